What follows belongs to an exercise in optimizing a design on an open flow for small area; a production flow would make more cautious choices. Where RTL was checked, it was by simulation tests only, not by an equivalence proof against the original. Runs are listed by start time; runs that overlapped did not see each other's results, and the first one shown may already differ from the original design. Some runs may be left out. An edit can pass the tests and still lose a function that they never use. No functional check of the RTL was part of run 4. Power is estimated from default activity; no workload was simulated.

[flow/config.mk]
export PLATFORM = sky130hd
export DESIGN_NAME = top_level
export DESIGN_NICKNAME = top_level
export VERILOG_FILES = /design/flow/design.v
export SDC_FILE = /design/flow/constraint.sdc
export NUM_CORES = 4
export LEC_CHECK = 0
export CAP_MARGIN = 20
export CORE_MARGIN = 2
export CORE_UTILIZATION = 40
export SLEW_MARGIN = 20
export SYNTH_MEMORY_MAX_BITS = 16384
[flow/constraint.sdc]
create_clock -name core_clock -period 10.0 [get_ports {clk}]
set_input_delay 2.0000 -clock core_clock [delete_from_list [all_inputs] [get_ports {clk}]]
set_output_delay 2.0000 -clock core_clock [all_outputs]
set_load 0.01 [all_outputs]
[flow/design.v]
module top_level(clk,reset,btn_left,btn_right,sw_left,sw_right,rgb,h_sync,v_sync);
    input clk, reset;
    input btn_left, btn_right;
    input sw_left, sw_right;
    output [11:0] rgb;
    output h_sync, v_sync;
    function [9:0] inc10(input [9:0] a);
        integer i;
        reg c;
        begin
            c = 1'b1;
            for (i = 0; i < 10; i = i + 1) begin
                inc10[i] = a[i] ^ c;
                c = c & a[i];
            end
        end
    endfunction
    function [9:0] dec10(input [9:0] a);
        integer i;
        reg b;
        begin
            b = 1'b1;
            for (i = 0; i < 10; i = i + 1) begin
                dec10[i] = a[i] ^ b;
                b = b & ~a[i];
            end
        end
    endfunction
    function lt10(input [9:0] a, input [9:0] b);
        integer i;
        reg l;
        begin
            l = 1'b0;
            for (i = 0; i < 10; i = i + 1)
                l = (~a[i] & b[i]) | (~(a[i] ^ b[i]) & l);
            lt10 = l;
        end
    endfunction
    function [9:0] add10(input [9:0] a, input [9:0] b);
        integer i;
        reg c;
        begin
            c = 1'b0;
            for (i = 0; i < 10; i = i + 1) begin
                add10[i] = a[i] ^ b[i] ^ c;
                c = (a[i] & b[i]) | (c & (a[i] ^ b[i]));
            end
        end
    endfunction
    reg [9:0] hc, vc;
    wire h_end = (hc == 798);            
    wire v_end = (vc == 523);            
    always @(posedge clk)
        if (reset) begin
            hc <= 799;
            vc <= 524;
        end else begin
            hc <= (hc == 799) ? 10'd0 : inc10(hc);
            if (h_end) vc <= (vc == 524) ? 10'd0 : inc10(vc);
        end
    wire refr = (hc == 799) && (vc == 479);    
    reg [6:0] lc;
    always @(posedge clk)
        if (reset) lc <= 0;
        else if (h_end) lc <= (lc == 124) ? 7'd0 : inc10({3'b000, lc});
    wire deb_tick = h_end && (lc == 124);
    reg [2:0] dl, dr;
    always @(posedge clk)
        if (reset) begin
            dl <= 3'b000;
            dr <= 3'b000;
        end else if (deb_tick) begin
            dl <= deb_next(dl, btn_left);
            dr <= deb_next(dr, btn_right);
        end
    function [2:0] deb_next(input [2:0] s, input in);
        case (s)
            3'b000: deb_next = in ? 3'b001 : 3'b000;
            3'b001: deb_next = in ? 3'b011 : 3'b000;
            3'b011: deb_next = in ? 3'b111 : 3'b000;
            3'b111: deb_next = in ? 3'b111 : 3'b110;
            3'b110: deb_next = in ? 3'b111 : 3'b100;
            3'b100: deb_next = in ? 3'b111 : 3'b000;
            default: deb_next = s;
        endcase
    endfunction
    reg [5:0] pl, pr;        
    reg [6:0] bx;            
    reg [5:0] by;            
    reg vx, vy;              
    reg [5:0] score;
    reg [1:0] cd;            
    reg cm;                  
    reg armed;               
    wire lost_l = (bx == 0);
    wire lost_r = (bx == 78);
    wire hit_l = (bx == 8) && lt10({4'b0, pl}, {4'b0, by}) && lt10({4'b0, by}, add10({4'b0, pl}, 10'd12));
    wire hit_r = (bx == 70) && lt10({4'b0, pr}, {4'b0, by}) && lt10({4'b0, by}, add10({4'b0, pr}, 10'd12));
    reg cd_at;
    always @*
        case ({cm, cd})
            3'b011: cd_at = (vc == 99)  && (hc == 2);
            3'b010: cd_at = (vc == 199) && (hc == 3);
            3'b001: cd_at = (vc == 299) && (hc == 4);
            3'b111: cd_at = (vc == 54)  && (hc == 3);
            3'b110: cd_at = (vc == 154) && (hc == 4);
            3'b101: cd_at = (vc == 254) && (hc == 5);
            default: cd_at = 1'b0;
        endcase
    wire cd_step = armed && cd_at;
    always @(posedge clk)
        if (reset) begin
            pl <= 23;
            pr <= 23;
            bx <= 39;
            by <= 29;
            vx <= 1;
            vy <= 0;
            score <= 0;
            cd <= 3;
            cm <= 0;
            armed <= 0;
        end else begin
            if (by <= 4) vy <= 1;
            else if (by >= 58) vy <= 0;
            else if (hit_l) vx <= 1;
            else if (hit_r) vx <= 0;
            if (refr) begin
                if (sw_left && dl[2] && (pl >= 5)) pl <= dec10({4'b0, pl});
                else if (!sw_left && dl[2] && (pl <= 45)) pl <= inc10({4'b0, pl});
                if (sw_right && dr[2] && (pr >= 5)) pr <= dec10({4'b0, pr});
                else if (!sw_right && dr[2] && (pr <= 45)) pr <= inc10({4'b0, pr});
            end
            if (refr && (lost_l || lost_r)) begin
                if (lost_l) score[2:0] <= inc10({7'b0, score[2:0]});
                if (lost_r || score[2:0] == 7) score[5:3] <= inc10({7'b0, score[5:3]});
                bx <= 39;
                by <= 29;
                cd <= 3;
                cm <= 1;
            end else begin
                if (refr && cd == 0) begin
                    bx <= vx ? inc10({3'b0, bx}) : dec10({3'b0, bx});
                    by <= vy ? inc10({4'b0, by}) : dec10({4'b0, by});
                end
                if (cd_step) cd <= dec10({8'b0, cd});
            end
            if (refr) armed <= !(lost_l || lost_r);
            else if (cd_step) armed <= 0;
        end
    wire video_on = ((hc < 639) || (hc == 799)) && ((vc < 479) || (vc == 524));
    wire top_on = (vc >= 33) && (vc <= 35);
    wire [6:0] vq = vc[9:3];
    wire [2:0] vl = vc[2:0];
    wire pl_v = lt10(add10({4'b0, pl, 3'b100}, 10'd0), vc) && lt10(vc, add10({1'b0, pl, 3'b000}, 10'd105));
    wire pr_v = lt10(add10({4'b0, pr, 3'b100}, 10'd0), vc) && lt10(vc, add10({1'b0, pr, 3'b000}, 10'd105));
    wire lp_on = (hc >= 59) && (hc <= 68) && pl_v;
    wire rp_on = (hc >= 569) && (hc <= 578) && pr_v;
    wire [2:0] hl = hc[2:0];
    wire bh0 = (hc[9:3] == bx);
    wire bv0 = (vc[9:3] == {1'b0, by});
    reg bh1, bv1;            
    always @(posedge clk) begin
        if (hl == 7) bh1 <= bh0;
        if (reset) bv1 <= 1'b0;
        else if (h_end && vl == 7) bv1 <= bv0;
    end
    wire [3:0] rx = bh0 ? {1'b0, hl} - 4'd2 : {1'b0, hl} + 4'd6;
    wire [3:0] ry = bv0 ? {1'b0, vl} - 4'd2 : {1'b0, vl} + 4'd6;
    wire bh_in = (bh0 && hl >= 2) || (bh1 && hl <= 3);
    wire bv_in = (bv0 && vl >= 2) || (bv1 && vl <= 3);
    reg shape;
    always @*
        case (ry)
            0, 9: shape = (rx >= 3) && (rx <= 6);
            1, 2, 7, 8: shape = (rx >= 1) && (rx <= 8);
            default: shape = 1'b1;
        endcase
    wire ball_on = bh_in && bv_in && shape;
    wire [6:0] tx = hc[9:3];
    wire [2:0] k = hc[2:0];
    wire [5:0] ty = vc[9:4];
    wire [3:0] r = vc[3:0];
    reg [4:0] code;
    reg cvalid;
    always @* begin
        cvalid = 1'b1;
        code = 5'd0;
        if (ty == 1)
            case (tx)
                1, 72: code = 8;
                2, 73: code = 9;
                3, 74: code = 10;
                4, 75: code = 11;
                5, 76: code = 12;
                6, 77: code = 13;
                7: code = {2'b00, score[5:3]};
                78: code = {2'b00, score[2:0]};
                33, 38: code = 14;
                34: code = 15;
                35, 40: code = 16;
                36, 41: code = 17;
                37: code = 18;
                39: code = 10;
                default: cvalid = 1'b0;
            endcase
        else if (ty == 15 && (tx == 35 || tx == 44) && cd != 0)
            code = {3'b000, cd};
        else
            cvalid = 1'b0;
    end
    reg [6:0] w;
    always @*
        case ({code, r})
            {5'd0, 4'd2}: w = 7'b0111110;   
            {5'd0, 4'd3}: w = 7'b1100011;   
            {5'd0, 4'd4}: w = 7'b1100011;   
            {5'd0, 4'd5}: w = 7'b1100111;   
            {5'd0, 4'd6}: w = 7'b1101111;   
            {5'd0, 4'd7}: w = 7'b1111011;   
            {5'd0, 4'd8}: w = 7'b1110011;   
            {5'd0, 4'd9}: w = 7'b1100011;   
            {5'd0, 4'd10}: w = 7'b1100011;   
            {5'd0, 4'd11}: w = 7'b0111110;   
            {5'd1, 4'd2}: w = 7'b0001100;   
            {5'd1, 4'd3}: w = 7'b0011100;   
            {5'd1, 4'd4}: w = 7'b0111100;   
            {5'd1, 4'd5}: w = 7'b0001100;   
            {5'd1, 4'd6}: w = 7'b0001100;   
            {5'd1, 4'd7}: w = 7'b0001100;   
            {5'd1, 4'd8}: w = 7'b0001100;   
            {5'd1, 4'd9}: w = 7'b0001100;   
            {5'd1, 4'd10}: w = 7'b0001100;   
            {5'd1, 4'd11}: w = 7'b0111111;   
            {5'd2, 4'd2}: w = 7'b0111110;   
            {5'd2, 4'd3}: w = 7'b1100011;   
            {5'd2, 4'd4}: w = 7'b0000011;   
            {5'd2, 4'd5}: w = 7'b0000110;   
            {5'd2, 4'd6}: w = 7'b0001100;   
            {5'd2, 4'd7}: w = 7'b0011000;   
            {5'd2, 4'd8}: w = 7'b0110000;   
            {5'd2, 4'd9}: w = 7'b1100000;   
            {5'd2, 4'd10}: w = 7'b1100011;   
            {5'd2, 4'd11}: w = 7'b1111111;   
            {5'd3, 4'd2}: w = 7'b0111110;   
            {5'd3, 4'd3}: w = 7'b1100011;   
            {5'd3, 4'd4}: w = 7'b0000011;   
            {5'd3, 4'd5}: w = 7'b0000011;   
            {5'd3, 4'd6}: w = 7'b0011110;   
            {5'd3, 4'd7}: w = 7'b0000011;   
            {5'd3, 4'd8}: w = 7'b0000011;   
            {5'd3, 4'd9}: w = 7'b0000011;   
            {5'd3, 4'd10}: w = 7'b1100011;   
            {5'd3, 4'd11}: w = 7'b0111110;   
            {5'd4, 4'd2}: w = 7'b0000110;   
            {5'd4, 4'd3}: w = 7'b0001110;   
            {5'd4, 4'd4}: w = 7'b0011110;   
            {5'd4, 4'd5}: w = 7'b0110110;   
            {5'd4, 4'd6}: w = 7'b1100110;   
            {5'd4, 4'd7}: w = 7'b1111111;   
            {5'd4, 4'd8}: w = 7'b0000110;   
            {5'd4, 4'd9}: w = 7'b0000110;   
            {5'd4, 4'd10}: w = 7'b0000110;   
            {5'd4, 4'd11}: w = 7'b0001111;   
            {5'd5, 4'd2}: w = 7'b1111111;   
            {5'd5, 4'd3}: w = 7'b1100000;   
            {5'd5, 4'd4}: w = 7'b1100000;   
            {5'd5, 4'd5}: w = 7'b1100000;   
            {5'd5, 4'd6}: w = 7'b1111110;   
            {5'd5, 4'd7}: w = 7'b0000011;   
            {5'd5, 4'd8}: w = 7'b0000011;   
            {5'd5, 4'd9}: w = 7'b0000011;   
            {5'd5, 4'd10}: w = 7'b1100011;   
            {5'd5, 4'd11}: w = 7'b0111110;   
            {5'd6, 4'd2}: w = 7'b0011100;   
            {5'd6, 4'd3}: w = 7'b0110000;   
            {5'd6, 4'd4}: w = 7'b1100000;   
            {5'd6, 4'd5}: w = 7'b1100000;   
            {5'd6, 4'd6}: w = 7'b1111110;   
            {5'd6, 4'd7}: w = 7'b1100011;   
            {5'd6, 4'd8}: w = 7'b1100011;   
            {5'd6, 4'd9}: w = 7'b1100011;   
            {5'd6, 4'd10}: w = 7'b1100011;   
            {5'd6, 4'd11}: w = 7'b0111110;   
            {5'd7, 4'd2}: w = 7'b1111111;   
            {5'd7, 4'd3}: w = 7'b1100011;   
            {5'd7, 4'd4}: w = 7'b0000011;   
            {5'd7, 4'd5}: w = 7'b0000011;   
            {5'd7, 4'd6}: w = 7'b0000110;   
            {5'd7, 4'd7}: w = 7'b0001100;   
            {5'd7, 4'd8}: w = 7'b0011000;   
            {5'd7, 4'd9}: w = 7'b0011000;   
            {5'd7, 4'd10}: w = 7'b0011000;   
            {5'd7, 4'd11}: w = 7'b0011000;   
            {5'd8, 4'd2}: w = 7'b0111110;   
            {5'd8, 4'd3}: w = 7'b1100011;   
            {5'd8, 4'd4}: w = 7'b1100011;   
            {5'd8, 4'd5}: w = 7'b0110000;   
            {5'd8, 4'd6}: w = 7'b0011100;   
            {5'd8, 4'd7}: w = 7'b0000110;   
            {5'd8, 4'd8}: w = 7'b0000011;   
            {5'd8, 4'd9}: w = 7'b1100011;   
            {5'd8, 4'd10}: w = 7'b1100011;   
            {5'd8, 4'd11}: w = 7'b0111110;   
            {5'd9, 4'd2}: w = 7'b0011110;   
            {5'd9, 4'd3}: w = 7'b0110011;   
            {5'd9, 4'd4}: w = 7'b1100001;   
            {5'd9, 4'd5}: w = 7'b1100000;   
            {5'd9, 4'd6}: w = 7'b1100000;   
            {5'd9, 4'd7}: w = 7'b1100000;   
            {5'd9, 4'd8}: w = 7'b1100000;   
            {5'd9, 4'd9}: w = 7'b1100001;   
            {5'd9, 4'd10}: w = 7'b0110011;   
            {5'd9, 4'd11}: w = 7'b0011110;   
            {5'd10, 4'd2}: w = 7'b0111110;   
            {5'd10, 4'd3}: w = 7'b1100011;   
            {5'd10, 4'd4}: w = 7'b1100011;   
            {5'd10, 4'd5}: w = 7'b1100011;   
            {5'd10, 4'd6}: w = 7'b1100011;   
            {5'd10, 4'd7}: w = 7'b1100011;   
            {5'd10, 4'd8}: w = 7'b1100011;   
            {5'd10, 4'd9}: w = 7'b1100011;   
            {5'd10, 4'd10}: w = 7'b1100011;   
            {5'd10, 4'd11}: w = 7'b0111110;   
            {5'd11, 4'd2}: w = 7'b1111110;   
            {5'd11, 4'd3}: w = 7'b0110011;   
            {5'd11, 4'd4}: w = 7'b0110011;   
            {5'd11, 4'd5}: w = 7'b0110011;   
            {5'd11, 4'd6}: w = 7'b0111110;   
            {5'd11, 4'd7}: w = 7'b0110110;   
            {5'd11, 4'd8}: w = 7'b0110011;   
            {5'd11, 4'd9}: w = 7'b0110011;   
            {5'd11, 4'd10}: w = 7'b0110011;   
            {5'd11, 4'd11}: w = 7'b1110011;   
            {5'd12, 4'd2}: w = 7'b1111111;   
            {5'd12, 4'd3}: w = 7'b0110011;   
            {5'd12, 4'd4}: w = 7'b0110001;   
            {5'd12, 4'd5}: w = 7'b0110100;   
            {5'd12, 4'd6}: w = 7'b0111100;   
            {5'd12, 4'd7}: w = 7'b0110100;   
            {5'd12, 4'd8}: w = 7'b0110000;   
            {5'd12, 4'd9}: w = 7'b0110001;   
            {5'd12, 4'd10}: w = 7'b0110011;   
            {5'd12, 4'd11}: w = 7'b1111111;   
            {5'd13, 4'd4}: w = 7'b0001100;   
            {5'd13, 4'd5}: w = 7'b0001100;   
            {5'd13, 4'd9}: w = 7'b0001100;   
            {5'd13, 4'd10}: w = 7'b0001100;   
            {5'd14, 4'd2}: w = 7'b1111110;   
            {5'd14, 4'd3}: w = 7'b0110011;   
            {5'd14, 4'd4}: w = 7'b0110011;   
            {5'd14, 4'd5}: w = 7'b0110011;   
            {5'd14, 4'd6}: w = 7'b0111110;   
            {5'd14, 4'd7}: w = 7'b0110000;   
            {5'd14, 4'd8}: w = 7'b0110000;   
            {5'd14, 4'd9}: w = 7'b0110000;   
            {5'd14, 4'd10}: w = 7'b0110000;   
            {5'd14, 4'd11}: w = 7'b1111000;   
            {5'd15, 4'd2}: w = 7'b0011110;   
            {5'd15, 4'd3}: w = 7'b0001100;   
            {5'd15, 4'd4}: w = 7'b0001100;   
            {5'd15, 4'd5}: w = 7'b0001100;   
            {5'd15, 4'd6}: w = 7'b0001100;   
            {5'd15, 4'd7}: w = 7'b0001100;   
            {5'd15, 4'd8}: w = 7'b0001100;   
            {5'd15, 4'd9}: w = 7'b0001100;   
            {5'd15, 4'd10}: w = 7'b0001100;   
            {5'd15, 4'd11}: w = 7'b0011110;   
            {5'd16, 4'd2}: w = 7'b1100011;   
            {5'd16, 4'd3}: w = 7'b1110011;   
            {5'd16, 4'd4}: w = 7'b1111011;   
            {5'd16, 4'd5}: w = 7'b1111111;   
            {5'd16, 4'd6}: w = 7'b1101111;   
            {5'd16, 4'd7}: w = 7'b1100111;   
            {5'd16, 4'd8}: w = 7'b1100011;   
            {5'd16, 4'd9}: w = 7'b1100011;   
            {5'd16, 4'd10}: w = 7'b1100011;   
            {5'd16, 4'd11}: w = 7'b1100011;   
            {5'd17, 4'd2}: w = 7'b0011110;   
            {5'd17, 4'd3}: w = 7'b0110011;   
            {5'd17, 4'd4}: w = 7'b1100001;   
            {5'd17, 4'd5}: w = 7'b1100000;   
            {5'd17, 4'd6}: w = 7'b1100000;   
            {5'd17, 4'd7}: w = 7'b1101111;   
            {5'd17, 4'd8}: w = 7'b1100011;   
            {5'd17, 4'd9}: w = 7'b1100011;   
            {5'd17, 4'd10}: w = 7'b0110011;   
            {5'd17, 4'd11}: w = 7'b0011101;   
            {5'd18, 4'd7}: w = 7'b0111111;   
            default: w = 7'b0000000;
        endcase
    wire text_on = cvalid && (k != 0) && w[3'd7 - k];
    wire [11:0] rgb_next =
        !video_on ? 12'h000 :
        text_on   ? 12'h0f0 :
        top_on    ? 12'hff0 :
        ball_on   ? 12'h00f :
        (lp_on || rp_on) ? 12'hfff : 12'h000;
    reg [11:0] rgb_reg;
    reg hs, vs;
    always @(posedge clk) begin
        rgb_reg <= rgb_next;
        hs <= ~((hc >= 663) && (hc < 759));
        vs <= ~((vc >= 489) && (vc < 491));
    end
    assign rgb = rgb_reg;
    assign h_sync = hs;
    assign v_sync = vs;
endmodule
[flow/run.sh]
#!/bin/bash
# synth_recipe.tcl (not shown) runs the flow's synth.tcl, then flattens the netlist and writes it again
# the make line also repeats each setting of config.mk as NAME=value (left out here)
make -C /OpenROAD-flow-scripts/flow DESIGN_CONFIG=/design/flow/config.mk WORK_HOME=/design/flow/orfs CLKGATE_MAP_FILE= SYNTH_SCRIPT=/design/flow/synth_recipe.tcl finish
==> flow_summary.ini, run 1 <==
[cells_and_area]
diodes = 0
drive_gt1_frac = 0.05386
fin_nets = 1243
seqCellArea_um2 = 1551
final_cell_mix = 128 x ha_1, 112 x nand2_1, 81 x nor2_1
n_fill_cell = 2204
multi_input_area_um2 = 6519
reg.largest.list = hc: 10 flops, vc: 10 flops
area_growth_pct = 5.662
mostFrequentLayoutCell = ha_1

[setup_path]
worstSetupPathType = flip-flop to flip-flop
crit_buf_inv = 0
required_ps = 10250
ff2ff_path_depth = 10
r2r_end = rgb_reg[6]
path_delay_family = compound AO/OA/AOI/OAI gates
crit_path_cell_trace = or3b_2 -> a2111oi_2 -> a31oi_1 -> a21oi_1 -> nor2_1 -> a211oi_1 -> a311oi_1 -> o22ai_1 -> nand4_1 -> a21o_1
cp.arrival_ps = 4480
endpoint_kind = flip-flop
r2r-start = hc[4]
max_stage_delay_ps = 870
worst-r2r-setup-slack_ps = 5770
cp_slowest_cell = dfxtp_1
path_max_fanout = 28
cp-start-kind = flip-flop

[floorplan]
fp.dieW_um = 151.5
dieArea_um2 = 22960
die_h_um = 151.5
initial_core_util = 0.4103
num_io_pins = 20
std_cell_rows = 53
core_um2 = 21220

[place]
io_buffers = 19
pre_cts_slack_ps = 5870
place.gp.congestion = 0.9753
place_hpwl_um = 20040

[synthesis]
synth-async-reset-ratio = 0
synthAdderAreaFrac = 0.1839
synth-edff-count = 1
synth_cell_types = 88
synth_area_um2 = 8707
seq_area_frac_synth = 0.1782
synth_fp_nets = 1291
synth.area.mux_share = 0.01897
synth_top_family_by_area = simple AND/OR/NAND/NOR gates
synthCells = 1157
yosysWarnings = 1
synth-seq-cells = 77
yosys.area_share.simple = 0.2579
synth_compound_area_frac = 0.2380
ys.flop_type = dfxtp_1
synth_xor_area_frac = 0.04929
postSynthAreaPerCell_um2 = 7.526

[timing]
worst_pin_slew_ps = 1121
max_slew_margin = 0.2461
fin_skew_ps = 7.301
fin_tns_setup_ps = 0
hold_violations = 0
fin_crit_sh = 0.4228
max_freq_mhz = 236.5
rsz0062_at_grt = no
slew_violations = 0
hold_slack_ps = 473.4
layout_setup_ws_ps = 5772
min_period_ps = 4228
setup_viol = 0

[cts]
numCtsBuffers = 9
htreeDepth = 3
cts_tree = built
cts_resized = 0
postCtsSetupBuffers = 0
path_clk_slew_ps = 60
clock_latency_ps = 350
cts-root-buf = clkbuf_16
cts.sinks = 77
cts_hold_buf = 0
cts_buffer_depth = 2

[flow_run]
cap_violations = 0

[hold_path]
hold_depth = 2
holdCritPathClass = flip-flop to flip-flop
min_from = lc[0]
worstHoldEndpoint = lc[0]

[power_and_ir_drop]
pwr-share-comb = 0.407
p_leak_nw = 3.633
p_per_area_nw_per_um2 = 141.9
switchingPower_w = 0.0005760
peakVddDrop_v = 0.00008840
p_sw_frac = 0.4412
p_int_w = 0.0007296
pwr-share-seq = 0.327
p_clk_frac = 0.266

[routing]
drcViolationCount = 0
drtIter0Drc = 885
vias_per_cell = 6.122
wl_per_cell_um = 19.63
vias = 8503
wl_um = 27270
drt_first_pass_iters = 5
ant_nets = 0

[global_route]
grt_pass1_wl_um = 44080
antenna_found_initial = 0
grt_max_degree = 53
overflow = 0
grt_pass1_vias = 7931
grt_usage = 0.2451

[run_status]
status = finished clean
## per-stage QoR
step,power (W),std cells,instance area (um2),util
6_report,0.001306,1389,9200,0.4336
5_1_grt,0.001382,1389,9200,0.4336
4_1_cts,0.001298,1389,9200,0.4336
3_5_place_dp,0.0009458,1373,8889,0.4189
3_3_place_gp,0.0009485,1373,8884,0.4186
2_1_floorplan,0.0007936,1157,8707,-
## worst max path at each step
stage,from,endpoint,slack (ps),depth (start not counted)
floorplan,vc[2],rgb_reg[2],6790,11
global placement,hc[4],rgb_reg[6],5930,10
detailed placement,hc[4],rgb_reg[6],5870,10
CTS,hc[3],score[5],5850,9
global route,hc[4],rgb_reg[6],5470,10
finish,hc[4],rgb_reg[6],5770,10
## cell families (layout without fill, tap and decap cells)
family                     Yosys count  in the layout
and+or+nand+nor                    430            430
buffers and inverters              146            103
AOI/OAI and AO/OA                  312            312
adders and majority gates          128            128
DFF                                 77             77
muxes                               15             15
xor gates and xnor gates            49             49
## cell usage after synthesis, types with 5 or more instances
cell type / n / area, um2
xnor2_1: 27 / 236.5
buf_4: 12 / 90.09
a21oi_1: 75 / 375.4
ha_1: 128 / 1602
a22oi_1: 8 / 60.06
a21o_1: 10 / 75.07
buf_2: 21 / 105.1
nor2b_1: 18 / 112.6
o21bai_1: 5 / 37.54
o221ai_1: 8 / 70.07
nand4_1: 34 / 212.7
a31oi_1: 16 / 100.1
nand2_1: 112 / 420.4
o2111ai_1: 6 / 52.55
and2_1: 11 / 68.82
mux2i_1: 12 / 120.1
clkbuf_1: 50 / 187.7
dfxtp_1: 76 / 1521
nand3_1: 37 / 185.2
xor2_1: 22 / 192.7
a211oi_1: 12 / 90.09
o211ai_1: 12 / 90.09
inv_1: 56 / 210.2
nor4_1: 17 / 106.4
o21ai_1: 7 / 35.03
nor3b_1: 7 / 52.55
nor2_1: 81 / 304.0
or3_1: 13 / 81.33
o31ai_1: 10 / 75.07
and3_1: 12 / 75.07
or4_1: 6 / 45.04
nor3_1: 21 / 105.1
o22ai_1: 11 / 68.82
or2_2: 9 / 56.30
nand2b_1: 25 / 156.4
o21ai_0: 72 / 360.4
o21a_1: 6 / 45.04
## routing by layer
layer,track usage,wire [um],up-vias
met5,0,0,-
met4,0.08472,793,0
met3,0.04641,1723,57
met2,0.3717,11790,304
met1,0.3471,12960,4016
li1,-,-,4126
## final cells by class
class	count	area share
inverter	59	0.02407
sequential	77	0.1686
clock buffer	11	0.02747
multi-input combinational	934	0.7086
clock inverter	5	0.006392
tap	275	0.03740
timing repair buffer	28	0.02747
## power by group through the flow
stage                     registers (W)  clock network (W)  logic (W)
after floorplan                0.000350                  0   0.000444
after global placement         0.000429                  0   0.000520
after detailed placement       0.000430                  0   0.000515
after CTS                      0.000423           0.000356   0.000519
after global routing           0.000436           0.000369   0.000578
final                          0.000427           0.000347   0.000532
## worst min-delay path, delay by kind of cell (launching register included)
family / cells / cell delay, ps
AO/OA/AOI/OAI: 1 / 50
flip-flops: 1 / 320
AND/OR/NAND/NOR: 1 / 60
==> inputs of run 2 (changes only) <==
==> flow/design.v (replaced) <==
module top_level(clk,reset,btn_left,btn_right,sw_left,sw_right,rgb,h_sync,v_sync);
    input clk, reset;
    input btn_left, btn_right;
    input sw_left, sw_right;
    output [11:0] rgb;
    output h_sync, v_sync;
    reg [9:0] hc, vc;
    wire line_end = (hc == 798);
    always @(posedge clk)
        if (reset) begin
            hc <= 798;
            vc <= 523;
        end else begin
            hc <= (hc == 799) ? 10'd0 : hc + 1'b1;
            if (line_end) vc <= (vc == 524) ? 10'd0 : vc + 1'b1;
        end
    wire refr = (hc == 799) && (vc == 479);
    wire refr_now = (hc == 798) && (vc == 478);
    reg [6:0] lc;
    always @(posedge clk)
        if (reset) lc <= 7'd112;
        else if (line_end) lc <= (lc == 7'd112) ? 7'd1 : {lc[5:0], lc[6] ^ lc[5]};
    wire deb_tick = (hc == 797) && (lc == 7'd112);
    reg [2:0] dl, dr;
    always @(posedge clk)
        if (reset) begin
            dl <= 3'b000;
            dr <= 3'b000;
        end else if (deb_tick) begin
            dl <= (btn_left == dl[2]) ? {3{dl[2]}} : {dl[1:0], btn_left};
            dr <= (btn_right == dr[2]) ? {3{dr[2]}} : {dr[1:0], btn_right};
        end
    reg [5:0] pl, pr;        
    always @(posedge clk)
        if (reset) begin
            pl <= 23;
            pr <= 23;
        end else if (refr_now) begin
            if (sw_left && dl[2] && (pl >= 5)) pl <= pl - 1'b1;
            else if (!sw_left && dl[2] && (pl <= 45)) pl <= pl + 1'b1;
            if (sw_right && dr[2] && (pr >= 5)) pr <= pr - 1'b1;
            else if (!sw_right && dr[2] && (pr <= 45)) pr <= pr + 1'b1;
        end
    wire [6:0] hq = hc[9:3];
    wire [2:0] hl = hc[2:0];
    wire [6:0] vq = vc[9:3];
    wire [2:0] vl = vc[2:0];
    wire [6:0] vq13 = vq - 7'd13;
    reg pl_rows, pr_rows;
    always @(posedge clk)
        if (reset) begin
            pl_rows <= 1'b0;
            pr_rows <= 1'b0;
        end else if (line_end) begin
            if (vq == {1'b0, pl} && vl == 4) pl_rows <= 1'b1;
            else if (vq13 == {1'b0, pl} && vl == 0) pl_rows <= 1'b0;
            if (vq == {1'b0, pr} && vl == 4) pr_rows <= 1'b1;
            else if (vq13 == {1'b0, pr} && vl == 0) pr_rows <= 1'b0;
        end
    wire lp_on = (hc >= 59) && (hc <= 68) && pl_rows;
    wire rp_on = (hc >= 569) && (hc <= 578) && pr_rows;
    reg [6:0] bx;            
    reg [5:0] by;            
    wire bh0 = (hq == bx);
    wire bv0 = (vq == {1'b0, by});
    reg bh1, bv1;            
    always @(posedge clk) begin
        if (hl == 7) bh1 <= bh0;
        if (reset) bv1 <= 1'b0;
        else if (line_end && vl == 7) bv1 <= bv0;
    end
    wire [3:0] rx = bh0 ? {1'b0, hl} - 4'd2 : {1'b0, hl} + 4'd6;
    wire [3:0] ry = bv0 ? {1'b0, vl} - 4'd2 : {1'b0, vl} + 4'd6;
    wire bh_in = (bh0 && hl >= 2) || (bh1 && hl <= 3);
    wire bv_in = (bv0 && vl >= 2) || (bv1 && vl <= 3);
    reg shape;
    always @*
        case (ry)
            0, 9: shape = (rx >= 3) && (rx <= 6);
            1, 2, 7, 8: shape = (rx >= 1) && (rx <= 8);
            default: shape = 1'b1;
        endcase
    wire ball_on = bh_in && bv_in && shape;
    reg vx, vy;              
    reg [5:0] score;
    reg [1:0] cd;            
    reg cx;                  
    wire lost_l = (bx == 0);
    wire lost_r = (bx == 78);
    wire moving = !cd[1] && !cx;
    wire row_0 = bv0 && vl == 2;
    wire row_9 = bv1 && vl == 3;
    reg cl, cr;              
    always @(posedge clk)
        if (row_0) begin
            cl <= pl_rows;
            cr <= pr_rows;
        end
    always @(posedge clk)
        if (reset) begin
            bx <= 39;
            by <= 29;
            vx <= 1;
            vy <= 0;
            score <= 0;
            cd <= 3;
            cx <= 0;
        end else begin
            if (row_9) begin
                if (by <= 4) vy <= 1;
                else if (by >= 58) vy <= 0;
                else if (bx == 8 && cl && pl_rows) vx <= 1;
                else if (bx == 70 && cr && pr_rows) vx <= 0;
            end
            if (refr) begin
                if (lost_l || lost_r) begin
                    if (lost_l) score <= score + 6'd1;
                    else score <= score + 6'd8;
                    bx <= 39;
                    by <= 29;
                    cd <= 3;
                    cx <= 0;
                end else begin
                    if (moving) begin
                        bx <= vx ? bx + 1'b1 : bx - 1'b1;
                        by <= vy ? by + 1'b1 : by - 1'b1;
                    end
                    case ({cd, cx})
                        3'b110: cd <= 2;
                        3'b100: begin cd <= 1; cx <= 1; end
                        3'b011: cx <= 0;
                        3'b010: cd <= 0;
                        default: ;
                    endcase
                end
            end
        end
    wire [6:0] tx = hq;
    wire [2:0] k = hl;
    wire [5:0] ty = vc[9:4];
    wire [3:0] r = vc[3:0];
    reg [2:0] d;
    reg dv;
    always @* begin
        dv = 1'b1;
        d = 3'd0;
        if (ty == 1 && tx == 7) d = score[5:3];
        else if (ty == 1 && tx == 78) d = score[2:0];
        else if (ty == 15 && (tx == 35 || tx == 44) && cd != 0) d = {1'b0, cd};
        else dv = 1'b0;
    end
    reg g_83;
    always @*
        case ({r, k})
            {4'd2, 3'd2}, {4'd2, 3'd3}, {4'd2, 3'd4}, {4'd2, 3'd5}, {4'd2, 3'd6}: g_83 = 1'b1;
            {4'd3, 3'd1}, {4'd3, 3'd2}, {4'd3, 3'd6}, {4'd3, 3'd7}: g_83 = 1'b1;
            {4'd4, 3'd1}, {4'd4, 3'd2}, {4'd4, 3'd6}, {4'd4, 3'd7}: g_83 = 1'b1;
            {4'd5, 3'd2}, {4'd5, 3'd3}: g_83 = 1'b1;
            {4'd6, 3'd3}, {4'd6, 3'd4}, {4'd6, 3'd5}: g_83 = 1'b1;
            {4'd7, 3'd5}, {4'd7, 3'd6}: g_83 = 1'b1;
            {4'd8, 3'd6}, {4'd8, 3'd7}: g_83 = 1'b1;
            {4'd9, 3'd1}, {4'd9, 3'd2}, {4'd9, 3'd6}, {4'd9, 3'd7}: g_83 = 1'b1;
            {4'd10, 3'd1}, {4'd10, 3'd2}, {4'd10, 3'd6}, {4'd10, 3'd7}: g_83 = 1'b1;
            {4'd11, 3'd2}, {4'd11, 3'd3}, {4'd11, 3'd4}, {4'd11, 3'd5}, {4'd11, 3'd6}: g_83 = 1'b1;
            default: g_83 = 1'b0;
        endcase
    reg g_67;
    always @*
        case ({r, k})
            {4'd2, 3'd3}, {4'd2, 3'd4}, {4'd2, 3'd5}, {4'd2, 3'd6}: g_67 = 1'b1;
            {4'd3, 3'd2}, {4'd3, 3'd3}, {4'd3, 3'd6}, {4'd3, 3'd7}: g_67 = 1'b1;
            {4'd4, 3'd1}, {4'd4, 3'd2}, {4'd4, 3'd7}: g_67 = 1'b1;
            {4'd5, 3'd1}, {4'd5, 3'd2}: g_67 = 1'b1;
            {4'd6, 3'd1}, {4'd6, 3'd2}: g_67 = 1'b1;
            {4'd7, 3'd1}, {4'd7, 3'd2}: g_67 = 1'b1;
            {4'd8, 3'd1}, {4'd8, 3'd2}: g_67 = 1'b1;
            {4'd9, 3'd1}, {4'd9, 3'd2}, {4'd9, 3'd7}: g_67 = 1'b1;
            {4'd10, 3'd2}, {4'd10, 3'd3}, {4'd10, 3'd6}, {4'd10, 3'd7}: g_67 = 1'b1;
            {4'd11, 3'd3}, {4'd11, 3'd4}, {4'd11, 3'd5}, {4'd11, 3'd6}: g_67 = 1'b1;
            default: g_67 = 1'b0;
        endcase
    reg g_79;
    always @*
        case ({r, k})
            {4'd2, 3'd2}, {4'd2, 3'd3}, {4'd2, 3'd4}, {4'd2, 3'd5}, {4'd2, 3'd6}: g_79 = 1'b1;
            {4'd3, 3'd1}, {4'd3, 3'd2}, {4'd3, 3'd6}, {4'd3, 3'd7}: g_79 = 1'b1;
            {4'd4, 3'd1}, {4'd4, 3'd2}, {4'd4, 3'd6}, {4'd4, 3'd7}: g_79 = 1'b1;
            {4'd5, 3'd1}, {4'd5, 3'd2}, {4'd5, 3'd6}, {4'd5, 3'd7}: g_79 = 1'b1;
            {4'd6, 3'd1}, {4'd6, 3'd2}, {4'd6, 3'd6}, {4'd6, 3'd7}: g_79 = 1'b1;
            {4'd7, 3'd1}, {4'd7, 3'd2}, {4'd7, 3'd6}, {4'd7, 3'd7}: g_79 = 1'b1;
            {4'd8, 3'd1}, {4'd8, 3'd2}, {4'd8, 3'd6}, {4'd8, 3'd7}: g_79 = 1'b1;
            {4'd9, 3'd1}, {4'd9, 3'd2}, {4'd9, 3'd6}, {4'd9, 3'd7}: g_79 = 1'b1;
            {4'd10, 3'd1}, {4'd10, 3'd2}, {4'd10, 3'd6}, {4'd10, 3'd7}: g_79 = 1'b1;
            {4'd11, 3'd2}, {4'd11, 3'd3}, {4'd11, 3'd4}, {4'd11, 3'd5}, {4'd11, 3'd6}: g_79 = 1'b1;
            default: g_79 = 1'b0;
        endcase
    reg g_82;
    always @*
        case ({r, k})
            {4'd2, 3'd1}, {4'd2, 3'd2}, {4'd2, 3'd3}, {4'd2, 3'd4}, {4'd2, 3'd5}, {4'd2, 3'd6}: g_82 = 1'b1;
            {4'd3, 3'd2}, {4'd3, 3'd3}, {4'd3, 3'd6}, {4'd3, 3'd7}: g_82 = 1'b1;
            {4'd4, 3'd2}, {4'd4, 3'd3}, {4'd4, 3'd6}, {4'd4, 3'd7}: g_82 = 1'b1;
            {4'd5, 3'd2}, {4'd5, 3'd3}, {4'd5, 3'd6}, {4'd5, 3'd7}: g_82 = 1'b1;
            {4'd6, 3'd2}, {4'd6, 3'd3}, {4'd6, 3'd4}, {4'd6, 3'd5}, {4'd6, 3'd6}: g_82 = 1'b1;
            {4'd7, 3'd2}, {4'd7, 3'd3}, {4'd7, 3'd5}, {4'd7, 3'd6}: g_82 = 1'b1;
            {4'd8, 3'd2}, {4'd8, 3'd3}, {4'd8, 3'd6}, {4'd8, 3'd7}: g_82 = 1'b1;
            {4'd9, 3'd2}, {4'd9, 3'd3}, {4'd9, 3'd6}, {4'd9, 3'd7}: g_82 = 1'b1;
            {4'd10, 3'd2}, {4'd10, 3'd3}, {4'd10, 3'd6}, {4'd10, 3'd7}: g_82 = 1'b1;
            {4'd11, 3'd1}, {4'd11, 3'd2}, {4'd11, 3'd3}, {4'd11, 3'd6}, {4'd11, 3'd7}: g_82 = 1'b1;
            default: g_82 = 1'b0;
        endcase
    reg g_69;
    always @*
        case ({r, k})
            {4'd2, 3'd1}, {4'd2, 3'd2}, {4'd2, 3'd3}, {4'd2, 3'd4}, {4'd2, 3'd5}, {4'd2, 3'd6}, {4'd2, 3'd7}: g_69 = 1'b1;
            {4'd3, 3'd2}, {4'd3, 3'd3}, {4'd3, 3'd6}, {4'd3, 3'd7}: g_69 = 1'b1;
            {4'd4, 3'd2}, {4'd4, 3'd3}, {4'd4, 3'd7}: g_69 = 1'b1;
            {4'd5, 3'd2}, {4'd5, 3'd3}, {4'd5, 3'd5}: g_69 = 1'b1;
            {4'd6, 3'd2}, {4'd6, 3'd3}, {4'd6, 3'd4}, {4'd6, 3'd5}: g_69 = 1'b1;
            {4'd7, 3'd2}, {4'd7, 3'd3}, {4'd7, 3'd5}: g_69 = 1'b1;
            {4'd8, 3'd2}, {4'd8, 3'd3}: g_69 = 1'b1;
            {4'd9, 3'd2}, {4'd9, 3'd3}, {4'd9, 3'd7}: g_69 = 1'b1;
            {4'd10, 3'd2}, {4'd10, 3'd3}, {4'd10, 3'd6}, {4'd10, 3'd7}: g_69 = 1'b1;
            {4'd11, 3'd1}, {4'd11, 3'd2}, {4'd11, 3'd3}, {4'd11, 3'd4}, {4'd11, 3'd5}, {4'd11, 3'd6}, {4'd11, 3'd7}: g_69 = 1'b1;
            default: g_69 = 1'b0;
        endcase
    reg g_58;
    always @*
        case ({r, k})
            {4'd4, 3'd4}, {4'd4, 3'd5}: g_58 = 1'b1;
            {4'd5, 3'd4}, {4'd5, 3'd5}: g_58 = 1'b1;
            {4'd9, 3'd4}, {4'd9, 3'd5}: g_58 = 1'b1;
            {4'd10, 3'd4}, {4'd10, 3'd5}: g_58 = 1'b1;
            default: g_58 = 1'b0;
        endcase
    reg g_80;
    always @*
        case ({r, k})
            {4'd2, 3'd1}, {4'd2, 3'd2}, {4'd2, 3'd3}, {4'd2, 3'd4}, {4'd2, 3'd5}, {4'd2, 3'd6}: g_80 = 1'b1;
            {4'd3, 3'd2}, {4'd3, 3'd3}, {4'd3, 3'd6}, {4'd3, 3'd7}: g_80 = 1'b1;
            {4'd4, 3'd2}, {4'd4, 3'd3}, {4'd4, 3'd6}, {4'd4, 3'd7}: g_80 = 1'b1;
            {4'd5, 3'd2}, {4'd5, 3'd3}, {4'd5, 3'd6}, {4'd5, 3'd7}: g_80 = 1'b1;
            {4'd6, 3'd2}, {4'd6, 3'd3}, {4'd6, 3'd4}, {4'd6, 3'd5}, {4'd6, 3'd6}: g_80 = 1'b1;
            {4'd7, 3'd2}, {4'd7, 3'd3}: g_80 = 1'b1;
            {4'd8, 3'd2}, {4'd8, 3'd3}: g_80 = 1'b1;
            {4'd9, 3'd2}, {4'd9, 3'd3}: g_80 = 1'b1;
            {4'd10, 3'd2}, {4'd10, 3'd3}: g_80 = 1'b1;
            {4'd11, 3'd1}, {4'd11, 3'd2}, {4'd11, 3'd3}, {4'd11, 3'd4}: g_80 = 1'b1;
            default: g_80 = 1'b0;
        endcase
    reg g_73;
    always @*
        case ({r, k})
            {4'd2, 3'd3}, {4'd2, 3'd4}, {4'd2, 3'd5}, {4'd2, 3'd6}: g_73 = 1'b1;
            {4'd3, 3'd4}, {4'd3, 3'd5}: g_73 = 1'b1;
            {4'd4, 3'd4}, {4'd4, 3'd5}: g_73 = 1'b1;
            {4'd5, 3'd4}, {4'd5, 3'd5}: g_73 = 1'b1;
            {4'd6, 3'd4}, {4'd6, 3'd5}: g_73 = 1'b1;
            {4'd7, 3'd4}, {4'd7, 3'd5}: g_73 = 1'b1;
            {4'd8, 3'd4}, {4'd8, 3'd5}: g_73 = 1'b1;
            {4'd9, 3'd4}, {4'd9, 3'd5}: g_73 = 1'b1;
            {4'd10, 3'd4}, {4'd10, 3'd5}: g_73 = 1'b1;
            {4'd11, 3'd3}, {4'd11, 3'd4}, {4'd11, 3'd5}, {4'd11, 3'd6}: g_73 = 1'b1;
            default: g_73 = 1'b0;
        endcase
    reg g_78;
    always @*
        case ({r, k})
            {4'd2, 3'd1}, {4'd2, 3'd2}, {4'd2, 3'd6}, {4'd2, 3'd7}: g_78 = 1'b1;
            {4'd3, 3'd1}, {4'd3, 3'd2}, {4'd3, 3'd3}, {4'd3, 3'd6}, {4'd3, 3'd7}: g_78 = 1'b1;
            {4'd4, 3'd1}, {4'd4, 3'd2}, {4'd4, 3'd3}, {4'd4, 3'd4}, {4'd4, 3'd6}, {4'd4, 3'd7}: g_78 = 1'b1;
            {4'd5, 3'd1}, {4'd5, 3'd2}, {4'd5, 3'd3}, {4'd5, 3'd4}, {4'd5, 3'd5}, {4'd5, 3'd6}, {4'd5, 3'd7}: g_78 = 1'b1;
            {4'd6, 3'd1}, {4'd6, 3'd2}, {4'd6, 3'd4}, {4'd6, 3'd5}, {4'd6, 3'd6}, {4'd6, 3'd7}: g_78 = 1'b1;
            {4'd7, 3'd1}, {4'd7, 3'd2}, {4'd7, 3'd5}, {4'd7, 3'd6}, {4'd7, 3'd7}: g_78 = 1'b1;
            {4'd8, 3'd1}, {4'd8, 3'd2}, {4'd8, 3'd6}, {4'd8, 3'd7}: g_78 = 1'b1;
            {4'd9, 3'd1}, {4'd9, 3'd2}, {4'd9, 3'd6}, {4'd9, 3'd7}: g_78 = 1'b1;
            {4'd10, 3'd1}, {4'd10, 3'd2}, {4'd10, 3'd6}, {4'd10, 3'd7}: g_78 = 1'b1;
            {4'd11, 3'd1}, {4'd11, 3'd2}, {4'd11, 3'd6}, {4'd11, 3'd7}: g_78 = 1'b1;
            default: g_78 = 1'b0;
        endcase
    reg g_71;
    always @*
        case ({r, k})
            {4'd2, 3'd3}, {4'd2, 3'd4}, {4'd2, 3'd5}, {4'd2, 3'd6}: g_71 = 1'b1;
            {4'd3, 3'd2}, {4'd3, 3'd3}, {4'd3, 3'd6}, {4'd3, 3'd7}: g_71 = 1'b1;
            {4'd4, 3'd1}, {4'd4, 3'd2}, {4'd4, 3'd7}: g_71 = 1'b1;
            {4'd5, 3'd1}, {4'd5, 3'd2}: g_71 = 1'b1;
            {4'd6, 3'd1}, {4'd6, 3'd2}: g_71 = 1'b1;
            {4'd7, 3'd1}, {4'd7, 3'd2}, {4'd7, 3'd4}, {4'd7, 3'd5}, {4'd7, 3'd6}, {4'd7, 3'd7}: g_71 = 1'b1;
            {4'd8, 3'd1}, {4'd8, 3'd2}, {4'd8, 3'd6}, {4'd8, 3'd7}: g_71 = 1'b1;
            {4'd9, 3'd1}, {4'd9, 3'd2}, {4'd9, 3'd6}, {4'd9, 3'd7}: g_71 = 1'b1;
            {4'd10, 3'd2}, {4'd10, 3'd3}, {4'd10, 3'd6}, {4'd10, 3'd7}: g_71 = 1'b1;
            {4'd11, 3'd3}, {4'd11, 3'd4}, {4'd11, 3'd5}, {4'd11, 3'd7}: g_71 = 1'b1;
            default: g_71 = 1'b0;
        endcase
    reg g_45;
    always @*
        case ({r, k})
            {4'd7, 3'd2}, {4'd7, 3'd3}, {4'd7, 3'd4}, {4'd7, 3'd5}, {4'd7, 3'd6}, {4'd7, 3'd7}: g_45 = 1'b1;
            default: g_45 = 1'b0;
        endcase
    reg g_d;
    always @*
        case ({d, r, k})
            {3'd0, 4'd2, 3'd2}, {3'd0, 4'd2, 3'd3}, {3'd0, 4'd2, 3'd4}, {3'd0, 4'd2, 3'd5}, {3'd0, 4'd2, 3'd6}: g_d = 1'b1;
            {3'd0, 4'd3, 3'd1}, {3'd0, 4'd3, 3'd2}, {3'd0, 4'd3, 3'd6}, {3'd0, 4'd3, 3'd7}: g_d = 1'b1;
            {3'd0, 4'd4, 3'd1}, {3'd0, 4'd4, 3'd2}, {3'd0, 4'd4, 3'd6}, {3'd0, 4'd4, 3'd7}: g_d = 1'b1;
            {3'd0, 4'd5, 3'd1}, {3'd0, 4'd5, 3'd2}, {3'd0, 4'd5, 3'd5}, {3'd0, 4'd5, 3'd6}, {3'd0, 4'd5, 3'd7}: g_d = 1'b1;
            {3'd0, 4'd6, 3'd1}, {3'd0, 4'd6, 3'd2}, {3'd0, 4'd6, 3'd4}, {3'd0, 4'd6, 3'd5}, {3'd0, 4'd6, 3'd6}, {3'd0, 4'd6, 3'd7}: g_d = 1'b1;
            {3'd0, 4'd7, 3'd1}, {3'd0, 4'd7, 3'd2}, {3'd0, 4'd7, 3'd3}, {3'd0, 4'd7, 3'd4}, {3'd0, 4'd7, 3'd6}, {3'd0, 4'd7, 3'd7}: g_d = 1'b1;
            {3'd0, 4'd8, 3'd1}, {3'd0, 4'd8, 3'd2}, {3'd0, 4'd8, 3'd3}, {3'd0, 4'd8, 3'd6}, {3'd0, 4'd8, 3'd7}: g_d = 1'b1;
            {3'd0, 4'd9, 3'd1}, {3'd0, 4'd9, 3'd2}, {3'd0, 4'd9, 3'd6}, {3'd0, 4'd9, 3'd7}: g_d = 1'b1;
            {3'd0, 4'd10, 3'd1}, {3'd0, 4'd10, 3'd2}, {3'd0, 4'd10, 3'd6}, {3'd0, 4'd10, 3'd7}: g_d = 1'b1;
            {3'd0, 4'd11, 3'd2}, {3'd0, 4'd11, 3'd3}, {3'd0, 4'd11, 3'd4}, {3'd0, 4'd11, 3'd5}, {3'd0, 4'd11, 3'd6}: g_d = 1'b1;
            {3'd1, 4'd2, 3'd4}, {3'd1, 4'd2, 3'd5}: g_d = 1'b1;
            {3'd1, 4'd3, 3'd3}, {3'd1, 4'd3, 3'd4}, {3'd1, 4'd3, 3'd5}: g_d = 1'b1;
            {3'd1, 4'd4, 3'd2}, {3'd1, 4'd4, 3'd3}, {3'd1, 4'd4, 3'd4}, {3'd1, 4'd4, 3'd5}: g_d = 1'b1;
            {3'd1, 4'd5, 3'd4}, {3'd1, 4'd5, 3'd5}: g_d = 1'b1;
            {3'd1, 4'd6, 3'd4}, {3'd1, 4'd6, 3'd5}: g_d = 1'b1;
            {3'd1, 4'd7, 3'd4}, {3'd1, 4'd7, 3'd5}: g_d = 1'b1;
            {3'd1, 4'd8, 3'd4}, {3'd1, 4'd8, 3'd5}: g_d = 1'b1;
            {3'd1, 4'd9, 3'd4}, {3'd1, 4'd9, 3'd5}: g_d = 1'b1;
            {3'd1, 4'd10, 3'd4}, {3'd1, 4'd10, 3'd5}: g_d = 1'b1;
            {3'd1, 4'd11, 3'd2}, {3'd1, 4'd11, 3'd3}, {3'd1, 4'd11, 3'd4}, {3'd1, 4'd11, 3'd5}, {3'd1, 4'd11, 3'd6}, {3'd1, 4'd11, 3'd7}: g_d = 1'b1;
            {3'd2, 4'd2, 3'd2}, {3'd2, 4'd2, 3'd3}, {3'd2, 4'd2, 3'd4}, {3'd2, 4'd2, 3'd5}, {3'd2, 4'd2, 3'd6}: g_d = 1'b1;
            {3'd2, 4'd3, 3'd1}, {3'd2, 4'd3, 3'd2}, {3'd2, 4'd3, 3'd6}, {3'd2, 4'd3, 3'd7}: g_d = 1'b1;
            {3'd2, 4'd4, 3'd6}, {3'd2, 4'd4, 3'd7}: g_d = 1'b1;
            {3'd2, 4'd5, 3'd5}, {3'd2, 4'd5, 3'd6}: g_d = 1'b1;
            {3'd2, 4'd6, 3'd4}, {3'd2, 4'd6, 3'd5}: g_d = 1'b1;
            {3'd2, 4'd7, 3'd3}, {3'd2, 4'd7, 3'd4}: g_d = 1'b1;
            {3'd2, 4'd8, 3'd2}, {3'd2, 4'd8, 3'd3}: g_d = 1'b1;
            {3'd2, 4'd9, 3'd1}, {3'd2, 4'd9, 3'd2}: g_d = 1'b1;
            {3'd2, 4'd10, 3'd1}, {3'd2, 4'd10, 3'd2}, {3'd2, 4'd10, 3'd6}, {3'd2, 4'd10, 3'd7}: g_d = 1'b1;
            {3'd2, 4'd11, 3'd1}, {3'd2, 4'd11, 3'd2}, {3'd2, 4'd11, 3'd3}, {3'd2, 4'd11, 3'd4}, {3'd2, 4'd11, 3'd5}, {3'd2, 4'd11, 3'd6}, {3'd2, 4'd11, 3'd7}: g_d = 1'b1;
            {3'd3, 4'd2, 3'd2}, {3'd3, 4'd2, 3'd3}, {3'd3, 4'd2, 3'd4}, {3'd3, 4'd2, 3'd5}, {3'd3, 4'd2, 3'd6}: g_d = 1'b1;
            {3'd3, 4'd3, 3'd1}, {3'd3, 4'd3, 3'd2}, {3'd3, 4'd3, 3'd6}, {3'd3, 4'd3, 3'd7}: g_d = 1'b1;
            {3'd3, 4'd4, 3'd6}, {3'd3, 4'd4, 3'd7}: g_d = 1'b1;
            {3'd3, 4'd5, 3'd6}, {3'd3, 4'd5, 3'd7}: g_d = 1'b1;
            {3'd3, 4'd6, 3'd3}, {3'd3, 4'd6, 3'd4}, {3'd3, 4'd6, 3'd5}, {3'd3, 4'd6, 3'd6}: g_d = 1'b1;
            {3'd3, 4'd7, 3'd6}, {3'd3, 4'd7, 3'd7}: g_d = 1'b1;
            {3'd3, 4'd8, 3'd6}, {3'd3, 4'd8, 3'd7}: g_d = 1'b1;
            {3'd3, 4'd9, 3'd6}, {3'd3, 4'd9, 3'd7}: g_d = 1'b1;
            {3'd3, 4'd10, 3'd1}, {3'd3, 4'd10, 3'd2}, {3'd3, 4'd10, 3'd6}, {3'd3, 4'd10, 3'd7}: g_d = 1'b1;
            {3'd3, 4'd11, 3'd2}, {3'd3, 4'd11, 3'd3}, {3'd3, 4'd11, 3'd4}, {3'd3, 4'd11, 3'd5}, {3'd3, 4'd11, 3'd6}: g_d = 1'b1;
            {3'd4, 4'd2, 3'd5}, {3'd4, 4'd2, 3'd6}: g_d = 1'b1;
            {3'd4, 4'd3, 3'd4}, {3'd4, 4'd3, 3'd5}, {3'd4, 4'd3, 3'd6}: g_d = 1'b1;
            {3'd4, 4'd4, 3'd3}, {3'd4, 4'd4, 3'd4}, {3'd4, 4'd4, 3'd5}, {3'd4, 4'd4, 3'd6}: g_d = 1'b1;
            {3'd4, 4'd5, 3'd2}, {3'd4, 4'd5, 3'd3}, {3'd4, 4'd5, 3'd5}, {3'd4, 4'd5, 3'd6}: g_d = 1'b1;
            {3'd4, 4'd6, 3'd1}, {3'd4, 4'd6, 3'd2}, {3'd4, 4'd6, 3'd5}, {3'd4, 4'd6, 3'd6}: g_d = 1'b1;
            {3'd4, 4'd7, 3'd1}, {3'd4, 4'd7, 3'd2}, {3'd4, 4'd7, 3'd3}, {3'd4, 4'd7, 3'd4}, {3'd4, 4'd7, 3'd5}, {3'd4, 4'd7, 3'd6}, {3'd4, 4'd7, 3'd7}: g_d = 1'b1;
            {3'd4, 4'd8, 3'd5}, {3'd4, 4'd8, 3'd6}: g_d = 1'b1;
            {3'd4, 4'd9, 3'd5}, {3'd4, 4'd9, 3'd6}: g_d = 1'b1;
            {3'd4, 4'd10, 3'd5}, {3'd4, 4'd10, 3'd6}: g_d = 1'b1;
            {3'd4, 4'd11, 3'd4}, {3'd4, 4'd11, 3'd5}, {3'd4, 4'd11, 3'd6}, {3'd4, 4'd11, 3'd7}: g_d = 1'b1;
            {3'd5, 4'd2, 3'd1}, {3'd5, 4'd2, 3'd2}, {3'd5, 4'd2, 3'd3}, {3'd5, 4'd2, 3'd4}, {3'd5, 4'd2, 3'd5}, {3'd5, 4'd2, 3'd6}, {3'd5, 4'd2, 3'd7}: g_d = 1'b1;
            {3'd5, 4'd3, 3'd1}, {3'd5, 4'd3, 3'd2}: g_d = 1'b1;
            {3'd5, 4'd4, 3'd1}, {3'd5, 4'd4, 3'd2}: g_d = 1'b1;
            {3'd5, 4'd5, 3'd1}, {3'd5, 4'd5, 3'd2}: g_d = 1'b1;
            {3'd5, 4'd6, 3'd1}, {3'd5, 4'd6, 3'd2}, {3'd5, 4'd6, 3'd3}, {3'd5, 4'd6, 3'd4}, {3'd5, 4'd6, 3'd5}, {3'd5, 4'd6, 3'd6}: g_d = 1'b1;
            {3'd5, 4'd7, 3'd6}, {3'd5, 4'd7, 3'd7}: g_d = 1'b1;
            {3'd5, 4'd8, 3'd6}, {3'd5, 4'd8, 3'd7}: g_d = 1'b1;
            {3'd5, 4'd9, 3'd6}, {3'd5, 4'd9, 3'd7}: g_d = 1'b1;
            {3'd5, 4'd10, 3'd1}, {3'd5, 4'd10, 3'd2}, {3'd5, 4'd10, 3'd6}, {3'd5, 4'd10, 3'd7}: g_d = 1'b1;
            {3'd5, 4'd11, 3'd2}, {3'd5, 4'd11, 3'd3}, {3'd5, 4'd11, 3'd4}, {3'd5, 4'd11, 3'd5}, {3'd5, 4'd11, 3'd6}: g_d = 1'b1;
            {3'd6, 4'd2, 3'd3}, {3'd6, 4'd2, 3'd4}, {3'd6, 4'd2, 3'd5}: g_d = 1'b1;
            {3'd6, 4'd3, 3'd2}, {3'd6, 4'd3, 3'd3}: g_d = 1'b1;
            {3'd6, 4'd4, 3'd1}, {3'd6, 4'd4, 3'd2}: g_d = 1'b1;
            {3'd6, 4'd5, 3'd1}, {3'd6, 4'd5, 3'd2}: g_d = 1'b1;
            {3'd6, 4'd6, 3'd1}, {3'd6, 4'd6, 3'd2}, {3'd6, 4'd6, 3'd3}, {3'd6, 4'd6, 3'd4}, {3'd6, 4'd6, 3'd5}, {3'd6, 4'd6, 3'd6}: g_d = 1'b1;
            {3'd6, 4'd7, 3'd1}, {3'd6, 4'd7, 3'd2}, {3'd6, 4'd7, 3'd6}, {3'd6, 4'd7, 3'd7}: g_d = 1'b1;
            {3'd6, 4'd8, 3'd1}, {3'd6, 4'd8, 3'd2}, {3'd6, 4'd8, 3'd6}, {3'd6, 4'd8, 3'd7}: g_d = 1'b1;
            {3'd6, 4'd9, 3'd1}, {3'd6, 4'd9, 3'd2}, {3'd6, 4'd9, 3'd6}, {3'd6, 4'd9, 3'd7}: g_d = 1'b1;
            {3'd6, 4'd10, 3'd1}, {3'd6, 4'd10, 3'd2}, {3'd6, 4'd10, 3'd6}, {3'd6, 4'd10, 3'd7}: g_d = 1'b1;
            {3'd6, 4'd11, 3'd2}, {3'd6, 4'd11, 3'd3}, {3'd6, 4'd11, 3'd4}, {3'd6, 4'd11, 3'd5}, {3'd6, 4'd11, 3'd6}: g_d = 1'b1;
            {3'd7, 4'd2, 3'd1}, {3'd7, 4'd2, 3'd2}, {3'd7, 4'd2, 3'd3}, {3'd7, 4'd2, 3'd4}, {3'd7, 4'd2, 3'd5}, {3'd7, 4'd2, 3'd6}, {3'd7, 4'd2, 3'd7}: g_d = 1'b1;
            {3'd7, 4'd3, 3'd1}, {3'd7, 4'd3, 3'd2}, {3'd7, 4'd3, 3'd6}, {3'd7, 4'd3, 3'd7}: g_d = 1'b1;
            {3'd7, 4'd4, 3'd6}, {3'd7, 4'd4, 3'd7}: g_d = 1'b1;
            {3'd7, 4'd5, 3'd6}, {3'd7, 4'd5, 3'd7}: g_d = 1'b1;
            {3'd7, 4'd6, 3'd5}, {3'd7, 4'd6, 3'd6}: g_d = 1'b1;
            {3'd7, 4'd7, 3'd4}, {3'd7, 4'd7, 3'd5}: g_d = 1'b1;
            {3'd7, 4'd8, 3'd3}, {3'd7, 4'd8, 3'd4}: g_d = 1'b1;
            {3'd7, 4'd9, 3'd3}, {3'd7, 4'd9, 3'd4}: g_d = 1'b1;
            {3'd7, 4'd10, 3'd3}, {3'd7, 4'd10, 3'd4}: g_d = 1'b1;
            {3'd7, 4'd11, 3'd3}, {3'd7, 4'd11, 3'd4}: g_d = 1'b1;
            default: g_d = 1'b0;
        endcase
    wire text_on = (dv && g_d) || ((ty == 1) && (
        ((tx == 1 || tx == 72) && g_83) ||
        ((tx == 2 || tx == 73) && g_67) ||
        ((tx == 3 || tx == 39 || tx == 74) && g_79) ||
        ((tx == 4 || tx == 75) && g_82) ||
        ((tx == 5 || tx == 76) && g_69) ||
        ((tx == 6 || tx == 77) && g_58) ||
        ((tx == 33 || tx == 38) && g_80) ||
        ((tx == 34) && g_73) ||
        ((tx == 35 || tx == 40) && g_78) ||
        ((tx == 36 || tx == 41) && g_71) ||
        ((tx == 37) && g_45)));
    wire video_on = ((hc < 639) || (hc == 799)) && ((vc < 479) || (vc == 524));
    wire top_on = (vc >= 33) && (vc <= 35);
    assign rgb =
        !video_on ? 12'h000 :
        text_on   ? 12'h0f0 :
        top_on    ? 12'hff0 :
        ball_on   ? 12'h00f :
        (lp_on || rp_on) ? 12'hfff : 12'h000;
    assign h_sync = ~((hc >= 663) && (hc < 759));
    assign v_sync = ~((vc >= 489) && (vc < 491));
endmodule
==> flow/flow/run.sh (new file) <==
#!/bin/bash
# Own layout flow:
#  1. the standard synthesis (standard.sh, up to 1_2_yosys.v);
#  2. the combinational logic between the synthesised flip-flops is mapped
#     again by ABC for area (flow/reopt.ys), from a few random seeds, keeping
#     the smallest; the flip-flops, their names and cell types are kept
#     exactly as synthesised;
#  3. the standard layout (standard.sh finish) from that netlist, with
#     plain buf_1 cells as the port buffers.
# Each tool's output goes to a log file of its own in the work folder.
set -euo pipefail
W=$(pwd)
R="$W/orfs/results/$FLOW_PLATFORM/top_level/base"
YOSYS="$FLOW_HOME/../tools/install/yosys/bin/yosys"
[[ -x "$YOSYS" ]] || YOSYS=$(command -v yosys)
LIB="$FLOW_HOME/platforms/$FLOW_PLATFORM/lib/sky130_fd_sc_hd__tt_025C_1v80.lib"

bash standard.sh "$R/1_2_yosys.v" > "$W/flow_synth.log" 2>&1
cp "$R/1_2_yosys.v" "$W/std_1_2_yosys.v"

# flip-flop cells the standard synthesis used: kept as black boxes
FFS=$(grep -o 'sky130_fd_sc_hd__[a-z0-9_]*' "$W/std_1_2_yosys.v" | sort -u | grep -E '__(df|edf|sdf|dl)' | tr '\n' ' ')
# cells the platform marks don't-use, as the standard synthesis passed them to ABC
DONT=$(grep -o -- '-dont_use [^ ]*' "$W/orfs/logs/$FLOW_PLATFORM/top_level/base/1_2_yosys.log" | sort -u | tr '\n' ' ')

best=""
best_area=""
for S in 1 2 3 4; do
  sed -e "s|@LIB@|$LIB|g" -e "s|@FFS@|$FFS|g" -e "s|@DONT@|$DONT|g" \
      -e "s|@T@|100|g" -e "s|@S@|$S|g" \
      -e "s|@IN@|$W/std_1_2_yosys.v|g" -e "s|@OUT@|$W/reopt_$S.v|g" \
      "$W/flow/reopt.ys" > "$W/reopt_$S.ys"
  "$YOSYS" -s "$W/reopt_$S.ys" > "$W/flow_reopt_$S.log" 2>&1 &
done
wait
for S in 1 2 3 4; do
  a=$(grep 'Chip area' "$W/flow_reopt_$S.log" | tail -1 | awk '{print $NF}') || continue
  [[ -n "$a" && -s "$W/reopt_$S.v" ]] || continue
  if [[ -z "$best" ]] || awk -v a="$a" -v b="$best_area" 'BEGIN{exit !(a < b)}'; then
    best=$S; best_area=$a
  fi
done
echo "reopt: seed $best, area $best_area" > "$W/flow_reopt.log"
cp "$W/reopt_$best.v" "$R/1_2_yosys.v"
touch "$R/1_2_yosys.v"
export BUFFER_PORTS_ARGS="-buffer_cell sky130_fd_sc_hd__buf_1"
bash standard.sh finish > "$W/flow_layout.log" 2>&1
==> flow/flow/reopt.ys (new file) <==
# Re-map the combinational logic of the standard synthesis for area.
# The liberty cells are read as logic so that flatten turns the netlist's
# gates into plain logic; the flip-flop cells stay black boxes.
read_liberty -ignore_miss_func -ignore_miss_dir -ignore_miss_data_latch @LIB@
read_verilog @IN@
hierarchy -check -top top_level
blackbox @FFS@
flatten
opt -purge
abc -liberty @LIB@ @DONT@ -script +strash;&get,-n;&st;&deepsyn,-T,@T@,-S,@S@;&dch;&nf,-a;&put;topo;stime,-c
# the cells ABC placed, as black boxes again
read_liberty -lib -overwrite -ignore_miss_dir @LIB@
hierarchy -check -top top_level
opt_clean -purge
hilomap -singleton -hicell sky130_fd_sc_hd__conb_1 HI -locell sky130_fd_sc_hd__conb_1 LO
insbuf -buf sky130_fd_sc_hd__buf_1 A X
opt_clean -purge
check -assert
stat -liberty @LIB@
write_verilog -noattr -noexpr -nohex -nodec @OUT@
==> flow/standard.sh (new file) <==
#!/bin/bash
# synth_recipe.tcl (not shown) runs the flow's synth.tcl, then flattens the netlist and writes it again
# the make line also repeats each setting of config.mk as NAME=value (left out here)
make -C /OpenROAD-flow-scripts/flow DESIGN_CONFIG=/design/flow/config.mk WORK_HOME=/design/flow/orfs CLKGATE_MAP_FILE= SYNTH_SCRIPT=/design/flow/synth_recipe.tcl "${@:-finish}"
--- a/flow/config.mk
+++ b/flow/config.mk
@@ -7,6 +7,6 @@
 export LEC_CHECK = 0
 export CAP_MARGIN = 20
 export CORE_MARGIN = 2
-export CORE_UTILIZATION = 40
+export CORE_UTILIZATION = 50
+export CTS_BUF_LIST = sky130_fd_sc_hd__clkbuf_8
 export SLEW_MARGIN = 20
-export SYNTH_MEMORY_MAX_BITS = 16384
removed: flow/run.sh
==> run 2 against run 1 <==
Power decreased by 34%. Largest power group is now registers. Sequential share of layout area grew 11 points. First-iteration DRC count down 63%. Clock-buffer cell count shrank 1. Cell area down 41%. Routed wire length decreased by 45%. Sequential power down 17%. Still clean. Critical endpoint is now rgb[3]. Maximum frequency shrank 41%.
==> flow_summary.ini, run 2 <==
[run_status]
status = finished clean

[routing]
drtIter0Drc = 328
ant_nets = 0
drcViolationCount = 0
drt_first_pass_iters = 5
vias = 5385
wl_um = 14980
vias_per_cell = 6.343
wl_per_cell_um = 17.64

[power_and_ir_drop]
switchingPower_w = 0.0003364
p_leak_nw = 1.917
p_per_area_nw_per_um2 = 158.7
peakVddDrop_v = 0.0001073
pwr-share-seq = 0.411
p_int_w = 0.0005233
p_clk_frac = 0.304
p_sw_frac = 0.3913
pwr-share-comb = 0.286

[cells_and_area]
area_growth_pct = 8.849
fin_nets = 717
mostFrequentLayoutCell = nor2_1
drive_gt1_frac = 0.02933
final_area_um2 = 5418
n_fill_cell = 1000
diodes = 0
reg.largest.list = hc: 10 flops, vc: 10 flops
final_cell_mix = 96 x nor2_1, 72 x dfxtp_1, 67 x o21ai_0

[cts]
cts.sinks = 75
cts_resized = 0
cts_buffer_depth = 2
cts-root-buf = clkbuf_8
cts_tree = built
htreeDepth = 3
clock_latency_ps = 390
numCtsBuffers = 9
postCtsSetupBuffers = 0
cts_hold_buf = 0
path_clk_slew_ps = 100

[setup_path]
path_delay_family = compound AO/OA/AOI/OAI gates
r2r_end = score[5]
cp-start-kind = flip-flop
r2r-start = vc[7]
crit_buf_inv = 1
cp.arrival_ps = 5150
worst-r2r-setup-slack_ps = 6100
ff2ff_path_depth = 10
path_max_fanout = 20
max_stage_delay_ps = 710
worstSetupPathType = flip-flop to primary output
endpoint_kind = primary output
crit_path_cell_trace = a21oi_1 -> nor2_1 -> a2111oi_0 -> a211o_1 -> o2111ai_1 -> a31oi_1 -> o221ai_1 -> a2111oi_0 -> o22ai_1 -> nand2_1 -> o2111ai_1 -> nor3_1 -> buf_1
required_ps = 8000
cp_slowest_cell = a21oi_1

[place]
io_buffers = 19
placedInstanceArea_um2 = 5201
place.gp.congestion = 0.9580
place_hpwl_um = 11130

[global_route]
overflow = 0
grt_usage = 0.2826
grt_pass1_wl_um = 24820
antenna_found_initial = 0
grt_max_degree = 50
grt_pass1_vias = 5029

[timing]
hold_slack_ps = 484.1
fin_skew_ps = 16.01
fin_crit_sh = 0.7153
setup_viol = 0
rsz0062_at_grt = no
min_period_ps = 7153
max_slew_margin = 0.4622
hold_violations = 0
max_freq_mhz = 139.8
worst_pin_slew_ps = 806.7
fin_tns_setup_ps = 0
slew_violations = 0

[floorplan]
die_h_um = 103.8
initial_core_util = 0.5116
num_io_pins = 20
std_cell_rows = 36
fp.dieW_um = 103.8
dieArea_um2 = 10770
core_um2 = 9729

[hold_path]
worstHoldEndpoint = dr[0]
holdCritPathClass = flip-flop to flip-flop
hold_depth = 1
min_from = dr[0]

[synthesis]
yosysWarnings = 1
postSynthAreaPerCell_um2 = 7.224
synth_area_um2 = 4977
synth_fp_nets = 695
synthCells = 689

[flow_run]
cap_violations = 0
[run 2: final cells by class]
class	count	area (um2)	area share
Clock buffer	10	137.6	0.02540
Clock inverter	6	78.83	0.01455
Sequential cell	75	1531	0.2827
Inverter	21	78.83	0.01455
Multi-Input combinational cell	581	3322	0.6132
Tap cell	133	166.4	0.03072
Timing Repair Buffer	23	102.6	0.01894
[run 2: metrics by stage]
step | util | setup WS, ps | total power (W) | instances
after floorplan | - | 4421 | 0.0005146 | 689
after global placement | 0.5346 | 3460 | 0.0006022 | 833
after detailed placement | 0.5346 | 3462 | 0.0005956 | 833
after CTS | 0.5568 | 2983 | 0.0008568 | 849
after global routing | 0.5568 | 2450 | 0.0009025 | 849
final | 0.5568 | 2847 | 0.0008597 | 849
[run 2: power groups by stage]
stage          Clock [W]  Sequential (W)  Combinational (W)
3_3_place_gp           0        0.000359           0.000244
3_5_place_dp           0        0.000359           0.000237
2_1_floorplan          0        0.000348           0.000166
5_1_grt         0.000275        0.000357           0.000270
4_1_cts         0.000266        0.000352           0.000239
6_report        0.000261        0.000353           0.000246
[run 2: layer usage]
metal  vias up  part of all wire  wire [um]  global-route usage
met2       229              0.45       6807              0.4484
met3        49             0.078       1175             0.06860
met4         0             0.041        614              0.1400
met1      2499              0.43       6382              0.3597
met5         -                 0          0                   0
li1       2608                 -          -                   -
[run 2: how the worst max path moves through the flow]
| stage | slack (ps) | depth (start not counted) | to | from |
|---|---|---|---|---|
| finish | 2850 | 13 | rgb[3] | hc[1] |
| detailed placement | 3460 | 13 | rgb[3] | hc[2] |
| CTS | 2980 | 13 | rgb[3] | hc[1] |
| global placement | 3460 | 13 | rgb[3] | hc[2] |
| global route | 2450 | 13 | rgb[3] | hc[1] |
| floorplan | 4420 | 14 | rgb[4] | hc[2] |
==> inputs of run 3 (changes only) <==
--- a/flow/config.mk
+++ b/flow/config.mk
@@ -8,5 +8,5 @@
 export CAP_MARGIN = 20
 export CORE_MARGIN = 2
 export CORE_UTILIZATION = 50
-export CTS_BUF_LIST = sky130_fd_sc_hd__clkbuf_8
+export CTS_BUF_LIST = sky130_fd_sc_hd__clkbuf_4 sky130_fd_sc_hd__clkbuf_8
 export SLEW_MARGIN = 20
==> run 3 against run 2 <==
Cell area stayed put. Setup slack unchanged. Still clean on timing, DRC and antenna. Worst hold slack stayed put. Register-to-register slack about the same. Critical path type unchanged. Power unchanged. Sequential power hardly changed. Global-route usage did not move. Largest power group unchanged. Critical endpoint unchanged.
==> flow_summary.ini, run 3 <==
[routing]
drcViolationCount = 0
ant_nets = 0
wl_um = 14980
drt_first_pass_iters = 5
vias_per_cell = 6.343
vias = 5385
wl_per_cell_um = 17.64
drtIter0Drc = 328

[timing]
fin_skew_ps = 16.01
max_slew_margin = 0.4622
fin_tns_setup_ps = 0
hold_violations = 0
min_period_ps = 7153
fin_crit_sh = 0.7153
worst_pin_slew_ps = 806.7
slew_violations = 0
rsz0062_at_grt = no
hold_slack_ps = 484.1
max_freq_mhz = 139.8
setup_viol = 0

[setup_path]
r2r-start = vc[7]
path_max_fanout = 20
cp.arrival_ps = 5150
cp-start-kind = flip-flop
worstSetupPathType = flip-flop to primary output
required_ps = 8000
r2r_end = score[5]
ff2ff_path_depth = 10
endpoint_kind = primary output
worst-r2r-setup-slack_ps = 6100

[global_route]
grtUsageMet3 = 0.06860
antenna_found_initial = 0
overflow = 0
grt_pass1_wl_um = 24820
grt_max_degree = 50
grt.met1_usage = 0.3597
met2_usage = 0.4484
grt_pass1_vias = 5029
gr-max-usage-layer = met2
grt_usage = 0.2826

[floorplan]
fp.dieW_um = 103.8
dieArea_um2 = 10770
initial_core_util = 0.5116
num_io_pins = 20
die_h_um = 103.8
core_um2 = 9729
std_cell_rows = 36

[synthesis]
synth_area_um2 = 4977
yosysWarnings = 1
synth_fp_nets = 695
synthCells = 689
postSynthAreaPerCell_um2 = 7.224

[cells_and_area]
area_growth_pct = 8.849
fin_cells = 849
fin_nets = 717
drive_gt1_frac = 0.02933
diodes = 0
final_cell_mix = 96 x nor2_1, 72 x dfxtp_1, 67 x o21ai_0
reg.largest.list = hc: 10 flops, vc: 10 flops
mostFrequentLayoutCell = nor2_1

[cts]
numCtsBuffers = 9
cts_tree = built
cts-root-buf = clkbuf_8
postCtsSetupBuffers = 0
cts_hold_buf = 0
cts_buffer_depth = 2
cts.sinks = 75
clock_latency_ps = 390
cts_resized = 0
path_clk_slew_ps = 100
htreeDepth = 3

[place]
place_inst = 833
place_hpwl_um = 11130
io_buffers = 19
place.gp.congestion = 0.9580

[power_and_ir_drop]
p_total_w = 0.0008597
p_leak_nw = 1.917
peakVddDrop_v = 0.0001073
p_per_area_nw_per_um2 = 158.7

[flow_run]
cap_violations = 0

[hold_path]
hold_depth = 1
holdCritPathClass = flip-flop to flip-flop
min_from = dr[0]
worstHoldEndpoint = dr[0]

[run_status]
status = finished clean
[run 3: how the worst max path moves through the flow]
stage          startpoint      to  slack (ps)  cells after the start
3_3_place_gp        hc[2]  rgb[3]        3460                     13
3_5_place_dp        hc[2]  rgb[3]        3460                     13
4_1_cts             hc[1]  rgb[3]        2980                     13
6_report            hc[1]  rgb[3]        2850                     13
5_1_grt             hc[1]  rgb[3]        2450                     13
2_1_floorplan       hc[2]  rgb[4]        4420                     14
[run 3: area by class of cell]
cell class | instances | area (um2)
inverters | 21 | 78.83
well taps | 133 | 166.4
fillers | 1000 | 4312
repair buffers | 23 | 102.6
clock buffers | 10 | 137.6
flip-flops and latches | 75 | 1531
clock inverters | 6 | 78.83
multi-input cells | 581 | 3322
[run 3: worst max-delay path, stage by stage, from the launching register on]
cell	delay, ps
dfxtp_1	500
a21oi_1	710
nor2_1	150
a2111oi_0	670
a211o_1	270
o2111ai_1	200
a31oi_1	410
o221ai_1	240
a2111oi_0	490
o22ai_1	140
nand2_1	80
o2111ai_1	210
nor3_1	480
buf_1	200
[run 3: through the flow]
stage	worst slack (ps)	cell area, um2	utilization
after global routing	2450	5418	0.5568
after global placement	3460	5201	0.5346
after detailed placement	3462	5201	0.5346
final	2847	5418	0.5568
after floorplan	4421	4977	-
after CTS	2983	5418	0.5568
[run 3: per-layer routing]
| layer | wire length [um] | up-vias |
|---|---|---|
| met2 | 6807 | 229 |
| met4 | 614 | 0 |
| met5 | 0 | - |
| met1 | 6382 | 2499 |
| li1 | - | 2608 |
| met3 | 1175 | 49 |
[run 3: power breakdown]
part           switching [W]  internal [W]
clock network       0.000133      0.000128
logic               0.000164     0.0000818
registers          0.0000393      0.000314
==> inputs of run 4 (changes only) <==
--- a/flow/design.v
+++ b/flow/design.v
@@ -5,22 +5,23 @@
     output [11:0] rgb;
     output h_sync, v_sync;
     reg [9:0] hc, vc;
-    wire line_end = (hc == 798);
+    wire [10:0] hc_inc = {1'b0, hc} + 1'b1;
+    wire line_end = (hc == 1022);
     always @(posedge clk)
         if (reset) begin
-            hc <= 798;
+            hc <= 1022;
             vc <= 523;
         end else begin
-            hc <= (hc == 799) ? 10'd0 : hc + 1'b1;
+            hc <= hc_inc[9:0] | {2'b00, {3{hc_inc[10]}}, 5'b00000};
             if (line_end) vc <= (vc == 524) ? 10'd0 : vc + 1'b1;
         end
-    wire refr = (hc == 799) && (vc == 479);
-    wire refr_now = (hc == 798) && (vc == 478);
+    wire refr = (hc == 1023) && (vc == 479);
+    wire refr_now = (hc == 1022) && (vc == 478);
     reg [6:0] lc;
     always @(posedge clk)
         if (reset) lc <= 7'd112;
         else if (line_end) lc <= (lc == 7'd112) ? 7'd1 : {lc[5:0], lc[6] ^ lc[5]};
-    wire deb_tick = (hc == 797) && (lc == 7'd112);
+    wire deb_tick = (hc == 1021) && (lc == 7'd112);
     reg [2:0] dl, dr;
     always @(posedge clk)
         if (reset) begin
@@ -57,8 +58,8 @@
             if (vq == {1'b0, pr} && vl == 4) pr_rows <= 1'b1;
             else if (vq13 == {1'b0, pr} && vl == 0) pr_rows <= 1'b0;
         end
-    wire lp_on = (hc >= 59) && (hc <= 68) && pl_rows;
-    wire rp_on = (hc >= 569) && (hc <= 578) && pr_rows;
+    wire lp_on = (hc >= 283) && (hc <= 292) && pl_rows;
+    wire rp_on = (hc >= 793) && (hc <= 802) && pr_rows;
     reg [6:0] bx;            
     reg [5:0] by;            
     wire bh0 = (hq == bx);
@@ -85,8 +86,8 @@
     reg [5:0] score;
     reg [1:0] cd;            
     reg cx;                  
-    wire lost_l = (bx == 0);
-    wire lost_r = (bx == 78);
+    wire lost_l = (bx == 28);
+    wire lost_r = (bx == 106);
     wire moving = !cd[1] && !cx;
     wire row_0 = bv0 && vl == 2;
     wire row_9 = bv1 && vl == 3;
@@ -98,7 +99,7 @@
         end
     always @(posedge clk)
         if (reset) begin
-            bx <= 39;
+            bx <= 67;
             by <= 29;
             vx <= 1;
             vy <= 0;
@@ -109,14 +110,14 @@
             if (row_9) begin
                 if (by <= 4) vy <= 1;
                 else if (by >= 58) vy <= 0;
-                else if (bx == 8 && cl && pl_rows) vx <= 1;
-                else if (bx == 70 && cr && pr_rows) vx <= 0;
+                else if (bx == 36 && cl && pl_rows) vx <= 1;
+                else if (bx == 98 && cr && pr_rows) vx <= 0;
             end
             if (refr) begin
                 if (lost_l || lost_r) begin
                     if (lost_l) score <= score + 6'd1;
                     else score <= score + 6'd8;
-                    bx <= 39;
+                    bx <= 67;
                     by <= 29;
                     cd <= 3;
                     cx <= 0;
@@ -144,9 +145,9 @@
     always @* begin
         dv = 1'b1;
         d = 3'd0;
-        if (ty == 1 && tx == 7) d = score[5:3];
-        else if (ty == 1 && tx == 78) d = score[2:0];
-        else if (ty == 15 && (tx == 35 || tx == 44) && cd != 0) d = {1'b0, cd};
+        if (ty == 1 && tx == 35) d = score[5:3];
+        else if (ty == 1 && tx == 106) d = score[2:0];
+        else if (ty == 15 && (tx == 63 || tx == 72) && cd != 0) d = {1'b0, cd};
         else dv = 1'b0;
     end
     reg g_83;
@@ -385,18 +386,18 @@
             default: g_d = 1'b0;
         endcase
     wire text_on = (dv && g_d) || ((ty == 1) && (
-        ((tx == 1 || tx == 72) && g_83) ||
-        ((tx == 2 || tx == 73) && g_67) ||
-        ((tx == 3 || tx == 39 || tx == 74) && g_79) ||
-        ((tx == 4 || tx == 75) && g_82) ||
-        ((tx == 5 || tx == 76) && g_69) ||
-        ((tx == 6 || tx == 77) && g_58) ||
-        ((tx == 33 || tx == 38) && g_80) ||
-        ((tx == 34) && g_73) ||
-        ((tx == 35 || tx == 40) && g_78) ||
-        ((tx == 36 || tx == 41) && g_71) ||
-        ((tx == 37) && g_45)));
-    wire video_on = ((hc < 639) || (hc == 799)) && ((vc < 479) || (vc == 524));
+        ((tx == 29 || tx == 100) && g_83) ||
+        ((tx == 30 || tx == 101) && g_67) ||
+        ((tx == 31 || tx == 67 || tx == 102) && g_79) ||
+        ((tx == 32 || tx == 103) && g_82) ||
+        ((tx == 33 || tx == 104) && g_69) ||
+        ((tx == 34 || tx == 105) && g_58) ||
+        ((tx == 61 || tx == 66) && g_80) ||
+        ((tx == 62) && g_73) ||
+        ((tx == 63 || tx == 68) && g_78) ||
+        ((tx == 64 || tx == 69) && g_71) ||
+        ((tx == 65) && g_45)));
+    wire video_on = ((hc < 863) || (hc == 1023)) && ((vc < 479) || (vc == 524));
     wire top_on = (vc >= 33) && (vc <= 35);
     assign rgb =
         !video_on ? 12'h000 :
@@ -404,6 +405,6 @@
         top_on    ? 12'hff0 :
         ball_on   ? 12'h00f :
         (lp_on || rp_on) ? 12'hfff : 12'h000;
-    assign h_sync = ~((hc >= 663) && (hc < 759));
+    assign h_sync = ~((hc >= 887) && (hc < 983));
     assign v_sync = ~((vc >= 489) && (vc < 491));
 endmodule
--- a/flow/flow/run.sh
+++ b/flow/flow/run.sh
@@ -6,7 +6,8 @@
 #     the smallest; the flip-flops, their names and cell types are kept
 #     exactly as synthesised;
 #  3. the standard layout (standard.sh finish) from that netlist, with
-#     plain buf_1 cells as the port buffers.
+#     plain buf_1 cells as the port buffers and a clock tree of clkbuf_8
+#     cells without dummy loads.
 # Each tool's output goes to a log file of its own in the work folder.
 set -euo pipefail
 W=$(pwd)
@@ -44,4 +45,5 @@
 cp "$W/reopt_$best.v" "$R/1_2_yosys.v"
 touch "$R/1_2_yosys.v"
 export BUFFER_PORTS_ARGS="-buffer_cell sky130_fd_sc_hd__buf_1"
+export CTS_ARGS="-sink_clustering_enable -repair_clock_nets -buf_list sky130_fd_sc_hd__clkbuf_8 -root_buf sky130_fd_sc_hd__clkbuf_8 -dont_use_dummy_load"
 bash standard.sh finish > "$W/flow_layout.log" 2>&1
--- a/flow/config.mk
+++ b/flow/config.mk
@@ -8,5 +8,4 @@
 export CAP_MARGIN = 20
 export CORE_MARGIN = 2
 export CORE_UTILIZATION = 50
-export CTS_BUF_LIST = sky130_fd_sc_hd__clkbuf_4 sky130_fd_sc_hd__clkbuf_8
 export SLEW_MARGIN = 20
==> run 4 against run 3 <==
Still clean. Flip-flop and latch count unchanged. Cell count decreased by 2.1%. Synthesized area decreased by 0.73%. Clock power decreased by about 30%. First-iteration DRC count increased by 13%. Largest cell class unchanged. Largest power group unchanged.
==> flow_summary.ini, run 4 <==
[run_status]
status = finished clean

[cts]
cts_resized = 0
clock_latency_ps = 360
cts-root-buf = clkbuf_8
cts_hold_buf = 0
cts_tree = built
path_clk_slew_ps = 60
htreeDepth = 3
numCtsBuffers = 9
cts_buffer_depth = 2
cts.sinks = 75
postCtsSetupBuffers = 0

[floorplan]
dieArea_um2 = 10690
core_um2 = 9684
num_io_pins = 20
initial_core_util = 0.5102
std_cell_rows = 36
fp.dieW_um = 103.4
die_h_um = 103.4

[setup_path]
endpoint_kind = primary output
worstSetupEndpoint = rgb[2]
cp-start-kind = flip-flop
cp-startpoint = vc[3]
path_max_fanout = 22
cp.arrival_ps = 4280
worst-r2r-setup-slack_ps = 6120
r2r_end = pr[5]
worstSetupPathType = flip-flop to primary output
required_ps = 8000
ff2ff_path_depth = 9
r2r-start = hc[5]

[global_route]
grt_usage = 0.2893
antenna_found_initial = 0
overflow = 0
grt_pass1_wl_um = 24120
grt_pass1_vias = 4860
grt_max_degree = 36

[routing]
vias = 5333
wl_met2_um = 6842
wl_um = 15040
vias_per_cell = 6.418
drt_first_pass_iters = 5
wl_met1_um = 6629
dr.max_layer_used = met4
drcViolationCount = 0
drtIter0Drc = 371
route.met3.wl_um = 931
ant_nets = 0
wl_per_cell_um = 18.10

[timing]
max_slew_margin = 0.4359
min_period_ps = 6276
rsz0062_at_grt = no
fin_crit_sh = 0.6276
layout_setup_ws_ps = 3724
worst_pin_slew_ps = 834.4
slew_violations = 0
fin_skew_ps = 23.25
max_freq_mhz = 159.3
setup_viol = 0
hold_violations = 0
fin_tns_setup_ps = 0

[place]
pre_cts_slack_ps = 4153
io_buffers = 19
place_inst = 822
place_hpwl_um = 10920
place.gp.congestion = 0.9846

[synthesis]
synthCells = 680
synth_fp_nets = 686
yosysWarnings = 1
synth_area_um2 = 4941
postSynthAreaPerCell_um2 = 7.266

[power_and_ir_drop]
p_per_area_nw_per_um2 = 154.1
peakVddDrop_v = 0.00008604
p_leak_nw = 1.781

[cells_and_area]
reg.largest.list = hc: 10 flops, vc: 10 flops
drive_gt1_frac = 0.01719
final_cell_mix = 72 x nand2_1, 72 x dfxtp_1, 71 x a21oi_1
n_fill_cell = 980
fin_cells = 831
diodes = 0
area_growth_pct = 6.812
fin_nets = 706

[hold_path]
holdCritPathClass = flip-flop to flip-flop

[flow_run]
cap_violations = 0
[run 4: worst min-delay path by stage]
stage	startpoint	end	slack, ps	cells past startpoint
after CTS	lc[4]	lc[4]	460	2
after detailed placement	lc[4]	lc[4]	450	2
final	lc[4]	lc[4]	460	2
after floorplan	lc[4]	lc[4]	430	2
after global placement	lc[4]	lc[4]	450	2
after global routing	lc[4]	lc[4]	490	2
[run 4: area by class of cell]
| type | count | area (um2) | share of cell area |
|---|---|---|---|
| flip-flops and latches | 75 | 1531 | 0.2902 |
| multi-input cells | 566 | 3268 | 0.6193 |
| inverters | 27 | 101.3 | 0.01920 |
| repair buffers | 21 | 86.33 | 0.01636 |
| well taps | 133 | 166.4 | 0.03153 |
| clock buffers | 9 | 123.9 | 0.02347 |
[run 4: layer usage]
layer  track usage  vias up
met1        0.3916     2501
met3       0.04839       46
met5             0        -
met2        0.4442      210
li1              -     2576
met4        0.1468        0
[run 4: where the power goes]
part           internal (W)  switching [W]
logic             0.0000893       0.000173
clock network     0.0000804       0.000102
registers          0.000317      0.0000523
[run 4: worst max-delay path: stages, from the launching register on]
cell       delay, ps
dfxtp_1          800
nand2b_1         460
o32a_1           230
a2111oi_0         70
a221oi_1         330
o221ai_1         220
o21ba_1          270
a31oi_1          220
nor3_1            70
a2111o_1         390
a221o_1          320
a211oi_1         360
buf_1            190
[run 4: through the flow]
step | utilization | cell area, um2 | hold WS [ps] | total power, W
finish | 0.5450 | 5278 | 460.6 | 0.0008131
global route | 0.5450 | 5278 | 494.8 | 0.0008554
CTS | 0.5444 | 5273 | 462.2 | 0.0008062
detailed placement | 0.5317 | 5149 | 453.2 | 0.0006263
global placement | 0.5317 | 5149 | 448.9 | 0.0006279
floorplan | - | 4941 | 434.9 | 0.0005403
==> inputs of run 5 (changes only) <==
--- a/flow/design.v
+++ b/flow/design.v
@@ -46,17 +46,19 @@
     wire [2:0] hl = hc[2:0];
     wire [6:0] vq = vc[9:3];
     wire [2:0] vl = vc[2:0];
-    wire [6:0] vq13 = vq - 7'd13;
+    wire [6:0] vq_cmp = vl[2] ? vq : vq - 7'd13;
+    wire pl_at = (vq_cmp == {1'b0, pl});
+    wire pr_at = (vq_cmp == {1'b0, pr});
     reg pl_rows, pr_rows;
     always @(posedge clk)
         if (reset) begin
             pl_rows <= 1'b0;
             pr_rows <= 1'b0;
-        end else if (line_end) begin
-            if (vq == {1'b0, pl} && vl == 4) pl_rows <= 1'b1;
-            else if (vq13 == {1'b0, pl} && vl == 0) pl_rows <= 1'b0;
-            if (vq == {1'b0, pr} && vl == 4) pr_rows <= 1'b1;
-            else if (vq13 == {1'b0, pr} && vl == 0) pr_rows <= 1'b0;
+        end else if (line_end && vl[1:0] == 0) begin
+            if (vl[2] && pl_at) pl_rows <= 1'b1;
+            else if (!vl[2] && pl_at) pl_rows <= 1'b0;
+            if (vl[2] && pr_at) pr_rows <= 1'b1;
+            else if (!vl[2] && pr_at) pr_rows <= 1'b0;
         end
     wire lp_on = (hc >= 283) && (hc <= 292) && pl_rows;
     wire rp_on = (hc >= 793) && (hc <= 802) && pr_rows;
@@ -397,10 +399,8 @@
         ((tx == 63 || tx == 68) && g_78) ||
         ((tx == 64 || tx == 69) && g_71) ||
         ((tx == 65) && g_45)));
-    wire video_on = ((hc < 863) || (hc == 1023)) && ((vc < 479) || (vc == 524));
-    wire top_on = (vc >= 33) && (vc <= 35);
+    wire top_on = (vc >= 33) && (vc <= 35) && ((hc < 863) || (hc == 1023));
     assign rgb =
-        !video_on ? 12'h000 :
         text_on   ? 12'h0f0 :
         top_on    ? 12'hff0 :
         ball_on   ? 12'h00f :
--- a/flow/flow/run.sh
+++ b/flow/flow/run.sh
@@ -2,8 +2,8 @@
 # Own layout flow:
 #  1. the standard synthesis (standard.sh, up to 1_2_yosys.v);
 #  2. the combinational logic between the synthesised flip-flops is mapped
-#     again by ABC for area (flow/reopt.ys), from a few random seeds, keeping
-#     the smallest; the flip-flops, their names and cell types are kept
+#     again by ABC for area (flow/reopt.ys: two rounds of deepsyn), from a
+#     few random seeds, keeping the smallest; the flip-flops, their names and cell types are kept
 #     exactly as synthesised;
 #  3. the standard layout (standard.sh finish) from that netlist, with
 #     plain buf_1 cells as the port buffers and a clock tree of clkbuf_8
@@ -28,7 +28,7 @@
 best_area=""
 for S in 1 2 3 4; do
   sed -e "s|@LIB@|$LIB|g" -e "s|@FFS@|$FFS|g" -e "s|@DONT@|$DONT|g" \
-      -e "s|@T@|100|g" -e "s|@S@|$S|g" \
+      -e "s|@T@|150|g" -e "s|@S@|$S|g" -e "s|@S2@|$((S + 10))|g" \
       -e "s|@IN@|$W/std_1_2_yosys.v|g" -e "s|@OUT@|$W/reopt_$S.v|g" \
       "$W/flow/reopt.ys" > "$W/reopt_$S.ys"
   "$YOSYS" -s "$W/reopt_$S.ys" > "$W/flow_reopt_$S.log" 2>&1 &
--- a/flow/flow/reopt.ys
+++ b/flow/flow/reopt.ys
@@ -7,7 +7,7 @@
 blackbox @FFS@
 flatten
 opt -purge
-abc -liberty @LIB@ @DONT@ -script +strash;&get,-n;&st;&deepsyn,-T,@T@,-S,@S@;&dch;&nf,-a;&put;topo;stime,-c
+abc -liberty @LIB@ @DONT@ -script +strash;&get,-n;&st;&deepsyn,-T,@T@,-S,@S@;&dch;&nf,-a;&put;strash;&get,-n;&st;&deepsyn,-T,@T@,-S,@S2@;&dch;&nf,-a;&put;topo;stime,-c
 # the cells ABC placed, as black boxes again
 read_liberty -lib -overwrite -ignore_miss_dir @LIB@
 hierarchy -check -top top_level
==> run 5 against run 4 <==
Sequential share of layout area decreased by 0.062 points. Sequential power increased by 2%. Synthesized cell count decreased by 2.5%. First-iteration DRC count increased by 72%. Cell count decreased by 1.8%. Power increased by 8.5%. Clock-buffer cell count unchanged. Clock skew about the same. Cell area increased by 0.21%. Still clean on timing, DRC and antenna.
==> flow_summary.ini, run 5 <==
[run_status]
status = finished clean

[routing]
wl_per_cell_um = 19.52
drcViolationCount = 0
vias = 5373
drtIter0Drc = 638
vias_per_cell = 6.585
ant_nets = 0
wl_um = 15930
drt_first_pass_iters = 5

[cells_and_area]
drive_gt1_frac = 0.01903
seqCellArea_um2 = 1531
final_cell_mix = 72 x dfxtp_1, 66 x nand2_1, 61 x nor2_1
mostFrequentLayoutCell = dfxtp_1
reg.largest.list = hc: 10 flops, vc: 10 flops
multi_input_area_um2 = 3287
n_fill_cell = 957
diodes = 0
fin_nets = 691
area_growth_pct = 7.013

[floorplan]
die_h_um = 103.4
std_cell_rows = 36
core_um2 = 9684
num_io_pins = 20
fp.dieW_um = 103.4
initial_core_util = 0.5103
dieArea_um2 = 10700

[cts]
cts_hold_buf = 0
cts_tree = built
clock_latency_ps = 370
cts_resized = 0
numCtsBuffers = 9
cts.sinks = 75
cts_buffer_depth = 2
postCtsSetupBuffers = 0
htreeDepth = 3
cts-root-buf = clkbuf_8
path_clk_slew_ps = 60

[setup_path]
crit_buf_inv = 1
path_delay_family = compound AO/OA/AOI/OAI gates
crit_path_cell_trace = and2_0 -> o21ai_0 -> nand4_1 -> a31o_1 -> a21oi_1 -> or4_1 -> a2111oi_0 -> o22ai_1 -> a21oi_1 -> buf_1
endpoint_kind = primary output
max_stage_delay_ps = 900
cp_slowest_cell = dfxtp_1
cp-start-kind = flip-flop
worstSetupPathType = flip-flop to primary output
required_ps = 8000
crit_path_frequent_cell = a21oi_1
cp.arrival_ps = 4070
path_max_fanout = 25

[timing]
fin_skew_ps = 23.23
worst_pin_slew_ps = 1032
fin_crit_sh = 0.6068
slew_violations = 0
setup_viol = 0
hold_slack_ps = 465.8
max_freq_mhz = 164.8
min_period_ps = 6068
fin_tns_setup_ps = 0
max_slew_margin = 0.2942
hold_violations = 0
rsz0062_at_grt = no

[global_route]
grt_pass1_wl_um = 25020
overflow = 0
grt_max_degree = 32
grt_usage = 0.3061
antenna_found_initial = 0
grt_pass1_vias = 4728

[place]
io_buffers = 19
place_hpwl_um = 11630
place.gp.congestion = 0.9584

[power_and_ir_drop]
switchingPower_w = 0.0003729
p_int_w = 0.0005089
p_sw_frac = 0.4229
p_leak_nw = 1.704
pwr-share-comb = 0.366
peakVddDrop_v = 0.0001061
p_per_area_nw_per_um2 = 166.7
p_clk_frac = 0.209
pwr-share-seq = 0.425

[synthesis]
synthCells = 663
synth_area_um2 = 4942
postSynthAreaPerCell_um2 = 7.454
yosysWarnings = 1
synth_fp_nets = 669

[hold_path]
holdCritPathClass = flip-flop to flip-flop

[flow_run]
cap_violations = 0
[run 5: cell types whose count changed in the layout (fill, tap and decap cells not counted), moves of 6 or more]
cell	before	now
clkinv_1	27	21
a21oi_1	71	49
nor3_1	34	46
nand3_1	20	29
nand2b_1	27	12
a32oi_1	0	6
nand2_1	72	66
[run 5: cell type report]
cell class	instances	area share
clock buffer	9	0.02342
inverter	21	0.01490
sequential	75	0.2896
timing repair buffer	23	0.01916
multi-input combinational	555	0.6215
tap	133	0.03146
[run 5: path summary, 6_finish.rpt]
path,from,end,slack [ps],depth (start not counted)
max,vc[1],rgb[9],3930,10
min,score[5],score[5],470,1
max reg2reg,hc[5],score[5],5740,9
min reg2reg,score[5],score[5],470,1
[run 5: power groups by stage]
stage | logic (W) | registers [W] | clock network, W
finish | 0.000323 | 0.000375 | 0.000184
detailed placement | 0.000311 | 0.000379 | 0
floorplan | 0.000219 | 0.000362 | 0
global route | 0.000350 | 0.000379 | 0.000200
global placement | 0.000318 | 0.000378 | 0
CTS | 0.000313 | 0.000372 | 0.000188
[run 5: through the flow]
step | util | power (W) | setup slack (ps) | instance area, um2 | instances
finish | 0.5461 | 0.0008819 | 3932 | 5289 | 816
global route | 0.5461 | 0.0009293 | 3619 | 5289 | 816
CTS | 0.5461 | 0.0008726 | 4055 | 5289 | 816
detailed placement | 0.5333 | 0.0006895 | 4440 | 5165 | 807
global placement | 0.5333 | 0.0006966 | 4340 | 5165 | 807
floorplan | - | 0.0005818 | 5168 | 4942 | 663
[run 5: layer usage]
| metal | vias up | GRT usage | routed length [um] |
|---|---|---|---|
| met3 | 48 | 0.04906 | 1064 |
| met5 | - | 0 | 0 |
| met2 | 248 | 0.4938 | 7434 |
| met4 | 0 | 0.1326 | 529 |
| li1 | 2564 | - | - |
| met1 | 2513 | 0.4049 | 6897 |
==> inputs of run 6 (changes only) <==
==> flow/flow/run.sh (replaced) <==
#!/bin/bash
# Own layout flow:
#  1. the standard synthesis (standard.sh, up to 1_2_yosys.v);
#  2. the combinational logic between the synthesised flip-flops is mapped
#     again by ABC for area (flow/reopt.ys): two rounds of deepsyn from four
#     random seeds, then don't-care based resynthesis (mfs3) of the best in a
#     few variants; each result must be proved equivalent to the standard
#     synthesis (flow/equiv.ys) and the smallest proved one is kept. The
#     flip-flops, their names and cell types stay exactly as synthesised;
#  3. the standard layout (standard.sh finish) from that netlist, with
#     plain buf_1 cells as the port buffers and a clock tree of clkbuf_8
#     cells without dummy loads.
# Each tool's output goes to a log file of its own in the work folder.
set -uo pipefail
W=$(pwd)
R="$W/orfs/results/$FLOW_PLATFORM/top_level/base"
YOSYS="$FLOW_HOME/../tools/install/yosys/bin/yosys"
[[ -x "$YOSYS" ]] || YOSYS=$(command -v yosys)
LIB="$FLOW_HOME/platforms/$FLOW_PLATFORM/lib/sky130_fd_sc_hd__tt_025C_1v80.lib"

bash standard.sh "$R/1_2_yosys.v" > "$W/flow_synth.log" 2>&1 || exit 1
STD="$W/std_1_2_yosys.v"
cp "$R/1_2_yosys.v" "$STD"

# flip-flop cells the standard synthesis used: kept as black boxes
FFS=$(grep -o 'sky130_fd_sc_hd__[a-z0-9_]*' "$STD" | sort -u | grep -E '__(df|edf|sdf|dl)' | tr '\n' ' ')
# cells the platform marks don't-use, as the standard synthesis passed them to ABC
DONT=$(grep -o -- '-dont_use [^ ]*' "$W/orfs/logs/$FLOW_PLATFORM/top_level/base/1_2_yosys.log" | sort -u | tr '\n' ' ')

# reopt NAME IN SCRIPT: writes $W/NAME.v and $W/flow_NAME.log
reopt() {
  local script
  script=$(printf '%s' "$3" | sed 's/[&|\\]/\\&/g')
  sed -e "s|@LIB@|$LIB|g" -e "s|@FFS@|$FFS|g" -e "s|@DONT@|$DONT|g" \
      -e "s|@SCRIPT@|$script|g" -e "s|@IN@|$2|g" -e "s|@OUT@|$W/$1.v|g" \
      "$W/flow/reopt.ys" > "$W/$1.ys"
  "$YOSYS" -s "$W/$1.ys" > "$W/flow_$1.log" 2>&1 || rm -f "$W/$1.v"
}
# proved NAME: NAME.v does what the standard synthesis does
proved() {
  sed -e "s|@LIB@|$LIB|g" -e "s|@GOLD@|$STD|g" -e "s|@GATE@|$W/$1.v|g" \
      "$W/flow/equiv.ys" > "$W/equiv_$1.ys"
  "$YOSYS" -s "$W/equiv_$1.ys" > "$W/flow_equiv_$1.log" 2>&1
}
area() { grep 'Chip area' "$W/flow_$1.log" | tail -1 | awk '{print $NF}'; }

best="std"; best_area=999999999
cp "$STD" "$W/std.v"
pick() {
  for n in "$@"; do
    [[ -s "$W/$n.v" ]] || continue
    a=$(area "$n"); [[ -n "$a" ]] || continue
    if awk -v a="$a" -v b="$best_area" 'BEGIN{exit !(a < b)}' && proved "$n"; then
      best=$n; best_area=$a
    fi
  done
}

DS='strash;&get,-n;&st;&deepsyn,-T,150,-S,@A@;&dch;&nf,-a;&put;strash;&get,-n;&st;&deepsyn,-T,150,-S,@B@;&dch;&nf,-a;&put;topo;stime,-c'
for S in 1 2 3 4; do
  reopt "ds_$S" "$STD" "$(echo "$DS" | sed -e "s/@A@/$S/" -e "s/@B@/$((S + 10))/")" &
done
wait
pick ds_1 ds_2 ds_3 ds_4
A="$best"

M='strash;&get,-n;&st;&dch;&nf,-a;&put;'
reopt mfs_1 "$W/$A.v" "${M}mfs3,-ae;mfs3,-ae;topo;stime,-c" &
reopt mfs_2 "$W/$A.v" "${M}mfs3,-ae,-R,2;topo;stime,-c" &
reopt mfs_3 "$W/$A.v" "${M}mfs3,-ae,-K,8;topo;stime,-c" &
reopt mfs_4 "$W/$A.v" "${M}mfs3,-ae;topo;stime,-c" &
wait
pick mfs_1 mfs_2 mfs_3 mfs_4

echo "reopt: kept $best, area $best_area (deepsyn best $A)" > "$W/flow_reopt.log"
cp "$W/$best.v" "$R/1_2_yosys.v"
touch "$R/1_2_yosys.v"
export BUFFER_PORTS_ARGS="-buffer_cell sky130_fd_sc_hd__buf_1"
export CTS_ARGS="-sink_clustering_enable -repair_clock_nets -buf_list sky130_fd_sc_hd__clkbuf_8 -root_buf sky130_fd_sc_hd__clkbuf_8 -dont_use_dummy_load"
bash standard.sh finish > "$W/flow_layout.log" 2>&1
==> flow/flow/equiv.ys (new file) <==
# Proves that @GATE@ does what @GOLD@ does: the combinational logic between
# the same, same-named flip-flops.
read_liberty -ignore_miss_func -ignore_miss_dir -ignore_miss_data_latch @LIB@
read_verilog @GOLD@
rename top_level gold
read_verilog @GATE@
rename top_level gate
hierarchy -check
flatten
rename -hide w:_*
opt_clean
equiv_make gold gate eq
hierarchy -top eq
equiv_simple
equiv_induct
equiv_status -assert
==> flow/flow/reopt.ys (replaced) <==
# Re-map the combinational logic of a netlist for area with the ABC script
# @SCRIPT@. The liberty cells are read as logic so that flatten turns the
# netlist's gates into plain logic; the flip-flop cells stay black boxes.
read_liberty -ignore_miss_func -ignore_miss_dir -ignore_miss_data_latch @LIB@
read_verilog @IN@
hierarchy -check -top top_level
blackbox @FFS@
flatten
opt -purge
abc -liberty @LIB@ @DONT@ -script +@SCRIPT@
# the cells ABC placed, as black boxes again
read_liberty -lib -overwrite -ignore_miss_dir @LIB@
hierarchy -check -top top_level
opt_clean -purge
hilomap -singleton -hicell sky130_fd_sc_hd__conb_1 HI -locell sky130_fd_sc_hd__conb_1 LO
insbuf -buf sky130_fd_sc_hd__buf_1 A X
opt_clean -purge
check -assert
stat -liberty @LIB@
write_verilog -noattr -noexpr -nohex -nodec @OUT@
==> run 6 against run 5 <==
Synthesized cell count is 0.60% lower. Combinational power is 31% lower. First-iteration DRC count is 42% lower. Clock power hardly changed. Still clean on timing, DRC and antenna. Cell area is 1.8% lower. Via count is 4.9% lower. Clock-buffer cell count stayed put.
==> flow_summary.ini, run 6 <==
[run_status]
status = finished clean

[floorplan]
fp.dieW_um = 102.7
die_h_um = 102.7
std_cell_rows = 36
core_um2 = 9594
initial_core_util = 0.5073
num_io_pins = 20
dieArea_um2 = 10540

[cts]
cts.sinks = 75
htreeDepth = 3
cts_buffer_depth = 2
cts-root-buf = clkbuf_8
cts_resized = 0
cts_tree = built
cts_hold_buf = 0
clock_latency_ps = 360
path_clk_slew_ps = 70
numCtsBuffers = 9
postCtsSetupBuffers = 0

[global_route]
overflow = 0
grt_pass1_vias = 4487
grt_pass1_wl_um = 23090
antenna_found_initial = 0
grt_max_degree = 55
grt_usage = 0.2797

[setup_path]
crit_path_cell_trace = nand3_1 -> nor3_1 -> o21a_1 -> mux2i_1 -> o2111ai_1 -> a31oi_1 -> a22oi_1 -> a22o_1 -> a211oi_1 -> buf_1
required_ps = 8000
cp-start-kind = flip-flop
cp_slowest_cell = dfxtp_1
worstSetupPathType = flip-flop to primary output
path_max_fanout = 15
endpoint_kind = primary output
max_stage_delay_ps = 660
cp.arrival_ps = 4150

[cells_and_area]
final_area_um2 = 5192
drive_gt1_frac = 0.01627
n_fill_cell = 965
diodes = 0
fin_nets = 684
mostFrequentLayoutCell = nor2_1
area_growth_pct = 6.684
reg.largest.list = hc: 10 flops, vc: 10 flops
final_cell_mix = 78 x nor2_1, 72 x dfxtp_1, 63 x nand2_1

[synthesis]
synth_area_um2 = 4867
yosysWarnings = 1
synthCells = 659
synth_fp_nets = 665
postSynthAreaPerCell_um2 = 7.386

[place]
io_buffers = 19
placedInstanceArea_um2 = 5069
place.gp.congestion = 1.117
place_hpwl_um = 10780

[timing]
slew_violations = 0
fin_crit_sh = 0.6155
fin_tns_setup_ps = 0
hold_slack_ps = 465.2
max_freq_mhz = 162.5
max_slew_margin = 0.3331
min_period_ps = 6155
setup_viol = 0
rsz0062_at_grt = no
fin_skew_ps = 26.87
hold_violations = 0
worst_pin_slew_ps = 992.7

[routing]
wl_per_cell_um = 17.69
drtIter0Drc = 370
vias_per_cell = 6.316
drcViolationCount = 0
vias = 5110
ant_nets = 0
drt_first_pass_iters = 5
wl_um = 14310

[hold_path]
holdCritPathClass = flip-flop to flip-flop

[power_and_ir_drop]
p_leak_nw = 1.727
p_total_w = 0.0007580
peakVddDrop_v = 0.00009021
p_per_area_nw_per_um2 = 146.0

[flow_run]
cap_violations = 0
run 6: metrics by stage:
step	worst slack (ps)	utilization	cells
global placement	4279	0.5283	800
detailed placement	4338	0.5283	800
CTS	3950	0.5412	809
finish	3845	0.5412	809
global route	3472	0.5412	809
floorplan	5137	-	659
run 6: path summary, 6_finish.rpt:
check             startpoint        to  slack [ps]  depth (start not counted)
setup reg to reg       hc[5]     by[5]        6180                          9
setup / recovery       hc[5]    rgb[1]        3850                         10
hold / removal      score[3]  score[3]         470                          2
hold reg to reg     score[3]  score[3]         470                          2
run 6: critical path: cells and delay by family (launching register included):
| kind | cells | cell delay, ps |
|---|---|---|
| flops | 1 | 660 |
| buf+inv | 1 | 210 |
| mux | 1 | 480 |
| simple gates | 2 | 830 |
| compound gates | 6 | 1630 |
run 6: power by group:
| part | leakage (nW) | total (W) | internal [W] | switching [W] |
|---|---|---|---|---|
| registers | 0.608 | 0.000353 | 0.000314 | 0.0000384 |
| clock network | 0.0647 | 0.000181 | 0.0000804 | 0.000101 |
| logic | 1.05 | 0.000224 | 0.0000752 | 0.000149 |
run 6: routing by layer:
metal,global-route usage,share of wire,vias to the layer above
met5,0,0,-
met4,0.09846,0.025,0
met3,0.05831,0.068,36
met2,0.4213,0.44,213
met1,0.3961,0.46,2368
li1,-,-,2493
run 6: layout make-up:
type	count	area, um2	area share
clock buffer	9	123.9	0.02386
inverter	25	93.84	0.01807
multi-input combinational	547	3197	0.6157
sequential	75	1531	0.2949
tap	133	166.4	0.03205
timing repair buffer	20	80.08	0.01542
==> inputs of run 7 (changes only) <==
--- a/flow/flow/run.sh
+++ b/flow/flow/run.sh
@@ -2,7 +2,7 @@
 # Own layout flow:
 #  1. the standard synthesis (standard.sh, up to 1_2_yosys.v);
 #  2. the combinational logic between the synthesised flip-flops is mapped
-#     again by ABC for area (flow/reopt.ys): two rounds of deepsyn from four
+#     again by ABC for area (flow/reopt.ys): two rounds of deepsyn (270 s each) from four
 #     random seeds, then don't-care based resynthesis (mfs3) of the best in a
 #     few variants; each result must be proved equivalent to the standard
 #     synthesis (flow/equiv.ys) and the smallest proved one is kept. The
@@ -56,7 +56,7 @@
   done
 }
 
-DS='strash;&get,-n;&st;&deepsyn,-T,150,-S,@A@;&dch;&nf,-a;&put;strash;&get,-n;&st;&deepsyn,-T,150,-S,@B@;&dch;&nf,-a;&put;topo;stime,-c'
+DS='strash;&get,-n;&st;&deepsyn,-T,270,-S,@A@;&dch;&nf,-a;&put;strash;&get,-n;&st;&deepsyn,-T,270,-S,@B@;&dch;&nf,-a;&put;topo;stime,-c'
 for S in 1 2 3 4; do
   reopt "ds_$S" "$STD" "$(echo "$DS" | sed -e "s/@A@/$S/" -e "s/@B@/$((S + 10))/")" &
 done
==> run 7 against run 6 <==
Still clean on timing, DRC and antenna. Sequential share of layout area about the same. Clock-buffer cell count unchanged. Die area barely moved. Global-route usage up 0.11 points. Cell area about the same. Clock power hardly changed. Sequential power about the same. Synthesized area is essentially flat. Combinational power fell by 3%. Largest power group unchanged.
==> flow_summary.ini, run 7 <==
[run_status]
status = finished clean

[floorplan]
dieArea_um2 = 10540
num_io_pins = 20
die_h_um = 102.7
std_cell_rows = 36
core_um2 = 9594
fp.dieW_um = 102.7
initial_core_util = 0.5074

[synthesis]
synth_area_um2 = 4868
synth_fp_nets = 669
yosysWarnings = 1
postSynthAreaPerCell_um2 = 7.343
synthCells = 663

[global_route]
grt_pass1_vias = 4508
grt_max_degree = 52
grt_usage = 0.2808
antenna_found_initial = 0
grt_pass1_wl_um = 22830
overflow = 0

[hold_path]
holdCritPathClass = flip-flop to flip-flop
hold_depth = 2

[power_and_ir_drop]
pwr-share-comb = 0.288
p_clk_frac = 0.243
p_leak_nw = 1.767
switchingPower_w = 0.0002818
p_int_w = 0.0004734
pwr-share-seq = 0.470
p_per_area_nw_per_um2 = 145.5
peakVddDrop_v = 0.0001124
p_sw_frac = 0.3731

[cts]
cts_resized = 0
cts_buffer_depth = 2
cts_tree = built
clock_latency_ps = 380
cts.sinks = 75
htreeDepth = 3
cts_hold_buf = 0
numCtsBuffers = 9
cts-root-buf = clkbuf_8
path_clk_slew_ps = 90
postCtsSetupBuffers = 0

[timing]
rsz0062_at_grt = no
setup_viol = 0
max_slew_margin = 0.3052
slew_violations = 0
min_period_ps = 6630
fin_tns_setup_ps = 0
worst_pin_slew_ps = 1034
fin_crit_sh = 0.6630
hold_violations = 0
max_freq_mhz = 150.8
fin_skew_ps = 27.39

[routing]
vias_per_cell = 6.268
vias = 5090
wl_per_cell_um = 17.50
drtIter0Drc = 446
drcViolationCount = 0
wl_um = 14210
ant_nets = 0
drt_first_pass_iters = 8

[setup_path]
crit_cells = 16
endpoint_kind = primary output
required_ps = 8000
max_stage_delay_ps = 840
cp-start-kind = flip-flop
path_delay_family = simple AND/OR/NAND/NOR gates
cp.arrival_ps = 4630
crit_buf_inv = 1
cp_slowest_cell = dfxtp_1
crit_path_cell_trace = nor2b_1 -> nand2_1 -> nor2b_1 -> or2_0 -> nand2_1 -> a22o_1 -> a31oi_1 -> nor2_1 -> nand2b_1 -> a21oi_1 -> a31oi_1 -> a221oi_1 -> o21ai_0 -> o21a_1 -> nor3_1 -> buf_1
worstSetupPathType = flip-flop to primary output
ff2ff_path_depth = 7
path_max_fanout = 22

[cells_and_area]
diodes = 0
seqCellArea_um2 = 1531
fin_nets = 687
multi_input_area_um2 = 3187
final_cell_mix = 77 x nand2_1, 72 x nor2_1, 72 x dfxtp_1
fin_cells = 812
mostFrequentLayoutCell = nand2_1
area_growth_pct = 6.605
n_fill_cell = 949
reg.largest.list = hc: 10 flops, vc: 10 flops
drive_gt1_frac = 0.01620

[place]
place.gp.congestion = 1.030
place_inst = 803
place_hpwl_um = 10550
io_buffers = 19

[flow_run]
cap_violations = 0
## run 7: changes by cell type in the layout (fill, tap and decap cells not counted), moves of 4 or more
cell	change
a31oi_1	+5
nor3_1	+10
o211ai_1	-4
nand3_1	-5
nand2_1	+14
nor2_1	-6
o22ai_1	-4
o21a_1	-4
o21ai_0	-4
xnor2_1	-5
xor2_1	+17
## run 7: layout make-up
| class | count | share of cell area |
|---|---|---|
| multi-input cells | 548 | 0.6140 |
| flip-flops and latches | 75 | 0.2951 |
| well taps | 133 | 0.03206 |
| clock buffers | 9 | 0.02387 |
| inverters | 27 | 0.01953 |
| repair buffers | 20 | 0.01543 |
## run 7: power groups by stage
stage	Combinational (W)	Sequential [W]	Clock (W)
2_1_floorplan	0.000160	0.000348	0
3_3_place_gp	0.000215	0.000360	0
3_5_place_dp	0.000212	0.000360	0
4_1_cts	0.000213	0.000353	0.000190
5_1_grt	0.000241	0.000358	0.000197
6_report	0.000217	0.000355	0.000183
## run 7: per-stage QoR
step                      hold slack (ps)  utilization  area [um2]  worst slack (ps)  total power [W]
after floorplan                     430.4            -        4868              4668        0.0005075
after global placement              454.2       0.5280        5066              3947        0.0005748
after detailed placement            448.8       0.5280        5066              3918        0.0005713
after CTS                           462.7       0.5409        5190              3485        0.0007560
after global routing                494.2       0.5409        5190              2912        0.0007961
final                               459.0       0.5409        5190              3370        0.0007552
## run 7: final timing paths
check / slack [ps] / end / startpoint
worst max-delay path: 3370 / rgb[10] / vc[3]
worst min-delay path: 460 / lc[5] / lc[4]
worst max register to register: 6210 / by[3] / hc[5]
worst min register to register: 460 / lc[5] / lc[4]
## run 7: tightest hold or removal path: stages, from the launching register on
cell     delay [ps]
dfxtp_1         320
nand2_1          50
a21oi_1          50
## run 7: metal layers
| metal | wire, um | vias to the layer above | share of wire | GRT usage |
|---|---|---|---|---|
| li1 | - | 2475 | - | - |
| met3 | 1114 | 46 | 0.078 | 0.07322 |
| met4 | 566 | 0 | 0.040 | 0.1262 |
| met5 | 0 | - | 0 | 0 |
| met1 | 6110 | 2352 | 0.43 | 0.3656 |
| met2 | 6419 | 217 | 0.45 | 0.4374 |

## re-timing with driven ports
No port has a modelled driver above. Below, the same layouts with a new extraction and two added sets of constraints.
Step 1, drivers: a clkbuf_16 drives clk and a buf_2 each remaining input, both assumed.
Step 2 times the ports against the registers' clock, not the clock port: input delays grow and output delays shrink by t, the midpoint of the rising clock arrivals with the driver on.
Slacks: no drivers / after step 1 / after step 2; pairs: no drivers / after step 1.
run | shift t [ns] | setup WS [ns] | worst setup path after step 2
run 1 | 0.392 | 5.772 / 5.772 / 5.772 | register to register
run 2 | 0.414 | 2.847 / 2.811 / 3.225 | register to output
run 3 | 0.414 | 2.847 / 2.811 / 3.225 | register to output
run 4 | 0.384 | 3.724 / 3.689 / 4.073 | register to output
run 5 | 0.387 | 3.932 / 3.901 / 4.288 | register to output
run 6 | 0.374 | 3.845 / 3.814 / 4.188 | register to output
run 7 | 0.396 | 3.370 / 3.338 / 3.734 | register to output
After both steps every run listed still meets setup and hold.
